Context: an optimization exercise on an open-source flow, tuned for small area and a short achievable clock period. The choices shown serve that exercise and are no tape-out recipe. RTL that was checked went through simulation tests only; none was proved equivalent to the original. Order is by start time. A run may have started before the one above it ended, and the first run may already hold edits. Not every run is shown, and edits may drop behaviour that the tests do not exercise. For run 4, only the layout was checked, not whether the RTL still works. No activity file was given, so power comes from the tool's default toggle rates.

==> flow/config.mk <==
export PLATFORM = sky130hd
export DESIGN_NAME = top
export DESIGN_NICKNAME = top
export VERILOG_FILES = /design/flow/design.v
export SDC_FILE = /design/flow/constraint.sdc
export NUM_CORES = 4
export LEC_CHECK = 0
export CAP_MARGIN = 20
export CORE_MARGIN = 2
export CORE_UTILIZATION = 40
export SLEW_MARGIN = 20
==> flow/constraint.sdc <==
create_clock -name core_clock -period 10.0 [get_ports {clk}]
set_input_delay 2.0000 -clock core_clock [delete_from_list [all_inputs] [get_ports {clk}]]
set_output_delay 2.0000 -clock core_clock [all_outputs]
set_load 0.01 [all_outputs]
==> flow/design.v <==
module HazardMux #(
    parameter DATA_WIDTH = 32
) (
    input   logic [DATA_WIDTH-1:0]  rdE,
    input   logic [DATA_WIDTH-1:0]  ResultW,
    input   logic [DATA_WIDTH-1:0]  ALUResultM,
    input   logic [1:0]             Forward,
    output  logic [DATA_WIDTH-1:0]  Out
);
    always_comb begin
        Out = '0;
        case (Forward)
            2'b00: Out = rdE;
            2'b01: Out = ResultW;
            2'b10: Out = ALUResultM;
            default: Out = rdE;
        endcase
    end
endmodule
module HazardUnit #(
) ( 
    input logic [4:0]       Rs1E,             
    input logic [4:0]       Rs2E,             
    input logic [4:0]       Rs1D,             
    input logic [4:0]       Rs2D,             
    input logic [4:0]       RdE,              
    input logic [4:0]       destReg_m,        
    input logic [4:0]       destReg_w,        
    input logic             memoryRead_e,     
    input logic             RegWriteM,        
    input logic             RegWriteW,        
    input logic             zero_hazard,      
    input logic             jump_hazard,      
    output logic [1:0]      ForwardAE,        
    output logic [1:0]      ForwardBE,        
    output logic            stall,            
    output logic            FlushD,           
    output logic            FlushE            
);
    always_comb begin
        stall = 1'b0;
        FlushD = 1'b0;
        FlushE = 1'b0;
        ForwardAE = 2'b00;
        ForwardBE = 2'b00;
        if (RegWriteM && (destReg_m != 0) && (destReg_m == Rs1E)) begin
            ForwardAE = 2'b10;   
        end 
        else if (RegWriteW && (destReg_w != 0) && (destReg_w == Rs1E)) begin
            ForwardAE = 2'b01;   
        end 
        else begin
            ForwardAE = 2'b00;   
        end
        if (RegWriteM && (destReg_m != 0) && (destReg_m == Rs2E)) begin
            ForwardBE = 2'b10;   
        end 
        else if (RegWriteW && (destReg_w != 0) && (destReg_w == Rs2E)) begin
            ForwardBE = 2'b01;   
        end 
        else begin
            ForwardBE = 2'b00;   
        end
        if (memoryRead_e && ((RdE == Rs1D) || (RdE == Rs2D))) begin
            stall = 1'b1;
        end 
        else begin
            stall = 1'b0;
        end
        if (zero_hazard || jump_hazard) begin
            FlushD = 1'b1;
            FlushE = 1'b1;
        end
        else if (stall) begin
            FlushE = 1'b1;   
        end
        else begin
            FlushD = 1'b0;
            FlushE = 1'b0;
        end
    end
endmodule
module JalrMux #(
    parameter ADDR_WIDTH = 32
) (
    input   logic [ADDR_WIDTH-1:0]  Rd1E,
    input   logic [ADDR_WIDTH-1:0]  PcE,
    input   logic                   JalrE,
    output  logic [ADDR_WIDTH-1:0]  PCEn
);
    assign PCEn = JalrE ? Rd1E : PcE;
endmodule
module PCMuxSelect #(
) (
    input   logic JumpE,
    input   logic BranchE,
    input   logic zero,
    output  logic pcSrcE
);
assign pcSrcE = JumpE | (BranchE & zero);
endmodule
module PRegDecode #(
    parameter DATA_WIDTH = 32
) (
    input   logic [DATA_WIDTH-1:0]  rd1,
    input   logic [DATA_WIDTH-1:0]  rd2,
    input   logic [DATA_WIDTH-1:0]  PCd,
    input   logic [DATA_WIDTH-1:0]  ImmExtD,
    input   logic                   clk,
    input   logic                   rst,           
    input   logic                   Flush,        
    input   logic [4:0]             RdD,
    input   logic [DATA_WIDTH-1:0]  PCPlus4D,
    output  logic [DATA_WIDTH-1:0]  rd1E,
    output  logic [DATA_WIDTH-1:0]  rd2E,
    output  logic [DATA_WIDTH-1:0]  PCe,
    output  logic [4:0]             RdE,
    output  logic [DATA_WIDTH-1:0]  ImmExtE,
    output  logic [DATA_WIDTH-1:0]  PcPlus4E,
    input   logic                   RegWriteD,
    input   logic [1:0]             ResultSrcD,
    input   logic                   MemWriteD,
    input   logic                   JumpD,
    input   logic                   BranchD,
    input   logic [3:0]             ALUControl,
    input   logic                   ALUSrcD,
    output  logic                   RegWriteE,
    output  logic [1:0]             ResultSrcE,
    output  logic                   MemWriteE,
    output  logic                   JumpE,
    output  logic                   BranchE,
    output  logic [3:0]             ALUControlE,
    output  logic                   ALUSrcE,
    input   logic [2:0]             sizeSrcD,
    output  logic [2:0]             sizeSrcE,
    input   logic [4:0]             Rs1D,
    input   logic [4:0]             Rs2D,
    output  logic [4:0]             Rs1E,
    output  logic [4:0]             Rs2E,
    input   logic                   jalrSrc,
    output  logic                   JalrE
);
    always_ff @(posedge clk or posedge rst) begin
        if (rst) begin
            rd1E        <= {DATA_WIDTH{1'b0}};
            rd2E        <= {DATA_WIDTH{1'b0}};
            PCe         <= {DATA_WIDTH{1'b0}};
            RdE         <= 5'b0;
            ImmExtE     <= {DATA_WIDTH{1'b0}};
            PcPlus4E    <= {DATA_WIDTH{1'b0}};
            RegWriteE   <= 1'b0;
            ResultSrcE  <= 2'b0;
            MemWriteE   <= 1'b0;
            JumpE       <= 1'b0;
            BranchE     <= 1'b0;
            ALUControlE <= 4'b0;
            ALUSrcE     <= 1'b0;
            sizeSrcE    <= 3'b0;
            Rs1E        <= 5'b0;
            Rs2E        <= 5'b0;
            JalrE       <= 1'b0;
        end else if (Flush) begin
            rd1E        <= {DATA_WIDTH{1'b0}};
            rd2E        <= {DATA_WIDTH{1'b0}};
            PCe         <= {DATA_WIDTH{1'b0}};
            RdE         <= 5'b0;
            ImmExtE     <= {DATA_WIDTH{1'b0}};
            PcPlus4E    <= {DATA_WIDTH{1'b0}};
            RegWriteE   <= 1'b0;
            ResultSrcE  <= 2'b0;
            MemWriteE   <= 1'b0;
            JumpE       <= 1'b0;
            BranchE     <= 1'b0;
            ALUControlE <= 4'b0;
            ALUSrcE     <= 1'b0;
            Rs1E        <= 5'b0;
            Rs2E        <= 5'b0;
            JalrE       <= 1'b0;
        end else begin
            rd1E        <= rd1;
            rd2E        <= rd2;
            PCe         <= PCd;
            RdE         <= RdD;
            ImmExtE     <= ImmExtD;
            PcPlus4E    <= PCPlus4D;
            RegWriteE   <= RegWriteD;
            ResultSrcE  <= ResultSrcD;
            MemWriteE   <= MemWriteD;
            JumpE       <= JumpD;
            BranchE     <= BranchD;
            ALUControlE <= ALUControl;
            ALUSrcE     <= ALUSrcD;
            sizeSrcE    <= sizeSrcD;
            Rs1E        <= Rs1D;
            Rs2E        <= Rs2D;
            JalrE       <= jalrSrc;
        end
    end
endmodule
module PRegExecute #(
    parameter DATA_WIDTH = 32
) (
    input   logic [DATA_WIDTH-1:0]  ALUout,
    input   logic [DATA_WIDTH-1:0]  WriteData,
    input   logic [DATA_WIDTH-1:0]  PCPlus4E,
    input   logic                   clk,
    input   logic                   rst,           
    input   logic [4:0]             RdE,
    output  logic [DATA_WIDTH-1:0]  ALUResultM,
    output  logic [DATA_WIDTH-1:0]  WriteDataM,
    output  logic [4:0]             RdM,
    output  logic [DATA_WIDTH-1:0]  PCPlus4M,
    input   logic                   RegWriteE,
    input   logic [1:0]             ResultSrcE,
    input   logic                   MemWriteE,
    output  logic                   RegWriteM,
    output  logic [1:0]             ResultSrcM,
    output  logic                   MemWriteM,
    input   logic [2:0]             sizeSrcE,
    output  logic [2:0]             sizeSrcM
);
    always_ff @(posedge clk or posedge rst) begin
        if (rst) begin
            ALUResultM <= 0;
            WriteDataM <= 0;
            PCPlus4M   <= 0;
            RdM        <= 0;
            RegWriteM  <= 0;
            ResultSrcM <= 0;
            MemWriteM  <= 0;
            sizeSrcM   <= 0;
        end else begin
            ALUResultM <= ALUout;
            WriteDataM <= WriteData;
            PCPlus4M   <= PCPlus4E;
            RdM        <= RdE;
            RegWriteM  <= RegWriteE;
            ResultSrcM <= ResultSrcE;
            MemWriteM  <= MemWriteE;
            sizeSrcM   <= sizeSrcE;
        end
    end
endmodule
module PRegFetch #(
    parameter DATA_WIDTH = 32
) (
    input   logic [DATA_WIDTH-1:0]  instr,
    input   logic [DATA_WIDTH-1:0]  PCf,
    input   logic [DATA_WIDTH-1:0]  PCPlus4F,
    input   logic                   clk,
    input   logic                   Flush,
    input   logic                   rst,          
    input   logic                   stall,
    output  logic [DATA_WIDTH-1:0]  PCPlus4D,
    output  logic [DATA_WIDTH-1:0]  PCd,
    output  logic [DATA_WIDTH-1:0]  InstrD
);
    always_ff @(posedge clk or posedge rst) begin 
        if (rst) begin
            InstrD   <= 32'b0;
            PCd      <= 32'b0;
            PCPlus4D <= 32'b0;
        end else 
        if (Flush) begin 
            InstrD   <= 32'b0;
            PCd      <= 32'b0;
            PCPlus4D <= 32'b0;
        end else if (!stall) begin
            InstrD   <= instr;
            PCd      <= PCf;
            PCPlus4D <= PCPlus4F;
        end
    end
endmodule
module PRegMemory #(
    parameter DATA_WIDTH = 32
) (
    input   logic [DATA_WIDTH-1:0]  ALUResultM,
    input   logic [DATA_WIDTH-1:0]  DMRd,
    input   logic [4:0]             RdM,
    input   logic [DATA_WIDTH-1:0]  PCPlus4M,
    input   logic                   clk,
    input   logic                   rst,          
    output  logic [4:0]             RdW,
    output  logic [DATA_WIDTH-1:0]  ALUResultW,
    output  logic [DATA_WIDTH-1:0]  ReadDataW,
    output  logic [DATA_WIDTH-1:0]  PCPlus4W,
    input   logic                   RegWriteM,
    input   logic [1:0]             ResultSrcM,
    output  logic                   RegWriteW,
    output  logic [1:0]             ResultSrcW
);
    always_ff @(posedge clk or posedge rst) begin
        if (rst) begin
            ALUResultW <= 32'b0;
            ReadDataW  <= 32'b0;
            RdW        <= 5'b0;
            PCPlus4W   <= 32'b0;
            RegWriteW  <= 1'b0;
            ResultSrcW <= 2'b0;
        end else begin
            ALUResultW <= ALUResultM;
            ReadDataW  <= DMRd;
            RdW        <= RdM;
            PCPlus4W   <= PCPlus4M;
            RegWriteW  <= RegWriteM;
            ResultSrcW <= ResultSrcM;
        end
    end
endmodule
module alu #(
    parameter DATA_WIDTH = 32
) (
    input   logic [DATA_WIDTH-1:0]  srcA,   
    input   logic [DATA_WIDTH-1:0]  srcB,   
    input   logic [3:0]             aluControl,  
    output  logic [DATA_WIDTH-1:0]  aluResult    
);
always_comb begin
    case (aluControl)
        4'b0000: aluResult = srcA + srcB;
        4'b0001: aluResult = srcA - srcB;
        4'b0010: aluResult = srcA & srcB;
        4'b0011: aluResult = srcA | srcB;
        4'b0100: aluResult = srcB;  
        4'b0101: aluResult = ($signed(srcA) < $signed(srcB)) ? 32'b1 : 32'b0;
        4'b0110: aluResult = srcA << srcB[4:0];
        4'b0111: aluResult = srcA >> srcB[4:0];
        default: aluResult = '0;
    endcase
end
endmodule
module aluDecoder (
    input   logic       op,           
    input   logic [1:0] aluOp,        
    input   logic [2:0] funct3,       
    input   logic       funct7,       
    output  logic [3:0] aluControl    
);
    logic [1:0] opfunct7;  
    assign opfunct7 = {op, funct7};
    always_comb begin
        case (aluOp)
            2'b00: aluControl = 4'b0000;  
            2'b01: begin
                case (funct3)
                    3'b000: aluControl = 4'b1000;  
                    3'b001: aluControl = 4'b1001;  
                    3'b100: aluControl = 4'b1100;  
                    3'b101: aluControl = 4'b1101;  
                    3'b110: aluControl = 4'b1110;  
                    3'b111: aluControl = 4'b1111;  
                    default: aluControl = 4'b0000;  
                endcase
            end
            2'b10: begin
                case (funct3)
                    3'b000: begin
                        if (opfunct7 == 2'b11)
                            aluControl = 4'b0001;  
                        else
                            aluControl = 4'b0000;  
                    end
                    3'b001: aluControl = 4'b0110;  
                    3'b010: aluControl = 4'b0101;  
                    3'b011: aluControl = 4'b0100;  
                    3'b100: aluControl = 4'b0010;  
                    3'b101: aluControl = 4'b0111;  
                    3'b110: aluControl = 4'b0011;  
                    3'b111: aluControl = 4'b0010;  
                    default: aluControl = 4'b0000;  
                endcase
            end
            2'b11: aluControl = 4'b0100;  
            default: aluControl = 4'b0000;  
        endcase
    end
endmodule
module aluMux #(
    parameter DATA_WIDTH = 32
) (
    input   logic [DATA_WIDTH-1:0]  immOp,
    input   logic [DATA_WIDTH-1:0]  regOp2,
    input   logic                   aluSrc,
    output  logic [DATA_WIDTH-1:0]  srcB
);
    assign srcB = aluSrc ? immOp : regOp2;
endmodule
module branchUnit #(
    parameter DATA_WIDTH = 32
) (
    input   logic [DATA_WIDTH-1:0]  srcA,
    input   logic [DATA_WIDTH-1:0]  srcB,
    input   logic [3:0]             aluControl,
    output  logic                   zero
);
    always_comb begin
        case (aluControl)
            4'b1000: zero = ((srcA - srcB) === 32'b0);  
            4'b1001: zero = ((srcA - srcB) !== 32'b0);  
            4'b1100: zero = $signed(srcA) < $signed(srcB);
            4'b1101: zero = $signed(srcA) >= $signed(srcB);
            4'b1110: zero = $unsigned(srcA) < $unsigned(srcB);
            4'b1111: zero = $unsigned(srcA) >= $unsigned(srcB);
            default: zero = 0;
        endcase
    end
endmodule
module controlUnit(
    input   logic [6:0] op,
    input   logic [2:0] funct3,
    input   logic       funct7,
    output  logic       Branch,
    output  logic       jumpSrc,
    output  logic       jalrSrc,
    output  logic [1:0] resultSrc,
    output  logic       memWrite,
    output  logic [3:0] aluControl,
    output  logic       aluSrc,
    output  logic [1:0] immSrc,
    output  logic       regWrite,
    output  logic [2:0] sizeSrc
);
    logic [1:0] aluOp;
    mainDecoder mainDecoder (
        .funct3(funct3),
        .sizeSrc(sizeSrc),
        .op(op),
        .Branch(Branch),
        .jumpSrc(jumpSrc),
        .jalrSrc(jalrSrc),
        .resultSrc(resultSrc),
        .memWrite(memWrite),
        .aluSrc(aluSrc),
        .immSrc(immSrc),
        .regWrite(regWrite),
        .aluOp(aluOp)
    );
    aluDecoder aluDecoder (
        .op(op[5]),
        .aluOp(aluOp),
        .funct3(funct3),
        .funct7(funct7),
        .aluControl(aluControl)
    );
endmodule
module extend #(
    parameter INSTR_WIDTH = 32,
    parameter DATA_WIDTH = 32
) (
    input   logic [INSTR_WIDTH-1:0] instruction,  
    input   logic [1:0]             immSrc,       
    input   logic                   jumpSrc,  
    output  logic [DATA_WIDTH-1:0]  immExt       
);
    always_comb begin
        case (immSrc)
            2'b00: immExt = {{20{instruction[31]}}, instruction[31:20]};
            2'b01: immExt = {{20{instruction[31]}}, instruction[31:25], instruction[11:7]};
            2'b10: immExt = {{20{instruction[31]}}, instruction[7], instruction[30:25], instruction[11:8], 1'b0};
            2'b11: begin
                if (jumpSrc)
                    immExt = {{11{instruction[31]}}, instruction[31], instruction[19:12], instruction[20], instruction[30:21], 1'b0};   
                else
                    immExt = {instruction[31:12], 12'b0};
            end
        endcase
    end
endmodule
module extendPC #(
    parameter DATA_WIDTH = 32,
    parameter ADDR_WIDTH = 32
) (
    input   logic [ADDR_WIDTH-1:0]  PCEn,
    input   logic [DATA_WIDTH-1:0]  immOp,
    output  logic [ADDR_WIDTH-1:0]  PCTargetE
);
    always_comb
            PCTargetE = PCEn + immOp;
endmodule
module loadExtend #(
    parameter DATA_WIDTH = 32
) (
    input  logic [2:0]             SizeCtr,
    input  logic [DATA_WIDTH-1:0]  rawData,
    output logic [DATA_WIDTH-1:0]  ReadData
);
    always_comb begin
        case (SizeCtr)
            3'b010: ReadData = rawData;
            3'b001: ReadData = {{16{rawData[15]}}, rawData[15:0]};
            3'b000: ReadData = {{24{rawData[7]}}, rawData[7:0]};
            3'b100: ReadData = {24'b0, rawData[7:0]};
            3'b101: ReadData = {16'b0, rawData[15:0]};
            default: ReadData = 32'b0;
        endcase
    end
endmodule
module mainDecoder (
    input   logic [6:0] op,          
    input   logic [2:0] funct3,      
    output  logic       Branch,      
    output  logic       jumpSrc,     
    output  logic       jalrSrc,     
    output  logic [1:0] resultSrc,   
    output  logic       memWrite,    
    output  logic       aluSrc,      
    output  logic [1:0] immSrc,      
    output  logic       regWrite,    
    output  logic [1:0] aluOp,       
    output  logic [2:0] sizeSrc      
);
    always_comb begin
        regWrite  = 0;
        memWrite  = 0;
        aluSrc    = 0;
        immSrc    = 2'b00;
        resultSrc = 2'b00;
        Branch    = 0;
        jumpSrc   = 0;
        jalrSrc   = 0;
        aluOp     = 2'b00;
        sizeSrc   = 3'b000;   
        case (op)
            7'b1101111: begin
                regWrite  = 1;
                immSrc    = 2'b11;
                aluSrc    = 1;
                resultSrc = 2'b10;  
                aluOp     = 2'b00;
                jumpSrc   = 1;      
            end
            7'b1100111: begin
                regWrite  = 1;
                immSrc    = 2'b00;
                aluSrc    = 1;
                resultSrc = 2'b10;  
                aluOp     = 2'b00;
                jumpSrc   = 1;      
                jalrSrc   = 1;      
            end
            7'b1100011: begin
                Branch    = 1;      
                immSrc    = 2'b10;  
                aluOp     = 2'b01;  
                aluSrc    = 0;
            end
            7'b0000011: begin
                regWrite  = 1;
                immSrc    = 2'b00;  
                aluSrc    = 1;      
                resultSrc = 2'b01;  
                case (funct3)
                    3'b000: sizeSrc = 3'b000;  
                    3'b001: sizeSrc = 3'b001;  
                    3'b010: sizeSrc = 3'b010;  
                    3'b100: sizeSrc = 3'b100;  
                    3'b101: sizeSrc = 3'b101;  
                    default: sizeSrc = 3'b000;  
                endcase
            end
            7'b0100011: begin
                memWrite  = 1;      
                immSrc    = 2'b01;  
                aluSrc    = 1;      
                case (funct3)
                    3'b000: sizeSrc = 3'b000;  
                    3'b001: sizeSrc = 3'b001;  
                    3'b010: sizeSrc = 3'b010;  
                    default: sizeSrc = 3'b000;  
                endcase
            end
            7'b0010011: begin
                regWrite  = 1;
                immSrc    = 2'b00;  
                aluSrc    = 1;      
                aluOp     = 2'b10;  
            end
            7'b0110011: begin
                regWrite  = 1;
                aluOp     = 2'b10;  
            end
            7'b0110111: begin
                regWrite  = 1;
                immSrc    = 2'b11;
                aluSrc    = 1;
                resultSrc = 2'b00;  
                aluOp     = 2'b11;  
            end
            default: begin
                regWrite  = 0;
                memWrite  = 0;
                aluSrc    = 0;
                immSrc    = 2'b00;
                resultSrc = 2'b00;
                Branch    = 0;
                jumpSrc   = 0;
                jalrSrc   = 0;
                aluOp     = 2'b00;
                sizeSrc   = 3'b000;
            end
        endcase
    end
endmodule
module pcMux #(
    parameter ADDR_WIDTH = 32
) (
    input   logic [ADDR_WIDTH-1:0]  branchPC,
    input   logic [ADDR_WIDTH-1:0]  PCPlus4F,
    input   logic                   PCsrc,
    output  logic [ADDR_WIDTH-1:0]  nextPC
);
    assign nextPC = PCsrc ? branchPC : PCPlus4F;
endmodule
module pcReg #(
    parameter OFFSET = 4,
    parameter ADDR_WIDTH = 32
) (
    input   logic [ADDR_WIDTH-1:0]  nextPC,
    input   logic                   clk,
    input   logic                   rst,    
    input   logic                   stall,    
    output  logic [ADDR_WIDTH-1:0]  PCPlus4F,
    output  logic [ADDR_WIDTH-1:0]  pc
);
    always_comb begin
        PCPlus4F = pc + OFFSET;
    end
    always_ff @ (posedge clk or posedge rst)
        if (rst)
            pc <= 32'hBFC00000;  
        else if (!stall)
            pc <= nextPC;
endmodule
module regfile #(
    parameter DATA_WIDTH = 32,
    parameter REG_DATA_WIDTH = 5
) (
    input   logic                       clk,
    input   logic [REG_DATA_WIDTH-1:0]  rs1,  
    input   logic [REG_DATA_WIDTH-1:0]  rs2,  
    input   logic [REG_DATA_WIDTH-1:0]  rd,   
    input   logic                       RegWrite,  
    input   logic [DATA_WIDTH-1:0]      ResultW,   
    output  logic [DATA_WIDTH-1:0]      ALUop1,   
    output  logic [DATA_WIDTH-1:0]      regOp2,   
    output  logic [DATA_WIDTH-1:0]      a0
);
    logic [DATA_WIDTH-1:0] rom_array [2**REG_DATA_WIDTH-1:0];
    logic wr_en;
    assign wr_en = RegWrite && rd != 5'd0;
    assign a0 = (wr_en && rd == 5'd10) ? ResultW : rom_array[10];
    always_comb begin
        if (rs1 == 5'd0)
            ALUop1 = '0;
        else if (wr_en && rd == rs1)
            ALUop1 = ResultW;
        else
            ALUop1 = rom_array[rs1];  
        if (rs2 == 5'd0)
            regOp2 = '0;
        else if (wr_en && rd == rs2)
            regOp2 = ResultW;
        else
            regOp2 = rom_array[rs2];  
    end
    always_ff @(posedge clk) begin
        if (RegWrite && rd!=5'd0)
            rom_array[rd] <= ResultW;   
    end
endmodule
module resultMux #(
    parameter DATA_WIDTH = 32
) (
    input   logic [DATA_WIDTH-1:0]  ReadDataW,
    input   logic [DATA_WIDTH-1:0]  ALUResult,
    input   logic [DATA_WIDTH-1:0]  PCPlus4,
    input   logic [1:0]             ResultSrc,
    output  logic [DATA_WIDTH-1:0]  Result
);
    always_comb begin
        Result = '0;
        case (ResultSrc)
            2'b00: Result = ALUResult;
            2'b01: Result = ReadDataW;
            2'b10: Result = PCPlus4;
            default: Result = '0;  
        endcase
    end
endmodule
module top #(
    parameter DATA_WIDTH = 32,
    parameter INSTR_WIDTH = 32,
    parameter ADDR_WIDTH = 32,
    parameter MEM_ADDR_WIDTH = 17,
    parameter REG_DATA_WIDTH = 5,
    parameter OFFSET = 4
) (
    input   logic                       clk,
    input   logic                       rst,
    output  logic [ADDR_WIDTH-1:0]      imem_addr,
    input   logic [INSTR_WIDTH-1:0]     imem_rdata,
    output  logic [MEM_ADDR_WIDTH-1:0]  dmem_addr,
    output  logic [DATA_WIDTH-1:0]      dmem_wdata,
    output  logic [2:0]                 dmem_size,
    output  logic                       dmem_we,
    output  logic                       dmem_re,
    input   logic [DATA_WIDTH-1:0]      dmem_rdata,
    output  logic [DATA_WIDTH-1:0]      a0
);
    logic [DATA_WIDTH-1:0] PCPlus4F, instr, pc, PCTargetE, nextPC;
    logic [DATA_WIDTH-1:0] PCd, PCPlus4D, rd1, rd2, ImmExtD, instrD;
    logic RegWriteD, MemWriteD, JumpD, BranchD, ALUSrcD;
    logic [2:0] sizeSrcD;
    logic [1:0] ResultSrcD, immSrcD;
    logic [3:0] ALUControlD;
    logic [DATA_WIDTH-1:0] PCe, PCEn, PCPlus4E, ImmExtE, rd1E, rd2E, srcB, aluResult;
    logic [4:0] RdE;
    logic RegWriteE, MemWriteE, JumpE, BranchE, ALUSrcE;
    logic [2:0] sizeSrcE;
    logic [1:0] ResultSrcE;
    logic [3:0] ALUControlE;
    logic [DATA_WIDTH-1:0] ALUResultM, WriteDataM, ReadData, PCPlus4M;
    logic [4:0] RdM;
    logic RegWriteM, MemWriteM;
    logic [2:0] sizeSrcM;
    logic [1:0] ResultSrcM;
    logic [DATA_WIDTH-1:0] ALUResultW, ReadDataW, PCPlus4W, ResultW;
    logic [4:0] RdW;
    logic RegWriteW;
    logic [1:0] ResultSrcW;
    logic FlushD, FlushE, stall, memoryRead;
    logic [1:0] ForwardAE, ForwardBE;
    logic [DATA_WIDTH-1:0] SrcAE, WriteDataE;
    logic [4:0] Rs1E, Rs2E;
    logic jalrSrc, pcSrc, zero, JalrE;
    always_comb begin
    memoryRead = (ResultSrcE == 1);  
    end
    HazardUnit #(
    ) HazardUnit (
    .Rs1E(Rs1E), 
    .Rs2E(Rs2E),  
    .Rs1D(instrD[19:15]), 
    .Rs2D(instrD[24:20]),     
    .RdE(RdE),
    .destReg_m(RdM),  
    .destReg_w(RdW),
    .memoryRead_e(memoryRead), 
    .RegWriteM(RegWriteM),     
    .RegWriteW(RegWriteW),   
    .zero_hazard(zero),   
    .jump_hazard(JumpE),
    .ForwardAE(ForwardAE),
    .ForwardBE(ForwardBE),  
    .stall(stall),          
    .FlushD(FlushD),
    .FlushE(FlushE)
    );
    HazardMux #(
    .DATA_WIDTH(DATA_WIDTH)
    ) HazardMux1 (
    .rdE(rd1E),
    .ResultW(ResultW),
    .ALUResultM(ALUResultM),
    .Forward(ForwardAE),
    .Out(SrcAE)
    );
    HazardMux #(
    .DATA_WIDTH(DATA_WIDTH)
    ) HazardMux2 (
    .rdE(rd2E),
    .ResultW(ResultW),
    .ALUResultM(ALUResultM),
    .Forward(ForwardBE),
    .Out(WriteDataE)
    );
    pcMux #(
    .ADDR_WIDTH(ADDR_WIDTH)
    ) pcMux (
    .branchPC(PCTargetE),
    .PCPlus4F(PCPlus4F),
    .PCsrc(pcSrc),
    .nextPC(nextPC)
    );
    PCMuxSelect #(
    ) PCMuxSelect (
    .zero(zero),
    .JumpE(JumpE),
    .BranchE(BranchE),
    .pcSrcE(pcSrc)
    );
    pcReg #(
        .ADDR_WIDTH(ADDR_WIDTH),
        .OFFSET(OFFSET)
    ) pcReg (
        .stall(stall),
        .clk(clk),
        .rst(rst),
        .nextPC(nextPC),
        .pc(pc),
        .PCPlus4F(PCPlus4F)
    );
    assign imem_addr = pc;
    assign instr = imem_rdata;
    PRegFetch #(
        .DATA_WIDTH(DATA_WIDTH)
    ) PRegFetch (
        .stall(stall),
        .instr(instr),
        .Flush(FlushD),
        .rst(rst),
        .PCf(pc),
        .PCPlus4F(PCPlus4F),
        .clk(clk),
        .PCPlus4D(PCPlus4D),
        .PCd(PCd),
        .InstrD(instrD)
    );
    controlUnit controlUnit (
        .op(instrD[6:0]),
        .funct3(instrD[14:12]),
        .funct7(instrD[30]),
        .regWrite(RegWriteD),
        .resultSrc(ResultSrcD),
        .memWrite(MemWriteD),
        .jumpSrc(JumpD),
        .Branch(BranchD),
        .jalrSrc(jalrSrc),
        .aluControl(ALUControlD),
        .aluSrc(ALUSrcD),
        .immSrc(immSrcD),
        .sizeSrc(sizeSrcD)
    );
    extend #(
        .INSTR_WIDTH(INSTR_WIDTH),
        .DATA_WIDTH(DATA_WIDTH)
    ) extend (
        .instruction(instrD),
        .immSrc(immSrcD),
        .jumpSrc(JumpD),
        .immExt(ImmExtD)
    );
    regfile #(
        .DATA_WIDTH(DATA_WIDTH),
        .REG_DATA_WIDTH(REG_DATA_WIDTH)
    ) regfile (
        .clk(clk),
        .rs1(instrD[19:15]),
        .rs2(instrD[24:20]),
        .rd(RdW),
        .RegWrite(RegWriteW),
        .ResultW(ResultW),
        .ALUop1(rd1),
        .regOp2(rd2),
        .a0(a0)
    );
    PRegDecode #(
        .DATA_WIDTH(DATA_WIDTH)
    ) PRegDecode (
        .Rs1D(instrD[19:15]), 
        .Rs2D(instrD[24:20]),
        .Rs1E(Rs1E),
        .Rs2E(Rs2E),
        .Flush(FlushE),
        .sizeSrcD(sizeSrcD),
        .sizeSrcE(sizeSrcE),
        .rd1(rd1),
        .rd2(rd2),
        .PCd(PCd),
        .ImmExtD(ImmExtD),
        .clk(clk),
        .rst(rst),
        .RdD(instrD[11:7]),
        .PCPlus4D(PCPlus4D),
        .rd1E(rd1E),
        .rd2E(rd2E),
        .PCe(PCe),
        .RdE(RdE),
        .ImmExtE(ImmExtE),
        .PcPlus4E(PCPlus4E),
        .RegWriteD(RegWriteD),
        .ResultSrcD(ResultSrcD),
        .MemWriteD(MemWriteD),
        .JumpD(JumpD),
        .BranchD(BranchD),
        .ALUControl(ALUControlD),
        .ALUSrcD(ALUSrcD),
        .RegWriteE(RegWriteE),
        .ResultSrcE(ResultSrcE),
        .MemWriteE(MemWriteE),
        .JumpE(JumpE),
        .BranchE(BranchE),
        .ALUControlE(ALUControlE),
        .ALUSrcE(ALUSrcE),
        .jalrSrc(jalrSrc),
        .JalrE(JalrE)
    );
    aluMux #(
        .DATA_WIDTH(DATA_WIDTH)
    ) aluMux (
        .immOp(ImmExtE),
        .regOp2(WriteDataE),
        .aluSrc(ALUSrcE),
        .srcB(srcB)
    );
    alu #(
        .DATA_WIDTH(DATA_WIDTH)
    ) alu (
        .srcA(SrcAE),
        .srcB(srcB),
        .aluControl(ALUControlE),
        .aluResult(aluResult)
    );
    branchUnit #(
        .DATA_WIDTH(DATA_WIDTH)
    ) branchUnit_inst (
        .srcA(SrcAE),
        .srcB(srcB),
        .aluControl(ALUControlE),
        .zero(zero)
    );
    JalrMux #(
    .ADDR_WIDTH(ADDR_WIDTH)
    ) JalrMux1 (
    .Rd1E(rd1E),
    .PcE(PCe),
    .JalrE(JalrE),
    .PCEn(PCEn)
    );
    extendPC #(   
    .DATA_WIDTH(DATA_WIDTH),
    .ADDR_WIDTH(ADDR_WIDTH)
    ) extendPC (
    .PCEn(PCEn),
    .immOp(ImmExtE),
    .PCTargetE(PCTargetE)
    );
    PRegExecute #(
        .DATA_WIDTH(DATA_WIDTH)
    ) PRegExecute (
        .sizeSrcE(sizeSrcE),
        .sizeSrcM(sizeSrcM),
        .rst(rst),
        .ALUout(aluResult),
        .WriteData(WriteDataE),
        .PCPlus4E(PCPlus4E),
        .clk(clk),
        .RdE(RdE),
        .ALUResultM(ALUResultM),
        .WriteDataM(WriteDataM),
        .RdM(RdM),
        .PCPlus4M(PCPlus4M),
        .RegWriteE(RegWriteE),
        .ResultSrcE(ResultSrcE),
        .MemWriteE(MemWriteE),
        .RegWriteM(RegWriteM),
        .ResultSrcM(ResultSrcM),
        .MemWriteM(MemWriteM)
    );
    PRegMemory # (
        .DATA_WIDTH(DATA_WIDTH)
    ) PRegMemory (
    .ALUResultM(ALUResultM),
    .DMRd(ReadData),
    .RdM(RdM),
    .PCPlus4M(PCPlus4M),
    .clk(clk),
    .rst(rst),          
    .RdW(RdW),
    .ALUResultW(ALUResultW),
    .ReadDataW(ReadDataW),
    .PCPlus4W(PCPlus4W),
    .RegWriteM(RegWriteM),
    .ResultSrcM(ResultSrcM),
    .RegWriteW(RegWriteW),
    .ResultSrcW(ResultSrcW)
    );
    assign dmem_addr  = ALUResultM[MEM_ADDR_WIDTH-1:0];
    assign dmem_wdata = WriteDataM;
    assign dmem_size  = sizeSrcM;
    assign dmem_we    = MemWriteM;
    assign dmem_re    = (ResultSrcM == 2'b01);
    loadExtend #(
        .DATA_WIDTH(DATA_WIDTH)
    ) loadExtend (
        .SizeCtr(sizeSrcM),
        .rawData(dmem_rdata),
        .ReadData(ReadData)
    );
    resultMux #(
        .DATA_WIDTH(DATA_WIDTH)
    ) resultMux (
        .ReadDataW(ReadDataW),
        .ALUResult(ALUResultW),
        .PCPlus4(PCPlus4W),
        .ResultSrc(ResultSrcW),
        .Result(ResultW)
    );
endmodule
==> flow/run.sh <==
#!/bin/bash
# synth_recipe.tcl (not shown) runs the flow's synth.tcl, then flattens the netlist and writes it again
# the make line also repeats each setting of config.mk as NAME=value (left out here)
make -C /OpenROAD-flow-scripts/flow DESIGN_CONFIG=/design/flow/config.mk WORK_HOME=/design/flow/orfs CLKGATE_MAP_FILE= SYNTH_SCRIPT=/design/flow/synth_recipe.tcl finish
==> run notes, run 1 <==
CTS Buf Count=165; Post-Synth Simple-Gate Area=0.0758; Post-Synth Adder-Cell Area=0.0209; Detailed Route WL=279 mm; headroom to the max-slew limit=0.209; Clock Latency Late Sink=0.85 ns; Clock power frac=0.314; Psw=6.43 mW; Finished Cell Area=0.0896 mm2; die width=448 um; fin crit share=0.874; top post-synthesis cells by area=edfxtp_1, mux4_2, dfrtp_1; share of the synthesized area in the top cell type=0.390; fin nets=6022; Peak Freq=114 MHz; Critical path origin=PRegMemory.RdW[3]; Clock Skews=0.0527 ns; Root Driver=clkbuf_16; share of layout cells above drive strength 1=0.196; dpl cell area=0.0842 mm2; starting density of the core=0.404; IO Count=184; Worst EP arrival=9.49 ns; Net Sw Frac=0.326; IO Port Bufs=183; Cells after Synth=5725; CTS tree=yes; FF-to-FF Start=PRegMemory.RdW[3]; deepest clock path buffer count=3; largest family of logic cells by synthesized area=multiplexers; Setup Fix Bufs, Post-CTS=0; WHS Path Cells=0; routed wire length per instance=32.5 um; prevailing post-synth register cell=edfxtp_1; # clock sinks=1550; Syn Area/Cell=13.8 um2; count leader, synth=edfxtp_1; Worst Hold Launch=PRegDecode.PcPlus4E[27]; First-pass DRT Iterations=5; FFs w/ async S/R, synth=0.339; Chip Height=448 um; Vias/cell=6.19; Area growth syn-to-layout=13.7%; Final min period=8.74 ns; total track usage=0.277; Netlist cell types=89; CP Capture Type=flip-flop; Synth Register Bits=1550; Hold Crit Class=reg2reg; Max Cap Violations=0; drt drc=0; initial drt markers=5967; cts hold-fix bufs=0; Req. time, crit path=10.76 ns; RSZ-0062 raised after global routing=no; Post-synth top cells=edfxtp_1, mux4_2, dfrtp_1; clock transition at the registers of the reported paths=0.06 ns; Fin. Hold Viols=0; vias in the first global route=52200; # rows=162; Post-synth EDFFs=1024; Core Region=0.195 mm2; Pint=13.3 mW; XOR/XNOR Fraction of Synth Area=0.0157; Setup Viol. Count Final=0; kind of start point of the critical path=flip-flop; Seq pwr share=0.446; post-cts gate resize count=0; worst-path maximum fanout=66; Cell Pwr Density=220 mW/mm2; static leakage power=31.9 nW; largest net degree at the start of global routing=169; initial antenna violation count=19; multiplexer share of the synthesized area=0.215; Ys Warns=17; die area=0.201 mm2; # fillers=17300; first-pass GRT wire length=394 mm; Hold Slack=0.343 ns; top cell type by total area after synthesis=edfxtp_1; Worst R2R Path Depth=22; Pins Over Slew Limit=0; grt ovf=0; complex-gate fraction of the synthesized area=0.0853; CP Class=reg2reg; Final ANT Viol Nets=0; Slew @ Worst Pin=1.19 ns; Comb pwr share=0.240; GP Congestion=1.02; Via Count=53100; share of the yosys chip area belonging to registers=0.557; outcome=no timing/DRC/antenna violations; post-DP HPWL=181 mm; setup TNS=0 ns; synthesized area=0.0788 mm2; Worst VDD drop=0.127 mV; # H-tree levels=4
## path summary, 6_finish.rpt
path | slack, ns | to
max in group asynchronous | 6.50 | PRegExecute.WriteDataM[9]
worst min register to register | 0.34 | PRegExecute.PCPlus4M[27]
worst min-delay path | 0.34 | PRegExecute.PCPlus4M[27]
worst max register to register | 1.26 | PRegDecode.PcPlus4E[4]
min in group asynchronous | 1.50 | PRegMemory.PCPlus4W[21]
worst max-delay path | 1.26 | PRegDecode.PcPlus4E[4]
## routing by layer
metal	GRT usage	share of wire	wire length [um]	up-vias
met1	0.361	0.38	107000	27800
met2	0.442	0.47	132000	2531
li1	-	-	-	22200
met3	0.0497	0.078	21800	585
met4	0.152	0.064	17700	16
met5	0	0.00045	125	-
## stage by stage
step / worst slack [ns] / power, mW / utilization / cells
finish: 1.26 / 19.7 / 0.459 / 8582
global route: 0.662 / 20.4 / 0.459 / 8581
CTS: 1.34 / 19.7 / 0.458 / 8580
detailed placement: 1.43 / 13.5 / 0.431 / 8282
global placement: 1.50 / 13.5 / 0.431 / 8282
floorplan: 0.859 / 11.4 / - / 5756
## layout by cell type, fill, tap and decap left out, types with 131 or more instances in the layout
cell / synthesis / routed
mux4_2: 597 / 597
buf_4: 18 / 152
inv_1: 142 / 141
edfxtp_1: 1024 / 1024
a211oi_1: 131 / 131
nor2_1: 289 / 262
clkbuf_16: 0 / 168
mux2i_1: 283 / 278
o21ai_0: 238 / 236
a21oi_1: 344 / 344
dfrtp_1: 517 / 504
clkdlybuf4s50_1: 0 / 183
nand2_1: 496 / 496
## layout make-up
class	instances	area, um2	share of cell area
Antenna cell	1	2.50	0.0000279
Clock inverter	88	990	0.0110
Clock buffer	210	4430	0.0494
Inverter	146	552	0.00616
Timing Repair Buffer	350	3260	0.0364
Sequential cell	1550	44000	0.491
Multi-Input combinational cell	3613	33100	0.370
Tap cell	2624	3280	0.0366
## power groups by stage
stage / sequential [mW] / clock, mW / combinational, mW
3_5_place_dp: 8.91 / 0 / 4.62
5_1_grt: 8.84 / 6.53 / 5.07
6_report: 8.81 / 6.19 / 4.74
4_1_cts: 8.79 / 6.28 / 4.65
2_1_floorplan: 8.45 / 0 / 2.96
3_3_place_gp: 8.91 / 0 / 4.59
## kinds of logic (layout without fill, tap and decap cells)
group	Yosys count	in the layout
flops	1550	1550
fa+ha+maj	130	130
compound gates	1073	1073
other cells	1	33
xor+xnor	141	141
mux	941	941
simple gates	1296	1296
buf+inv	593	794
## worst max-delay path: stages, from the launching register on
cell	delay, ns
dfrtp_1	0.57
or3_1	0.63
o21ai_1	0.38
nor4_4	0.10
mux2i_1	0.35
o21ai_0	0.90
inv_1	0.20
ha_1	0.30
fa_1	0.50
nand2b_1	0.20
a21o_1	0.23
a311oi_2	0.43
o21ai_0	0.21
a21oi_1	0.30
o32ai_2	0.16
and2_1	0.26
o311a_1	0.35
a311o_1	0.39
nor4_4	0.40
xnor2_1	0.35
o211a_4	0.73
buf_4	0.41
and2_1	0.19
## state kept, by name, indices dropped and copies added (netlist names), 30 cells and up
name	count
PRegDecode.ImmExtE	32
PRegDecode.PCe	32
PRegDecode.PcPlus4E	30
PRegDecode.rd1E	32
PRegDecode.rd2E	32
PRegExecute.ALUResultM	32
PRegExecute.PCPlus4M	32
PRegExecute.WriteDataM	32
PRegFetch.InstrD	32
PRegFetch.PCPlus4D	30
PRegFetch.PCd	32
PRegMemory.ALUResultW	32
PRegMemory.PCPlus4W	32
PRegMemory.ReadDataW	32
pcReg.pc	32
regfile.rom_array	1024
==> inputs of run 2 (changes only) <==
==> flow/design.v (replaced) <==
module top #(
    parameter DATA_WIDTH = 32,
    parameter INSTR_WIDTH = 32,
    parameter ADDR_WIDTH = 32,
    parameter MEM_ADDR_WIDTH = 17,
    parameter REG_DATA_WIDTH = 5,
    parameter OFFSET = 4
) (
    input   logic                       clk,
    input   logic                       rst,
    output  logic [ADDR_WIDTH-1:0]      imem_addr,
    input   logic [INSTR_WIDTH-1:0]     imem_rdata,
    output  logic [MEM_ADDR_WIDTH-1:0]  dmem_addr,
    output  logic [DATA_WIDTH-1:0]      dmem_wdata,
    output  logic [2:0]                 dmem_size,
    output  logic                       dmem_we,
    output  logic                       dmem_re,
    input   logic [DATA_WIDTH-1:0]      dmem_rdata,
    output  logic [DATA_WIDTH-1:0]      a0
);
    logic [31:0] pc;
    logic [31:0] instrD;
    logic        validD;
    logic        regWriteE, loadE, storeE, jumpE;
    logic        beqE, bneE, bltE, bgeE, bltuE, bgeuE;
    logic        jalrE, subE;
    logic        rAddE, rAndE, rOrE, rBE, rSltE, rSllE, rSrlE;
    logic        aFwdE, bImmE, bFwdE, bRegE, wdFwdE;
    logic [31:0] rd1E, rd2E, immE;
    logic [4:0]  rdE;
    logic [2:0]  sizeE;
    logic        regWriteM, loadM, storeM;
    logic [31:0] aluM, wdataM;
    logic [4:0]  rdM;
    logic [2:0]  sizeM;
    logic        weW, a0W;
    logic [31:0] resW;
    logic [4:0]  rdW;
    logic [31:1][31:0] rf;
    logic        stall, redirect;
    logic [31:0] target;
    assign imem_addr = pc;
    always_ff @(posedge clk or posedge rst) begin
        if (rst)
            pc <= 32'hBFC00000;
        else if (redirect)
            pc <= target;
        else if (!stall)
            pc <= pc + 32'd4;
    end
    always_ff @(posedge clk or posedge rst) begin
        if (rst)
            validD <= 1'b0;
        else if (redirect)
            validD <= 1'b0;
        else if (!stall)
            validD <= 1'b1;
    end
    always_ff @(posedge clk) begin
        if (!stall)
            instrD <= imem_rdata;
    end
    logic [6:0] op;
    logic [2:0] f3;
    logic [4:0] rs1, rs2, rdD;
    assign op  = instrD[6:0];
    assign f3  = instrD[14:12];
    assign rs1 = instrD[19:15];
    assign rs2 = instrD[24:20];
    assign rdD = instrD[11:7];
    logic isJal, isJalr, isBr, isLd, isSt, isOpImm, isOp, isLui;
    assign isJal   = (op == 7'b1101111);
    assign isJalr  = (op == 7'b1100111);
    assign isBr    = (op == 7'b1100011);
    assign isLd    = (op == 7'b0000011);
    assign isSt    = (op == 7'b0100011);
    assign isOpImm = (op == 7'b0010011);
    assign isOp    = (op == 7'b0110011);
    assign isLui   = (op == 7'b0110111);
    logic isAlu, isJump, regWriteD;
    assign isAlu     = isOpImm | isOp;
    assign isJump    = isJal | isJalr;
    assign regWriteD = isJump | isLd | isAlu | isLui;
    assign stall = loadE && ((rdE == rs1) || (rdE == rs2));
    logic [31:0] r1, r2;
    logic [31:0] rfa [0:31];
    always_comb begin
        rfa[0] = '0;
        for (int i = 1; i < 32; i++) rfa[i] = rf[i];
    end
    always_comb begin
        r1 = rfa[rs1];
        r2 = rfa[rs2];
        if (weW && rdW == rs1 && rs1 != 5'd0) r1 = resW;
        if (weW && rdW == rs2 && rs2 != 5'd0) r2 = resW;
    end
    logic [31:0] ldExt, resM;
    always_comb begin
        case (sizeM)
            3'b010:  ldExt = dmem_rdata;
            3'b001:  ldExt = {{16{dmem_rdata[15]}}, dmem_rdata[15:0]};
            3'b000:  ldExt = {{24{dmem_rdata[7]}}, dmem_rdata[7:0]};
            3'b100:  ldExt = {24'b0, dmem_rdata[7:0]};
            3'b101:  ldExt = {16'b0, dmem_rdata[15:0]};
            default: ldExt = 32'b0;
        endcase
    end
    assign resM = loadM ? ldExt : aluM;
    logic fA_M, fB_M, fA_W, fB_W;
    assign fA_M = regWriteE && rdE != 5'd0 && rdE == rs1;
    assign fB_M = regWriteE && rdE != 5'd0 && rdE == rs2;
    assign fA_W = regWriteM && rdM != 5'd0 && rdM == rs1;
    assign fB_W = regWriteM && rdM != 5'd0 && rdM == rs2;
    logic [31:0] immI, immS, immB, immJ, immU, immBJ, immDec;
    assign immI = {{20{instrD[31]}}, instrD[31:20]};
    assign immS = {{20{instrD[31]}}, instrD[31:25], instrD[11:7]};
    assign immB = {{20{instrD[31]}}, instrD[7], instrD[30:25], instrD[11:8], 1'b0};
    assign immJ = {{12{instrD[31]}}, instrD[19:12], instrD[20], instrD[30:21], 1'b0};
    assign immU = {instrD[31:12], 12'b0};
    assign immBJ = (isJal ? immJ : immB) - 32'd8;
    always_comb begin
        if (isBr | isJal) immDec = immBJ;
        else if (isSt)    immDec = immS;
        else if (isLui)   immDec = immU;
        else              immDec = immI;
    end
    logic dSub, dAdd, dAnd, dOr, dB, dSlt, dSll, dSrl;
    always_comb begin
        dSub = 1'b0; dAdd = 1'b0; dAnd = 1'b0; dOr = 1'b0;
        dB = 1'b0; dSlt = 1'b0; dSll = 1'b0; dSrl = 1'b0;
        if (isAlu) begin
            case (f3)
                3'b000: begin dAdd = 1'b1; dSub = isOp & instrD[30]; end
                3'b001: dSll = 1'b1;
                3'b010: begin dSlt = 1'b1; dSub = 1'b1; end
                3'b011: dB = 1'b1;
                3'b100: dAnd = 1'b1;
                3'b101: dSrl = 1'b1;
                3'b110: dOr = 1'b1;
                3'b111: dAnd = 1'b1;
            endcase
        end else if (isLui | isJump) begin
            dB = 1'b1;
        end else begin
            dAdd = 1'b1;
            dSub = isBr;
        end
    end
    logic [2:0] sizeD;
    always_comb begin
        sizeD = 3'b000;
        if (isLd) begin
            case (f3)
                3'b001: sizeD = 3'b001;
                3'b010: sizeD = 3'b010;
                3'b100: sizeD = 3'b100;
                3'b101: sizeD = 3'b101;
                default: sizeD = 3'b000;
            endcase
        end else if (isSt) begin
            case (f3)
                3'b001: sizeD = 3'b001;
                3'b010: sizeD = 3'b010;
                default: sizeD = 3'b000;
            endcase
        end
    end
    logic goE;
    assign goE = validD && !redirect && !stall;
    always_ff @(posedge clk or posedge rst) begin
        if (rst) begin
            regWriteE <= 1'b0; loadE <= 1'b0; storeE <= 1'b0; jumpE <= 1'b0;
            beqE <= 1'b0; bneE <= 1'b0; bltE <= 1'b0; bgeE <= 1'b0;
            bltuE <= 1'b0; bgeuE <= 1'b0;
        end else begin
            regWriteE <= goE & regWriteD;
            loadE     <= goE & isLd;
            storeE    <= goE & isSt;
            jumpE     <= goE & isJump;
            beqE      <= goE & isBr & (f3 == 3'b000);
            bneE      <= goE & isBr & (f3 == 3'b001);
            bltE      <= goE & isBr & (f3 == 3'b100);
            bgeE      <= goE & isBr & (f3 == 3'b101);
            bltuE     <= goE & isBr & (f3 == 3'b110);
            bgeuE     <= goE & isBr & (f3 == 3'b111);
        end
    end
    logic useImm;
    assign useImm = isLd | isSt | isOpImm | isLui;
    always_ff @(posedge clk) begin
        jalrE  <= isJalr;
        subE   <= dSub;
        rAddE  <= dAdd;
        rAndE  <= dAnd;
        rOrE   <= dOr;
        rBE    <= dB;
        rSltE  <= dSlt;
        rSllE  <= dSll;
        rSrlE  <= dSrl;
        aFwdE  <= fA_M;
        bImmE  <= useImm;
        bFwdE  <= !useImm && !isJump && fB_M;
        bRegE  <= !useImm && (isJump || !fB_M);
        wdFwdE <= fB_M;
        rd1E   <= (fA_W && !isJalr) ? resM : r1;
        rd2E   <= isJump ? pc : (fB_W ? resM : r2);
        immE   <= immDec;
        rdE    <= rdD;
        sizeE  <= sizeD;
    end
    logic [31:0] srcA, srcB, wdataE;
    assign srcA   = aFwdE ? aluM : rd1E;
    assign srcB   = ({32{bImmE}} & immE) | ({32{bFwdE}} & aluM) | ({32{bRegE}} & rd2E);
    assign wdataE = wdFwdE ? aluM : rd2E;
    logic [32:0] sum;
    assign sum = {1'b0, srcA} + {1'b0, srcB ^ {32{subE}}} + {32'b0, subE};
    logic eq, ltu, lts;
    assign eq  = (srcA == srcB);
    assign ltu = !sum[32];
    assign lts = (srcA[31] ^ srcB[31]) ? srcA[31] : sum[31];
    logic [31:0] aluE;
    assign aluE = ({32{rAddE}} & sum[31:0])
                | ({32{rAndE}} & (srcA & srcB))
                | ({32{rOrE}}  & (srcA | srcB))
                | ({32{rBE}}   & srcB)
                | ({32{rSltE}} & {31'b0, lts})
                | ({32{rSllE}} & (srcA << srcB[4:0]))
                | ({32{rSrlE}} & (srcA >> srcB[4:0]));
    assign redirect = jumpE
                    | (beqE  &  eq)  | (bneE  & !eq)
                    | (bltE  &  lts) | (bgeE  & !lts)
                    | (bltuE &  ltu) | (bgeuE & !ltu);
    assign target = (jalrE ? rd1E : pc) + immE;
    always_ff @(posedge clk or posedge rst) begin
        if (rst) begin
            regWriteM <= 1'b0; loadM <= 1'b0; storeM <= 1'b0;
        end else begin
            regWriteM <= regWriteE; loadM <= loadE; storeM <= storeE;
        end
    end
    always_ff @(posedge clk) begin
        aluM   <= aluE;
        wdataM <= wdataE;
        rdM    <= rdE;
        sizeM  <= sizeE;
    end
    assign dmem_addr  = aluM[MEM_ADDR_WIDTH-1:0];
    assign dmem_wdata = wdataM;
    assign dmem_size  = sizeM;
    assign dmem_we    = storeM;
    assign dmem_re    = loadM;
    always_ff @(posedge clk or posedge rst) begin
        if (rst) begin
            weW <= 1'b0; a0W <= 1'b0;
        end else begin
            weW <= regWriteM && rdM != 5'd0;
            a0W <= regWriteM && rdM == 5'd10;
        end
    end
    always_ff @(posedge clk) begin
        resW <= resM;
        rdW  <= rdM;
    end
    always_ff @(posedge clk) begin
        for (int i = 1; i < 32; i++)
            if (weW && rdW == i[4:0]) rf[i] <= resW;
    end
    assign a0 = a0W ? resW : rf[10];
endmodule
==> run notes, run 2 <==
post-cts gate resize count=0 (unchanged); kind of start point of the critical path=flip-flop; Clock Skews=0.0576 ns (+0.00486 ns); WL met1=105 mm (-1.9%); Slowest Stage Delay on Critical Path=0.63 ns (-0.27 ns); fin nets=5591 (-7.2%); Finished Cell Area=0.0722 mm2 (-19%); Largest register FFs=992 (-3.1%); dpl cell area=0.0674 mm2 (-20%); Hold Crit Class=reg2reg; clock transition at the registers of the reported paths=0.06 ns (about the same); Chip Height=399 um (-11%); top cell type by total area after synthesis=edfxtp_1; met3 wire length=50.8 mm (+130%); top post-synthesis cells by area=edfxtp_1, a22oi_1, dfxtp_1; Cell Pwr Density=229 mW/mm2 (+4.0%); largest net degree at the start of global routing=65 (-62%); Synth Register Bits=1299 (-16%); Req. time, crit path=10.67 ns (-0.09 ns); Vias/cell=7.35 (+19%); outcome=no timing/DRC/antenna violations; Ys Warns=2 (-15); worst-path maximum fanout=44 (-33%); cts hold-fix bufs=0 (unchanged); CP Capture Type=flip-flop; Core Region=0.155 mm2 (-21%); Post-synth top cells=edfxtp_1, a22oi_1, nand2_1; Root Driver=clkbuf_16; DP Cell Count=7294 (-12%); Netlist cell types=78 (-12%); total track usage=0.381 (+0.104); routed wire length per instance=41.3 um (+27%); CTS Buf Count=141 (-15%); IO Count=184 (unchanged); Reg area=0.0365 mm2 (-17%); Final ANT Viol Nets=0 (unchanged); Multi-input gate area=0.0246 mm2 (-26%); post-DP HPWL=190 mm (+5.3%); # rows=144 (-11%); Worst VDD drop=0.226 mV (+78%); Clock Latency Late Sink=0.84 ns (about the same); FFs w/ async S/R, synth=0.0370 (-0.302); most common cell after layout, fill and taps aside=edfxtp_1; Area growth syn-to-layout=15.6%; routed wl met2=128 mm (-3.6%); Max Cap Violations=0 (unchanged); Fin. Hold Viols=0 (unchanged); Peak Freq=162 MHz (+42%); Slew @ Worst Pin=1.35 ns (+0.162 ns); # clock sinks=1299 (-16%); headroom to the max-slew limit=0.0986 (-0.110); # H-tree levels=4 (unchanged); fin crit share=0.616 (-0.258); share of the synthesized area in the top cell type=0.493 (+0.103); share of layout cells above drive strength 1=0.120 (-0.0764); die area=0.159 mm2 (-21%); CP Class=reg2reg; grt ovf=0 (unchanged); drt drc=0 (unchanged); vias in the first global route=51900 (-0.67%); non-filler cells, final=7564 (-12%); Via Count=55600 (+4.7%); Setup Fix Bufs, Post-CTS=0 (unchanged); Worst EP arrival=6.83 ns (-2.66 ns); First-pass DRT Iterations=13 (+8); first-pass GRT wire length=421 mm (+6.7%); starting density of the core=0.404 (about the same); CTS tree=yes; synthesized area=0.0624 mm2 (-21%); Cells after Synth=5274 (-7.9%); Top Layer Used=met5; initial antenna violation count=12 (-7); most frequent cells in the layout=edfxtp_1, a22oi_1, nand2_1; Final min period=6.16 ns (-2.58 ns); Detailed Route WL=313 mm (+12%); cells along the critical path=buf_4, nand2_1, nand2_1, clkinv_2, xnor2_1, fa_1, a21o_1, a221oi_1, a21o_1, nand2_1, a41o_1, a21o_1, mux2i_1, a2111o_2, buf_4, mux2_2; static leakage power=25.3 nW (-21%); # fillers=13900 (-20%); Syn Area/Cell=11.8 um2 (-14%); share of the yosys chip area belonging to registers=0.585 (+0.0277); GP Congestion=1.03 (+1.0%); register with the most flip-flops=rf; deepest clock path buffer count=3 (unchanged); prevailing post-synth register cell=edfxtp_1; initial drt markers=12700 (+110%); Post-synth EDFFs=1024 (unchanged); setup TNS=0 ns (unchanged); critical path's slowest cell=clkinv_2; Setup Viol. Count Final=0 (unchanged); IO Port Bufs=183 (unchanged); Pins Over Slew Limit=0 (unchanged); die width=399 um (-11%); RSZ-0062 raised after global routing=no; count leader, synth=edfxtp_1
[run 2: kinds of logic (layout without fill, tap and decap cells)]
group	count (synthesis)	after routing	share of synthesized area
and+or+nand+nor	1205	1205	0.0906
buffers and inverters	527	762	0.0332
muxes	233	233	0.0397
AOI/OAI and AO/OA	1738	1738	0.206
DFF	1299	1299	0.585
xor gates and xnor gates	141	141	0.0198
other	0	11	0
adders and majority gates	131	131	0.0265
[run 2: metrics by stage]
stage          hold slack [ns]  power, mW   util  worst slack (ns)
6_report                 0.328       16.5  0.467              3.84
5_1_grt                  0.333       16.9  0.467              3.61
4_1_cts                  0.329       16.4  0.467              3.99
3_5_place_dp             0.315       11.0  0.436              4.04
3_3_place_gp             0.311       11.0  0.436              4.07
2_1_floorplan            0.310       9.26      -              5.33
[run 2: final timing paths]
check / startpoint / depth (start not counted) / slack, ns / end
worst max-delay path: bImmE / 16 / 3.84 / pc[1]
worst min-delay path: sizeE[2] / 0 / 0.33 / sizeM[2]
worst max register to register: bImmE / 16 / 3.84 / pc[1]
worst min register to register: sizeE[2] / 0 / 0.33 / sizeM[2]
max in group asynchronous: rst / 3 / 7.69 / pc[19]
min in group asynchronous: rst / 3 / 1.73 / loadE
[run 2: report_power, final]
group          leakage, nW  switching [mW]  total, mW  internal [mW]
Combinational         11.2            2.62       3.88           1.26
Sequential            11.8           0.503       7.25           6.74
Clock                 2.32            2.36       5.42           3.05
[run 2: metal layers]
layer,vias up,global-route usage
met2,5919,0.542
met3,1667,0.154
met1,26800,0.466
met5,-,0.00726
met4,16,0.275
li1,21300,-
[run 2: critical path: cells and delay by family, from the launching register on]
kind	cells	cell delay [ns]
AO/OA/AOI/OAI	6	1.79
adder cells (fa/ha/maj)	1	0.47
flip-flops	1	0.50
XOR/XNOR	1	0.36
multiplexers	2	0.60
AND/OR/NAND/NOR	3	0.58
buffers and inverters	3	1.58
[run 2: cell type report]
class / count / share of cell area
Sequential cell: 1299 / 0.506
Multi-Input combinational cell: 3448 / 0.340
Clock buffer: 180 / 0.0531
Timing Repair Buffer: 367 / 0.0445
Tap cell: 2044 / 0.0354
Clock inverter: 78 / 0.0132
Inverter: 137 / 0.00718
Antenna cell: 11 / 0.000381
==> inputs of run 3 (changes only) <==
--- a/flow/config.mk
+++ b/flow/config.mk
@@ -10,2 +10,3 @@
 export CORE_UTILIZATION = 40
+export SETUP_SLACK_MARGIN = 5
 export SLEW_MARGIN = 20
==> run notes, run 3 <==
Detailed Route WL=313 mm (about the same); share of the synthesized area in the top cell type=0.493 (unchanged); Syn Area/Cell=11.8 um2 (unchanged); synthesized area=0.0624 mm2 (unchanged); headroom to the max-slew limit=0.103 (+0.00447); deepest clock path buffer count=3 (unchanged); Worst R2R Path Depth=13 (-3); IO Count=184 (unchanged); Post-synth EDFFs=1024 (unchanged); Critical path origin=a0W; Cells after Synth=5274 (unchanged); share of layout cells above drive strength 1=0.122 (+0.00163); initial drt markers=12700 (+0.40%); static leakage power=25.3 nW (about the same); FFs w/ async S/R, synth=0.0370 (unchanged); total track usage=0.381 (about the same); # fillers=13900 (-0.11%); Area growth syn-to-layout=15.8%; # rows=144 (unchanged); First-pass DRT Iterations=12 (-1); post-DP HPWL=190 mm (unchanged); CP Capture Type=primary output; drt drc=0 (unchanged); Hold Crit Class=reg2reg; Slowest Stage Delay on Critical Path=0.74 ns (+0.11 ns); prevailing post-synth register cell=edfxtp_1; first-pass GRT wire length=421 mm (about the same); Worst EP arrival=3.00 ns (-3.83 ns); CTS tree=yes; Ys Warns=2 (unchanged); Netlist cell types=78 (unchanged); most common cell after layout, fill and taps aside=edfxtp_1; Pins Over Slew Limit=0 (unchanged); CTS Buf Count=141 (unchanged); Slew @ Worst Pin=1.34 ns (-0.00668 ns); kind of start point of the critical path=flip-flop; die area=0.159 mm2 (unchanged); Final ANT Viol Nets=0 (unchanged); initial antenna violation count=12 (unchanged); Fin. Hold Viols=0 (unchanged); FF-to-FF End=pc[1]; Post-synth top cells=edfxtp_1, a22oi_1, nand2_1; starting density of the core=0.404 (unchanged); most frequent cells in the layout=edfxtp_1, a22oi_1, nand2_1; setup TNS=0 ns (unchanged); WHS Path Cells=0 (unchanged); # clock sinks=1299 (unchanged); count leader, synth=edfxtp_1; Chip Height=399 um (unchanged); grt ovf=0 (unchanged); fin crit share=0.500 (-0.115); IO Port Bufs=183 (unchanged); CP Class=reg2out; Req. time, crit path=8.00 ns (-2.67 ns); # H-tree levels=4 (unchanged); top cell type by total area after synthesis=edfxtp_1; FF-to-FF Start=aFwdE; fin nets=5591 (unchanged); Max Cap Violations=0 (unchanged); Reg area=0.0365 mm2 (about the same); Clock Skews=0.0574 ns (-0.000160 ns); Worst Setup EP=a0[9]; Peak Freq=200 MHz (+23%); register with the most flip-flops=rf; Via Count=55500 (-0.14%); outcome=no timing/DRC/antenna violations; Synth Register Bits=1299 (unchanged); Place WS=4.04 ns (unchanged); cells along the critical path=buf_4, mux2_2, clkdlybuf4s50_1; Worst VDD drop=0.225 mV (-0.22%); GP Congestion=1.03 (unchanged); min setup slack post-route=5.00 ns (+1.15 ns); die width=399 um (unchanged); Root Driver=clkbuf_16; routed wire length per instance=41.3 um (about the same); reg2reg setup slack=5.13 ns (+1.29 ns); top post-synthesis cells by area=edfxtp_1, a22oi_1, dfxtp_1; Clock Latency Late Sink=0.84 ns (about the same); post-layout util=0.468 (+0.000663); clock transition at the registers of the reported paths=0.06 ns (about the same); vias in the first global route=51900 (+0.027%); Final min period=5.00 ns (-1.15 ns); Multi-input gate area=0.0246 mm2 (+0.21%); Vias/cell=7.35 (about the same); Setup Viol. Count Final=0 (unchanged); Cell Pwr Density=229 mW/mm2 (about the same); worst-path maximum fanout=32 (-27%); Core Region=0.155 mm2 (unchanged); largest net degree at the start of global routing=65 (unchanged); critical path's slowest cell=buf_4; Largest register FFs=992 (unchanged); share of the yosys chip area belonging to registers=0.585 (unchanged); RSZ-0062 raised after global routing=no
## run 3: cell types whose count changed in the layout (fill, tap and decap cells not counted), sizes merged
cell   before  now
diode      11    7
## run 3: worst min-delay path by stage
stage | start | end
2_1_floorplan | sizeE[0] | sizeM[0]
5_1_grt | sizeE[0] | sizeM[0]
3_3_place_gp | sizeE[2] | sizeM[2]
4_1_cts | sizeE[2] | sizeM[2]
6_report | sizeE[2] | sizeM[2]
3_5_place_dp | sizeE[2] | sizeM[2]
## run 3: critical path: cells and delay by family (launching register included)
| family | cells | cell delay (ns) |
|---|---|---|
| mux | 1 | 0.52 |
| buf+inv | 2 | 1.28 |
| flops | 1 | 0.34 |
## run 3: logic make-up after synthesis
logic type,Yosys count,synth area share
AND/OR/NAND/NOR,1205,0.0906
flip-flops,1299,0.585
XOR/XNOR,141,0.0198
multiplexers,233,0.0397
AO/OA/AOI/OAI,1738,0.206
adder cells (fa/ha/maj),131,0.0265
buffers and inverters,527,0.0332
## run 3: where the power goes
group	internal, mW	switching (mW)
clock	3.05	2.37
combinational	1.27	2.63
sequential	6.74	0.501
## run 3: repair_timing
action / in CTS / in global routing
endpoints found under the setup margin: 46 / 43
buffers inserted: 0 / 0
pin swaps: 0 / 1
endpoints found under the hold margin: 0 / 0
gates cloned: 0 / 0
resized for setup: 12 / 13
hold buffers: 0 / 0
## run 3: area by class of cell
cell class                      instances  share of cell area
Antenna cell                            7            0.000242
Clock buffer                          180              0.0530
Clock inverter                         78              0.0132
Inverter                              137             0.00732
Multi-Input combinational cell       3448               0.341
Sequential cell                      1299               0.505
Tap cell                             2044              0.0354
Timing Repair Buffer                  367              0.0451
## run 3: per-layer routing
metal / wire length (um) / track usage / vias to the layer above
li1: - / - / 21200
met1: 106000 / 0.467 / 26700
met2: 127000 / 0.542 / 5925
met3: 50500 / 0.154 / 1633
met4: 28700 / 0.275 / 12
met5: 223 / 0.00726 / -
## run 3: metrics by stage
step	std cells	hold slack, ns	total power [mW]	area, um2
floorplan	5274	0.310	9.26	62400
global placement	7294	0.311	11.0	67400
detailed placement	7294	0.315	11.0	67400
CTS	7552	0.329	16.4	72200
global route	7553	0.333	17.0	72300
finish	7560	0.327	16.6	72300
==> inputs of run 4 (changes only) <==
--- a/flow/design.v
+++ b/flow/design.v
@@ -27,3 +27,4 @@
     logic        rAddE, rAndE, rOrE, rBE, rSltE, rSllE, rSrlE;
-    logic        aFwdE, bImmE, bFwdE, bRegE, wdFwdE;
+    logic        aFwdE, bImmE, bFwdE, bFwdNE, bRegE, wdFwdE;
+    logic        cRR, cMR, cRM, cMM;
     logic [31:0] rd1E, rd2E, immE;
@@ -35,3 +36,3 @@
     logic [2:0]  sizeM;
-    logic        weW, a0W;
+    logic        weW, a0W, a0Wn;
     logic [31:0] resW;
@@ -145,3 +146,2 @@
             dAdd = 1'b1;
-            dSub = isBr;
         end
@@ -201,8 +201,13 @@
         bImmE  <= useImm;
-        bFwdE  <= !useImm && !isJump && fB_M;
+        bFwdE  <= !useImm && !isJump && fB_M && !dSub;
+        bFwdNE <= !useImm && !isJump && fB_M && dSub;
         bRegE  <= !useImm && (isJump || !fB_M);
         wdFwdE <= fB_M;
+        cRR    <= !fA_M && !fB_M;
+        cMR    <=  fA_M && !fB_M;
+        cRM    <= !fA_M &&  fB_M;
+        cMM    <=  fA_M &&  fB_M;
         rd1E   <= (fA_W && !isJalr) ? resM : r1;
-        rd2E   <= isJump ? pc : (fB_W ? resM : r2);
-        immE   <= immDec;
+        rd2E   <= (isJump ? pc : (fB_W ? resM : r2)) ^ {32{dSub}};
+        immE   <= immDec ^ {32{dSub}};
         rdE    <= rdD;
@@ -212,18 +217,35 @@
     assign srcA   = aFwdE ? aluM : rd1E;
-    assign srcB   = ({32{bImmE}} & immE) | ({32{bFwdE}} & aluM) | ({32{bRegE}} & rd2E);
+    assign srcB   = ({32{bImmE}} & immE) | ({32{bFwdE}} & aluM)
+                  | ({32{bFwdNE}} & ~aluM) | ({32{bRegE}} & rd2E);
     assign wdataE = wdFwdE ? aluM : rd2E;
     logic [32:0] sum;
-    assign sum = {1'b0, srcA} + {1'b0, srcB ^ {32{subE}}} + {32'b0, subE};
-    logic eq, ltu, lts;
-    assign eq  = (srcA == srcB);
-    assign ltu = !sum[32];
-    assign lts = (srcA[31] ^ srcB[31]) ? srcA[31] : sum[31];
-    logic [31:0] aluE;
-    assign aluE = ({32{rAddE}} & sum[31:0])
-                | ({32{rAndE}} & (srcA & srcB))
-                | ({32{rOrE}}  & (srcA | srcB))
-                | ({32{rBE}}   & srcB)
-                | ({32{rSltE}} & {31'b0, lts})
-                | ({32{rSllE}} & (srcA << srcB[4:0]))
-                | ({32{rSrlE}} & (srcA >> srcB[4:0]));
+    assign sum = {1'b0, srcA} + {1'b0, srcB} + {32'b0, subE};
+    logic eq, ltu, lts, ltLow;
+    logic eqRR, eqMR, eqRM, ltRR, ltMR, ltRM;
+    assign eqRR = (rd1E == rd2E);
+    assign eqMR = (aluM == rd2E);
+    assign eqRM = (rd1E == aluM);
+    assign ltRR = (rd1E[30:0] < rd2E[30:0]);
+    assign ltMR = (aluM[30:0] < rd2E[30:0]);
+    assign ltRM = (rd1E[30:0] < aluM[30:0]);
+    assign eq    = (cRR & eqRR) | (cMR & eqMR) | (cRM & eqRM) | cMM;
+    assign ltLow = (cRR & ltRR) | (cMR & ltMR) | (cRM & ltRM);
+    assign ltu   = (srcA[31] ^ wdataE[31]) ? wdataE[31] : ltLow;
+    assign lts   = (srcA[31] ^ wdataE[31]) ? srcA[31]   : ltLow;
+    logic [31:0] shIn, shOut, shRev;
+    always_comb begin
+        for (int i = 0; i < 32; i++) shIn[i] = rSllE ? srcA[31-i] : srcA[i];
+        shOut = shIn >> srcB[4:0];
+        for (int i = 0; i < 32; i++) shRev[i] = shOut[31-i];
+    end
+    logic slt;
+    assign slt = (srcA[31] ^ srcB[31] ^ subE) ? srcA[31] : sum[31];
+    logic [31:0] aluE, aluOther;
+    assign aluOther = ({32{rAndE}} & (srcA & srcB))
+                    | ({32{rOrE}}  & (srcA | srcB))
+                    | ({32{rBE}}   & srcB)
+                    | ({32{rSltE}} & {31'b0, slt})
+                    | ({32{rSllE}} & (srcA << srcB[4:0]))
+                    | ({32{rSrlE}} & (srcA >> srcB[4:0]));
+    assign aluE = rAddE ? sum[31:0] : aluOther;
     assign redirect = jumpE
@@ -253,6 +275,7 @@
         if (rst) begin
-            weW <= 1'b0; a0W <= 1'b0;
+            weW <= 1'b0; a0W <= 1'b0; a0Wn <= 1'b1;
         end else begin
             weW <= regWriteM && rdM != 5'd0;
-            a0W <= regWriteM && rdM == 5'd10;
+            a0W  <= regWriteM && rdM == 5'd10;
+            a0Wn <= !(regWriteM && rdM == 5'd10);
         end
@@ -267,3 +290,4 @@
     end
-    assign a0 = a0W ? resW : rf[10];
+    assign a0[15:0]  = a0W  ? resW[15:0]  : rf[10][15:0];
+    assign a0[31:16] = a0Wn ? rf[10][31:16] : resW[31:16];
 endmodule
==> flow/flow/run.sh (new file) <==
#!/bin/bash
export SETUP_SLACK_MARGIN=6.5
export CTS_ARGS="-sink_clustering_enable -repair_clock_nets -dont_use_dummy_load -sink_clustering_size 25 -sink_clustering_max_diameter 100"
bash standard.sh > standard.log 2>&1
==> flow/standard.sh (new file) <==
#!/bin/bash
# synth_recipe.tcl (not shown) runs the flow's synth.tcl, then flattens the netlist and writes it again
# the make line also repeats each setting of config.mk as NAME=value (left out here)
make -C /OpenROAD-flow-scripts/flow DESIGN_CONFIG=/design/flow/config.mk WORK_HOME=/design/flow/orfs CLKGATE_MAP_FILE= SYNTH_SCRIPT=/design/flow/synth_recipe.tcl "${@:-finish}"
--- a/flow/config.mk
+++ b/flow/config.mk
@@ -10,3 +10,2 @@
 export CORE_UTILIZATION = 40
-export SETUP_SLACK_MARGIN = 5
 export SLEW_MARGIN = 20
removed: flow/run.sh
==> run notes, run 4 <==
worst path bufs/invs=3 (+1); largest net degree at the start of global routing=65 (unchanged); Worst Setup EP=a0[22]; Root Driver=clkbuf_16; Max Cap Violations=0 (unchanged); static leakage power=26.6 nW (+5.1%); Hold Slack=0.332 ns (+0.00555 ns); share of the synthesized area in the top cell type=0.475 (-0.0174); CP Class=reg2out; DP Cell Count=7726 (+5.9%); Fin. Hold Viols=0 (unchanged); most common cell after layout, fill and taps aside=edfxtp_1; most frequent cells in the layout=edfxtp_1, a22oi_1, nand2_1; outcome=no timing/DRC/antenna violations; register with the most flip-flops=rf; share of the yosys chip area belonging to registers=0.566 (-0.0187); post-DP HPWL=188 mm (-1.3%); XOR/XNOR Fraction of Synth Area=0.0227 (+0.00295); kind of start point of the critical path=flip-flop; # rows=147 (+2.1%); Cell Pwr Density=202 mW/mm2 (-12%); reg2reg setup slack=6.28 ns (+1.15 ns); Via Count=59200 (+6.5%); Vias/cell=7.32 (-0.30%); Worst R2R Path Depth=16 (+3); FF-to-FF End=aluM[0]; Clock Skews=0.120 ns (+0.0626 ns); # clock sinks=1305 (+0.46%); Setup Viol. Count Final=0 (unchanged); clock transition at the registers of the reported paths=0.11 ns (+0.05 ns); dpl cell area=0.0695 mm2 (+3.2%); CTS Buf Count=61 (-57%); CTS tree=yes; initial drt markers=13400 (+4.8%); Multi-input gate area=0.0282 mm2 (+15%); top post-synthesis cells by area=edfxtp_1, a22oi_1, dfxtp_1; RSZ-0062 raised after global routing=yes; Netlist cell types=88 (+13%); Largest delay share family, worst path=flip-flops; Peak Freq=236 MHz (+18%); Core Region=0.161 mm2 (+3.9%); Slowest Stage Delay on Critical Path=0.70 ns (-0.04 ns); routed wire length per instance=41.4 um (+0.12%); CP Capture Type=primary output; Req. time, crit path=8.00 ns (about the same); critical path's slowest cell=dfstp_4; Slew @ Worst Pin=1.29 ns (-0.0561 ns); Chip Height=406 um (+1.8%); Final ANT Viol Nets=0 (unchanged); Post-Synth Adder-Cell Area=0.0379 (+0.0114); # fillers=14400 (+4.1%); prevailing post-synth register cell=edfxtp_1; IO Port Bufs=183 (unchanged); # H-tree levels=2 (-2); min setup slack post-route=5.76 ns (+0.764 ns); die width=406 um (+1.8%); headroom to the max-slew limit=0.143 (+0.0395); initial antenna violation count=23 (+11); GP Congestion=0.995 (-3.5%); Finished Cell Area=0.0760 mm2 (+5.1%); Hold Crit Class=reg2reg; Critical path origin=a0Wn; Pins Over Slew Limit=0 (unchanged); top cell type by total area after synthesis=edfxtp_1; Clock Latency Late Sink=0.78 ns (-0.06 ns); FFs w/ async S/R, synth=0.0375 (+0.000596); multiplexer share of the synthesized area=0.0389 (-0.000824); Worst VDD drop=0.156 mV (-31%); Post-synth EDFFs=1024 (unchanged); Ys Warns=2 (unchanged); complex-gate fraction of the synthesized area=0.208 (+0.00238); die area=0.165 mm2 (+3.6%); count leader, synth=edfxtp_1; deepest clock path buffer count=3 (unchanged); largest family of logic cells by synthesized area=compound AO/OA/AOI/OAI gates; Detailed Route WL=334 mm (+7.0%); vias in the first global route=54100 (+4.2%); drt drc=0 (unchanged); Synth Register Bits=1305 (+0.46%); Post-synth top cells=edfxtp_1, a22oi_1, nand2_1; share of layout cells above drive strength 1=0.183 (+0.0614); worst-path maximum fanout=5 (-84%); post-layout util=0.473 (+0.00537); FF-to-FF Start=bRegE; WHS Path Cells=0 (unchanged); Post-Synth Simple-Gate Area=0.0917 (+0.00115); Worst EP arrival=2.24 ns (-0.76 ns); non-filler cells, final=8077 (+6.8%); cells along the critical path=buf_12, buf_16, mux2_4, buf_6; fin crit share=0.424 (-0.0764); Largest register FFs=992 (unchanged); total track usage=0.389 (+0.00823); Final min period=4.24 ns (-0.764 ns); Place WS=5.16 ns (+1.12 ns); first-pass GRT wire length=445 mm (+5.7%); First-pass DRT Iterations=14 (+2); Syn Area/Cell=11.5 um2 (-2.8%); grt ovf=0 (unchanged); critical path depth=4 (+1); fin nets=6162 (+10%); setup TNS=0 ns (unchanged); Area growth syn-to-layout=17.4%; starting density of the core=0.403 (-0.000778); Cells after Synth=5626 (+6.7%); Reg area=0.0368 mm2 (+0.77%); IO Count=184 (unchanged); synthesized area=0.0647 mm2 (+3.7%); Overall Power=15.3 mW (-7.4%)
==> run 4: metal layers <==
| layer | track usage | part of all wire | vias up |
|---|---|---|---|
| met5 | 0 | 0.00071 | - |
| met4 | 0.277 | 0.093 | 28 |
| met3 | 0.156 | 0.15 | 1743 |
| met2 | 0.566 | 0.41 | 6152 |
| met1 | 0.468 | 0.34 | 28600 |
| li1 | - | - | 22600 |
==> run 4: timing repair <==
action,in CTS,in global routing
resized for setup,656,184
endpoints found under the setup margin,276,177
cloned,21,2
setup buffers,184,66
hold buffers,0,0
pin swaps,72,59
==> run 4: logic make-up after synthesis <==
| group | Yosys count |
|---|---|
| AO/OA/AOI/OAI | 1893 |
| XOR/XNOR | 168 |
| adder cells (fa/ha/maj) | 194 |
| buffers and inverters | 564 |
| flip-flops | 1305 |
| multiplexers | 239 |
| AND/OR/NAND/NOR | 1263 |
==> run 4: final cells by class <==
cell class                      count  share of cell area
Sequential cell                  1305               0.485
Multi-Input combinational cell   3767               0.372
Timing Repair Buffer              604              0.0795
Tap cell                         2160              0.0356
Clock buffer                       61              0.0201
Inverter                          163             0.00825
Antenna cell                       17            0.000560
==> run 4: worst min path at each step <==
stage / start / to
after global placement: sizeE[2] / sizeM[2]
after CTS: sizeE[2] / sizeM[2]
after global routing: sizeE[1] / sizeM[1]
after detailed placement: sizeE[0] / sizeM[0]
after floorplan: sizeE[0] / sizeM[0]
final: sizeE[1] / sizeM[1]
==> run 4: power breakdown <==
group	switching, mW	internal (mW)
logic	3.37	1.84
registers	0.479	6.81
clock network	1.75	1.09
total	5.60	9.74
==> inputs of run 5 (changes only) <==
--- a/flow/design.v
+++ b/flow/design.v
@@ -27,6 +27,6 @@
     logic        rAddE, rAndE, rOrE, rBE, rSltE, rSllE, rSrlE;
-    logic        aFwdE, bImmE, bFwdE, bFwdNE, bRegE, wdFwdE;
-    logic        cRR, cMR, cRM, cMM;
+    logic        aFwdE, bImmE, bFwdE, bRegE, wdFwdE;
     logic [31:0] rd1E, rd2E, immE;
-    logic [4:0]  rdE;
+    logic [4:0]  rdE, shamtE;
+    logic        shFwdE;
     logic [2:0]  sizeE;
@@ -36,3 +36,3 @@
     logic [2:0]  sizeM;
-    logic        weW, a0W, a0Wn;
+    logic        weW, a0W, a0W2, a0W3, w10M, w10E, w10M2;
     logic [31:0] resW;
@@ -171,3 +171,3 @@
         if (rst) begin
-            regWriteE <= 1'b0; loadE <= 1'b0; storeE <= 1'b0; jumpE <= 1'b0;
+            regWriteE <= 1'b0; loadE <= 1'b0; storeE <= 1'b0; jumpE <= 1'b0; w10E <= 1'b0;
             beqE <= 1'b0; bneE <= 1'b0; bltE <= 1'b0; bgeE <= 1'b0;
@@ -176,2 +176,3 @@
             regWriteE <= goE & regWriteD;
+            w10E      <= goE & regWriteD & (rdD == 5'd10);
             loadE     <= goE & isLd;
@@ -201,14 +202,11 @@
         bImmE  <= useImm;
-        bFwdE  <= !useImm && !isJump && fB_M && !dSub;
-        bFwdNE <= !useImm && !isJump && fB_M && dSub;
+        bFwdE  <= !useImm && !isJump && fB_M;
         bRegE  <= !useImm && (isJump || !fB_M);
         wdFwdE <= fB_M;
-        cRR    <= !fA_M && !fB_M;
-        cMR    <=  fA_M && !fB_M;
-        cRM    <= !fA_M &&  fB_M;
-        cMM    <=  fA_M &&  fB_M;
         rd1E   <= (fA_W && !isJalr) ? resM : r1;
-        rd2E   <= (isJump ? pc : (fB_W ? resM : r2)) ^ {32{dSub}};
-        immE   <= immDec ^ {32{dSub}};
+        rd2E   <= isJump ? pc : (fB_W ? resM : r2);
+        immE   <= immDec;
         rdE    <= rdD;
+        shamtE <= useImm ? immI[4:0] : (fB_W ? resM[4:0] : r2[4:0]);
+        shFwdE <= !useImm && fB_M;
         sizeE  <= sizeD;
@@ -217,17 +215,11 @@
     assign srcA   = aFwdE ? aluM : rd1E;
-    assign srcB   = ({32{bImmE}} & immE) | ({32{bFwdE}} & aluM)
-                  | ({32{bFwdNE}} & ~aluM) | ({32{bRegE}} & rd2E);
+    assign srcB   = ({32{bImmE}} & immE) | ({32{bFwdE}} & aluM) | ({32{bRegE}} & rd2E);
     assign wdataE = wdFwdE ? aluM : rd2E;
+    logic [4:0] shamt;
+    assign shamt = shFwdE ? aluM[4:0] : shamtE;
     logic [32:0] sum;
-    assign sum = {1'b0, srcA} + {1'b0, srcB} + {32'b0, subE};
+    assign sum = {1'b0, srcA} + {1'b0, srcB ^ {32{subE}}} + {32'b0, subE};
     logic eq, ltu, lts, ltLow;
-    logic eqRR, eqMR, eqRM, ltRR, ltMR, ltRM;
-    assign eqRR = (rd1E == rd2E);
-    assign eqMR = (aluM == rd2E);
-    assign eqRM = (rd1E == aluM);
-    assign ltRR = (rd1E[30:0] < rd2E[30:0]);
-    assign ltMR = (aluM[30:0] < rd2E[30:0]);
-    assign ltRM = (rd1E[30:0] < aluM[30:0]);
-    assign eq    = (cRR & eqRR) | (cMR & eqMR) | (cRM & eqRM) | cMM;
-    assign ltLow = (cRR & ltRR) | (cMR & ltMR) | (cRM & ltRM);
+    assign eq    = (srcA == wdataE);
+    assign ltLow = (srcA[30:0] < wdataE[30:0]);
     assign ltu   = (srcA[31] ^ wdataE[31]) ? wdataE[31] : ltLow;
@@ -241,3 +233,3 @@
     logic slt;
-    assign slt = (srcA[31] ^ srcB[31] ^ subE) ? srcA[31] : sum[31];
+    assign slt = (srcA[31] ^ srcB[31]) ? srcA[31] : sum[31];
     logic [31:0] aluE, aluOther;
@@ -246,5 +238,5 @@
                     | ({32{rBE}}   & srcB)
-                    | ({32{rSltE}} & {31'b0, slt})
-                    | ({32{rSllE}} & (srcA << srcB[4:0]))
-                    | ({32{rSrlE}} & (srcA >> srcB[4:0]));
+                    | ({32{rSllE}} & (srcA << shamt))
+                    | ({32{rSrlE}} & (srcA >> shamt))
+                    | ({32{rSltE}} & {31'b0, slt});
     assign aluE = rAddE ? sum[31:0] : aluOther;
@@ -257,5 +249,7 @@
         if (rst) begin
-            regWriteM <= 1'b0; loadM <= 1'b0; storeM <= 1'b0;
+            regWriteM <= 1'b0; loadM <= 1'b0; storeM <= 1'b0; w10M <= 1'b0; w10M2 <= 1'b0;
         end else begin
             regWriteM <= regWriteE; loadM <= loadE; storeM <= storeE;
+            w10M      <= regWriteE && rdE == 5'd10;
+            w10M2     <= w10E;
         end
@@ -275,3 +269,3 @@
         if (rst) begin
-            weW <= 1'b0; a0W <= 1'b0; a0Wn <= 1'b1;
+            weW <= 1'b0; a0W <= 1'b0; a0W2 <= 1'b0; a0W3 <= 1'b0;
         end else begin
@@ -279,3 +273,4 @@
             a0W  <= regWriteM && rdM == 5'd10;
-            a0Wn <= !(regWriteM && rdM == 5'd10);
+            a0W2 <= w10M;
+            a0W3 <= w10M2;
         end
@@ -290,4 +285,5 @@
     end
-    assign a0[15:0]  = a0W  ? resW[15:0]  : rf[10][15:0];
-    assign a0[31:16] = a0Wn ? rf[10][31:16] : resW[31:16];
+    assign a0[10:0]  = a0W  ? resW[10:0]  : rf[10][10:0];
+    assign a0[21:11] = a0W2 ? resW[21:11] : rf[10][21:11];
+    assign a0[31:22] = a0W3 ? resW[31:22] : rf[10][31:22];
 endmodule
==> flow/run.sh (new file) <==
#!/bin/bash
# synth_recipe.tcl (not shown) runs the flow's synth.tcl, then flattens the netlist and writes it again
# the make line also repeats each setting of config.mk as NAME=value (left out here)
make -C /OpenROAD-flow-scripts/flow DESIGN_CONFIG=/design/flow/config.mk WORK_HOME=/design/flow/orfs CLKGATE_MAP_FILE= SYNTH_SCRIPT=/design/flow/synth_recipe.tcl finish
--- a/flow/config.mk
+++ b/flow/config.mk
@@ -10,2 +10,3 @@
 export CORE_UTILIZATION = 40
+export SETUP_SLACK_MARGIN = 5
 export SLEW_MARGIN = 20
removed: flow/flow/run.sh
removed: flow/standard.sh
==> run notes, run 5 <==
most frequent cells in the layout=edfxtp_1, a22oi_1, nand2_1; total track usage=0.383 (-0.00617); CTS Buf Count=145 (+140%); Req. time, crit path=8.00 ns (about the same); Worst EP arrival=2.94 ns (+0.70 ns); CTS tree=yes; vias in the first global route=53600 (-0.82%); share of layout cells above drive strength 1=0.114 (-0.0694); GP Congestion=1.02 (+2.3%); Clock Latency Late Sink=0.82 ns (+0.04 ns); Clock Skews=0.0388 ns (-0.0812 ns); fin crit share=0.494 (+0.0707); worst-path maximum fanout=34 (+29); Worst VDD drop=0.189 mV (+21%); # clock sinks=1310 (+0.38%); most common cell after layout, fill and taps aside=edfxtp_1; Setup Fix Bufs, Post-CTS=0 (-100%); kind of start point of the critical path=flip-flop; largest net degree at the start of global routing=65 (unchanged); routed wire length per instance=41.0 um (-0.87%); Syn Area/Cell=11.5 um2 (-0.23%); die area=0.163 mm2 (-1.2%); XOR/XNOR Fraction of Synth Area=0.0182 (-0.00453); post-layout util=0.464 (-0.00906); Post-Synth Adder-Cell Area=0.0194 (-0.0184); first-pass GRT wire length=434 mm (-2.4%); # rows=146 (-0.68%); deepest clock path buffer count=3 (unchanged); top post-synthesis cells by area=edfxtp_1, a22oi_1, dfxtp_1; IO Count=184 (unchanged); Root Driver=clkbuf_16; Post-synth EDFFs=1024 (unchanged); fin nets=5835 (-5.3%); Largest register FFs=992 (unchanged); die width=404 um (-0.63%); initial drt markers=12500 (-6.2%); grt ovf=0 (unchanged); Core Region=0.159 mm2 (-1.2%); post-DP HPWL=193 mm (+2.6%); share of the synthesized area in the top cell type=0.481 (+0.00607); Slew @ Worst Pin=1.23 ns (-0.0523 ns); drt drc=0 (unchanged); critical path's slowest cell=dfxtp_1; initial antenna violation count=14 (-39%); FFs w/ async S/R, synth=0.0405 (+0.00291); count leader, synth=edfxtp_1; Peak Freq=202 MHz (-14%); Netlist cell types=89 (+1.1%); Slowest Stage Delay on Critical Path=1.08 ns (+0.38 ns); static leakage power=26.0 nW (-2.3%); First-pass DRT Iterations=11 (-3); top cell type by total area after synthesis=edfxtp_1; WHS Endpoint=sizeM[0]; FF-to-FF Start=aFwdE; Area growth syn-to-layout=15.1%; Detailed Route WL=323 mm (-3.4%); # H-tree levels=4 (+2); Cells after Synth=5568 (-1.0%); starting density of the core=0.403 (about the same); multiplexer share of the synthesized area=0.0485 (+0.00964); Worst R2R Path Depth=13 (-3); RSZ-0062 raised after global routing=no; IO Port Bufs=183 (unchanged); WHS Path Cells=0 (unchanged); Hold Crit Class=reg2reg; Post-synth top cells=edfxtp_1, a22oi_1, nand2_1; clock transition at the registers of the reported paths=0.06 ns (-0.05 ns); synthesized area=0.0639 mm2 (-1.3%); Cell Pwr Density=232 mW/mm2 (+15%); Synth Register Bits=1310 (+0.38%); Vias/cell=7.24 (-1.2%); Ys Warns=2 (unchanged); CP Capture Type=primary output; largest family of logic cells by synthesized area=compound AO/OA/AOI/OAI gates; Chip Height=404 um (-0.63%); share of the yosys chip area belonging to registers=0.575 (+0.00909); Fin. Hold Viols=0 (unchanged); Final ANT Viol Nets=0 (unchanged); Worst Hold Launch=sizeE[0]; Setup Viol. Count Final=0 (unchanged); Via Count=56900 (-3.7%); Final min period=4.94 ns (+0.707 ns); cells along the critical path=mux2_2, clkdlybuf4s50_1; headroom to the max-slew limit=0.169 (+0.0262); register with the most flip-flops=rf; Max Cap Violations=0 (unchanged); complex-gate fraction of the synthesized area=0.195 (-0.0125); outcome=no timing/DRC/antenna violations; CP Class=reg2out; reg2reg setup slack=5.23 ns (-1.05 ns); setup TNS=0 ns (unchanged); FF-to-FF End=pc[25]; Pins Over Slew Limit=0 (unchanged); prevailing post-synth register cell=edfxtp_1; Post-Synth Simple-Gate Area=0.108 (+0.0167)
==> run 5: changes by cell type in the layout (fill, tap and decap cells not counted), moves of 70 or more <==
| cell | change |
|---|---|
| a221oi_1 | -90 |
| a22o_1 | -72 |
| a22oi_1 | +74 |
| and3_1 | +99 |
| buf_4 | -111 |
| buf_6 | -74 |
| clkbuf_16 | +86 |
| clkdlybuf4s50_1 | +118 |
| dlygate4sd2_1 | -74 |
| ha_1 | -70 |
| nand2_1 | +127 |
==> run 5: critical path: cells and delay by family (launching register included) <==
family / cells / cell delay (ns)
flip-flops: 1 / 1.08
multiplexers: 1 / 0.46
buffers and inverters: 1 / 0.59
==> run 5: kinds of logic after synthesis <==
logic type | count (synthesis)
flip-flops | 1310
XOR/XNOR | 132
AND/OR/NAND/NOR | 1430
multiplexers | 294
AO/OA/AOI/OAI | 1752
buffers and inverters | 552
adder cells (fa/ha/maj) | 98
==> run 5: cell type report <==
class / instances / area (um2)
well taps: 2072 / 2590
multi-input cells: 3706 / 25600
diodes: 10 / 25.0
flip-flops and latches: 1310 / 36800
clock inverters: 77 / 905
inverters: 130 / 490
fillers: 14300 / 85000
repair buffers: 378 / 3310
clock buffers: 187 / 3920
==> run 5: layer usage <==
| metal | up-vias | global-route usage | wire (um) |
|---|---|---|---|
| li1 | 22100 | - | - |
| met1 | 27300 | 0.465 | 110000 |
| met2 | 5785 | 0.551 | 133000 |
| met3 | 1728 | 0.161 | 51500 |
| met4 | 16 | 0.264 | 28500 |
| met5 | - | 0.00297 | 186 |
==> run 5: per-stage QoR <==
stage	total power [mW]	cells	cell area, um2	hold slack, ns	worst slack (ns)
after floorplan	9.54	5568	63900	0.310	6.28
after global placement	11.4	7594	68700	0.312	4.93
after detailed placement	11.4	7596	68700	0.317	4.82
after CTS	16.8	7860	73500	0.330	5.11
after global routing	17.4	7860	73500	0.335	5.02
final	17.0	7870	73600	0.329	5.06
==> run 5: where the power goes <==
part	switching [mW]	internal, mW	leakage [nW]
Clock	2.38	3.12	2.30
Sequential	0.570	6.81	11.9
Combinational	2.80	1.36	11.9
Total	5.75	11.3	26.0
==> run 5: worst max-delay path by stage <==
stage                         to  slack [ns]  cells after the start    start
after floorplan            pc[1]        6.28                     16    aFwdE
after global placement     pc[0]        4.93                     12    aFwdE
after detailed placement   pc[0]        4.82                     12    aFwdE
after CTS                 pc[31]        5.11                     13    aFwdE
after global routing       a0[4]        5.02                      2  resW[4]
final                      a0[4]        5.06                      2  resW[4]
==> run 5: timing repair <==
item	in CTS	in global routing
gates cloned	0	0
hold buffers	0	0
gates resized for setup	3	3
setup endpoints to repair	31	17
==> inputs of run 6 (changes only) <==
==> flow/flow/run.sh (new file) <==
#!/bin/bash
export SETUP_SLACK_MARGIN=6.0
export CTS_ARGS="-sink_clustering_enable -repair_clock_nets -dont_use_dummy_load -sink_clustering_size 25 -sink_clustering_max_diameter 100"
bash standard.sh > standard.log 2>&1
==> flow/standard.sh (new file) <==
#!/bin/bash
# synth_recipe.tcl (not shown) runs the flow's synth.tcl, then flattens the netlist and writes it again
# the make line also repeats each setting of config.mk as NAME=value (left out here)
make -C /OpenROAD-flow-scripts/flow DESIGN_CONFIG=/design/flow/config.mk WORK_HOME=/design/flow/orfs CLKGATE_MAP_FILE= SYNTH_SCRIPT=/design/flow/synth_recipe.tcl "${@:-finish}"
--- a/flow/config.mk
+++ b/flow/config.mk
@@ -10,3 +10,2 @@
 export CORE_UTILIZATION = 40
-export SETUP_SLACK_MARGIN = 5
 export SLEW_MARGIN = 20
removed: flow/run.sh
==> run notes, run 6 <==
total track usage=0.382 (-0.000944); worst path bufs/invs=4 (+3); Setup Viol. Count Final=0 (unchanged); CP dominant cell by count=buf_4; IO Port Bufs=183 (unchanged); Area growth syn-to-layout=12.7%; Fin. Hold Viols=0 (unchanged); Final ANT Viol Nets=0 (unchanged); setup TNS=0 ns (unchanged); CP Class=reg2reg; prevailing post-synth register cell=edfxtp_1; synthesized area=0.0639 mm2 (unchanged); CTS tree=yes; Post-synth EDFFs=1024 (unchanged); Cell Pwr Density=204 mW/mm2 (-12%); share of layout cells above drive strength 1=0.126 (+0.0127); Place WS=4.82 ns (unchanged); top cell type by total area after synthesis=edfxtp_1; initial drt markers=12500 (-0.53%); count leader, synth=edfxtp_1; static leakage power=25.4 nW (-2.5%); worst-path maximum fanout=39 (+15%); largest net degree at the start of global routing=65 (unchanged); most frequent cells in the layout=edfxtp_1, a22oi_1, nand2_1; Pins Over Slew Limit=0 (unchanged); cells along the critical path=buf_4, nor2b_2, buf_4, and2_2, buf_4, a22oi_1, nand4_1, nor4_1, buf_2, o211ai_1, o21ai_0, o21ai_0; Worst EP arrival=4.84 ns (+1.90 ns); post-layout util=0.454 (-0.00961); CTS Buf Count=66 (-54%); Largest delay share family, worst path=buffers and inverters; Overall Power=14.7 mW (-14%); share of the synthesized area in the top cell type=0.481 (unchanged); Largest register FFs=992 (unchanged); Vias/cell=7.32 (+1.2%); First-pass DRT Iterations=14 (+3); Psw=5.23 mW (-9.1%); die width=404 um (unchanged); # clock sinks=1310 (unchanged); vias in the first global route=52900 (-1.3%); Post-synth top cells=edfxtp_1, a22oi_1, nand2_1; first-pass GRT wire length=433 mm (-0.22%); # H-tree levels=3 (-1); Cells after Synth=5568 (unchanged); headroom to the max-slew limit=0.216 (+0.0473); Ys Warns=2 (unchanged); top post-synthesis cells by area=edfxtp_1, a22oi_1, dfxtp_1; Synth Register Bits=1310 (unchanged); Slowest Stage Delay on Critical Path=0.58 ns (-0.50 ns); GP Congestion=1.02 (unchanged); grt ovf=0 (unchanged); RSZ-0062 raised after global routing=yes; min setup slack post-route=5.76 ns (+0.705 ns); Slew @ Worst Pin=1.18 ns (-0.0578 ns); drt drc=0 (unchanged); # rows=146 (unchanged); most common cell after layout, fill and taps aside=edfxtp_1; IO Count=184 (unchanged); register with the most flip-flops=rf; Syn Area/Cell=11.5 um2 (unchanged); Clock power frac=0.203 (-0.119); fin nets=5863 (+0.48%); kind of start point of the critical path=flip-flop; Core Region=0.159 mm2 (unchanged); outcome=no timing/DRC/antenna violations; CP Capture Type=flip-flop; Detailed Route WL=323 mm (about the same); die area=0.163 mm2 (unchanged); routed wire length per instance=41.5 um (+1.1%); Clock Latency Late Sink=0.76 ns (-0.06 ns); # fillers=14500 (+1.2%); FFs w/ async S/R, synth=0.0405 (unchanged); Chip Height=404 um (unchanged); deepest clock path buffer count=3 (unchanged); Hold Crit Class=reg2reg; Hold Slack=0.335 ns (+0.00576 ns); critical path's slowest cell=and2_2; Req. time, crit path=10.60 ns (+2.60 ns); Final min period=4.24 ns (-0.705 ns); Netlist cell types=89 (unchanged); share of the yosys chip area belonging to registers=0.575 (unchanged); Clock Skews=0.0994 ns (+0.0607 ns); clock transition at the registers of the reported paths=0.10 ns (+0.04 ns); Comb pwr share=0.294 (+0.050); Via Count=57000 (+0.088%); initial antenna violation count=20 (+6); starting density of the core=0.403 (unchanged); Max Cap Violations=0 (unchanged); Seq pwr share=0.503 (+0.070); Peak Freq=236 MHz (+17%); fin crit share=0.424 (-0.0705); Net Sw Frac=0.356 (+0.0187); Pint=9.45 mW (-16%); Root Driver=clkbuf_16; Worst VDD drop=0.132 mV (-30%); post-DP HPWL=193 mm (unchanged)
-- run 6: cell count changes in the layout (fill, tap and decap cells not counted), moves of 10 or more --
cell	before	now
clkbuf_16	149	66
clkinv_1	22	0
clkinvlp_4	10	0
buf_6	0	43
clkbuf_1	33	0
buf_4	193	254
mux2_2	88	72
mux2i_4	5	22
clkinv_2	12	0
mux2_4	0	16
mux2i_1	193	170
clkdlybuf4s50_1	183	149
buf_12	1	16
bufinv_16	12	0
-- run 6: power groups by stage --
stage | Sequential [mW] | Clock [mW] | Combinational [mW]
after CTS | 7.35 | 2.96 | 4.07
after floorplan | 7.48 | 0 | 2.06
after global placement | 7.46 | 0 | 3.95
final | 7.39 | 2.98 | 4.32
after detailed placement | 7.46 | 0 | 3.95
after global routing | 7.40 | 3.12 | 4.50
-- run 6: repair_timing --
action	in CTS	in global routing
gates resized for setup	203	109
pin swaps	12	14
cloned	1	0
endpoints found under the setup margin	127	103
hold buffers	0	0
buffers inserted	55	51
-- run 6: layout make-up --
type,count,area (um2),area share
diodes,17,42.5,0.000590
clock buffers,66,1650,0.0229
inverters,130,490,0.00681
multi-input cells,3706,26100,0.362
flip-flops and latches,1310,36800,0.511
well taps,2072,2590,0.0360
repair buffers,485,4400,0.0611
-- run 6: final timing paths --
| path | slack, ns | startpoint | cells past startpoint | end |
|---|---|---|---|---|
| setup / recovery | 5.76 | instrD[24] | 12 | rd2E[28] |
| hold / removal | 0.33 | sizeE[2] | 0 | sizeM[2] |
| setup reg to reg | 5.76 | instrD[24] | 12 | rd2E[28] |
| hold reg to reg | 0.33 | sizeE[2] | 0 | sizeM[2] |
| max in group asynchronous | 7.55 | rst | 3 | a0W3 |
| min in group asynchronous | 1.84 | rst | 3 | storeM |
-- run 6: cell families (layout without fill, tap and decap cells) --
kind of cell               after synthesis  in the layout  share of synthesized area
other                                    0             17                          0
AOI/OAI and AO/OA                     1752           1752                      0.195
buffers and inverters                  552            681                     0.0349
muxes                                  294            294                     0.0485
adders and majority gates               98             98                     0.0194
DFF                                   1310           1310                      0.575
and+or+nand+nor                       1430           1430                      0.108
xor gates and xnor gates               132            132                     0.0182
-- run 6: metal layers --
| metal | wire length (um) | up-vias | track usage | part of all wire |
|---|---|---|---|---|
| li1 | - | 22000 | - | - |
| met4 | 28700 | 10 | 0.260 | 0.089 |
| met5 | 152 | - | 0.00119 | 0.00047 |
| met2 | 134000 | 5918 | 0.556 | 0.41 |
| met3 | 51300 | 1633 | 0.154 | 0.16 |
| met1 | 109000 | 27400 | 0.465 | 0.34 |
-- run 6: per-stage QoR --
stage                     instance area [um2]  instances
after global placement                  68700       7594
final                                   72000       7786
after CTS                               71200       7718
after floorplan                         63900       5568
after detailed placement                68700       7596
after global routing                    72000       7769
-- run 6: worst reg2reg max path, stage by stage, from the launching register on --
cell and delay (ns):
edfxtp_1 0.35, buf_4 0.35, nor2b_2 0.23, buf_4 0.49, and2_2 0.61, buf_4 0.58
a22oi_1 0.21, nand4_1 0.15, nor4_1 0.06, buf_2 0.19, o211ai_1 0.56, o21ai_0 0.22
o21ai_0 0.17

[re-timing with driven ports]
The flow's constraints put no driver on any port. The routed layouts listed below were extracted and timed again, unchanged, in two steps. Step 1: set_driving_cell puts a clkbuf_16 on clk and a buf_2 on each other input, an assumption about the parent block. Step 2 also shifts input and output timing later by t, the mid clock arrival at the registers, as if the neighbouring blocks saw the same clock. Three values: ideal, step 1, step 2; two values: the first two.
run	t (ns)	setup slack, ns	hold WS [ns]	worst setup path after step 2	pins driven straight from the clock port
run 1	0.903	1.264 / 1.264 / 1.264	0.343 / 0.343 / 0.343	register to register	1
run 2	0.893	3.845 / 3.845 / 3.845	0.328 / 0.328 / 0.328	register to register	1
run 3	0.894	4.998 / 4.917 / 5.132	0.327 / 0.327 / 0.327	register to register	1
run 4	0.800	5.762 / 5.679 / 5.794	0.332 / 0.332 / 0.332	input to register	1
run 5	0.878	5.055 / 4.975 / 5.233	0.329 / 0.329 / 0.329	register to register	1
run 6	0.785	5.760 / 5.758 / 5.392	0.335 / 0.335 / 0.335	input to register	1
After both steps every run listed still meets setup and hold. The setup slack of run 6, which loses most, moves by -0.002 ns with the drivers and by -0.368 ns with both steps.
